Background: an optimization exercise with open tools, aiming at small area and a short achievable clock period. Do not read the settings as production practice.
In this exercise RTL edits were held to simulation tests only and were not proved equivalent to the original.
Runs are listed by start time; runs that overlapped did not see each other's results, and the first one shown may already differ from the original design.
The series may have gaps, and a smaller design here may also do less where the tests do not look.

### flow/run.sh
#!/bin/bash
# synth_recipe.tcl (not shown) runs the flow's synth.tcl, then flattens the netlist and writes it again
# the make line also repeats each setting of config.mk as NAME=value (left out here)
make -C /OpenROAD-flow-scripts/flow DESIGN_CONFIG=/design/flow/config.mk WORK_HOME=/design/flow/orfs CLKGATE_MAP_FILE= SYNTH_SCRIPT=/design/flow/synth_recipe.tcl finish
### flow/config.mk
export PLATFORM = sky130hd
export DESIGN_NAME = lc4_processor
export DESIGN_NICKNAME = lc4_processor
export VERILOG_FILES = /design/flow/design.v
export SDC_FILE = /design/flow/constraint.sdc
export NUM_CORES = 4
export LEC_CHECK = 0
export CAP_MARGIN = 20
export CORE_MARGIN = 2
export CORE_UTILIZATION = 28
export SLEW_MARGIN = 20
### flow/constraint.sdc
create_clock -name core_clock -period 45.0 [get_ports {clk}]
set_input_delay 9.0000 -clock core_clock [delete_from_list [all_inputs] [get_ports {clk}]]
set_output_delay 9.0000 -clock core_clock [all_outputs]
set_load 0.01 [all_outputs]
### flow/design.v
`timescale 1ns / 1ps
`default_nettype none
module Nbit_reg #(parameter n=1, r=0)
   (input  wire [n-1:0] in,
    output wire [n-1:0] out,
    input  wire         clk,
    input  wire         we,
    input  wire         gwe,
    input  wire         rst
    );
   reg [n-1:0] state;
   assign out = state;
   always @(posedge clk) 
     begin 
       if (gwe & rst) 
         state <= r;
       else if (gwe & we) 
         state <= in; 
     end
endmodule
`timescale 1ns / 1ps
`default_nettype none
module lc4_divider(input  wire [15:0] i_dividend,
                   input  wire [15:0] i_divisor,
                   output wire [15:0] o_remainder,
                   output wire [15:0] o_quotient);
      wire[15:0] dividend[16:0];
      wire[15:0] quotient[16:0];
      wire[15:0] remainder[16:0];
      assign dividend[0] = i_dividend;
      assign quotient[0] = 16'd0;
      assign remainder[0] = 16'd0;
      genvar i;
      for(i = 0; i < 16; i = i+1) begin
        lc4_divider_one_iter h0(.i_dividend(dividend[i]), .i_divisor(i_divisor), .i_remainder(remainder[i]), .i_quotient(quotient[i]), .o_dividend(dividend[i+1]), .o_remainder(remainder[i+1]), .o_quotient(quotient[i+1]));
      end
      assign o_remainder = i_divisor == 0 ? 0 : remainder[16];
      assign o_quotient = i_divisor == 0 ? 0 : quotient[16];
endmodule  
module lc4_divider_one_iter(input  wire [15:0] i_dividend,
                            input  wire [15:0] i_divisor,
                            input  wire [15:0] i_remainder,
                            input  wire [15:0] i_quotient,
                            output wire [15:0] o_dividend,
                            output wire [15:0] o_remainder,
                            output wire [15:0] o_quotient);
      wire [15:0] remainder, temp_quotient, temp_remainder;
      wire [0:0] less_than;
      assign remainder =  (i_remainder << 1) | ((i_dividend >> 15) & 16'd1);
      assign less_than = remainder < i_divisor;
      assign temp_quotient = less_than[0] ? ((i_quotient << 1) | 16'd0) : ((i_quotient << 1) | 16'd1);
      assign temp_remainder = less_than[0] ? remainder : (remainder - i_divisor);
      assign o_quotient = (i_divisor == 0) ? 16'd0 : temp_quotient;
      assign o_remainder = (i_divisor == 0) ? 16'd0 : temp_remainder;
      assign o_dividend = i_dividend << 1;
endmodule
`timescale 1ns / 1ps
`default_nettype none
module lc4_alu(input  wire [15:0] i_insn,
               input wire [15:0]  i_pc,
               input wire [15:0]  i_r1data,
               input wire [15:0]  i_r2data,
               output wire [15:0] o_result);
      wire [15:0] o_br, o_operation, o_cmp, o_jsr, o_logic, o_ldr_str, o_rti, o_const, o_shift, o_jump, o_hiconst, o_trap;
      br h0(.operation_type(i_insn[15:12]), .br_type(i_insn[11:9]), 
            .adder(i_insn[8:0]), .pc(i_pc), .o(o_br));
      operation h1(.operation_type(i_insn[15:12]), .op_type(i_insn[5:3]), 
                   .adder(i_insn[4:0]), .r1_data(i_r1data), .r2_data(i_r2data), .o(o_operation));
      compare h2(.operation_type(i_insn[15:12]), .cmp_type(i_insn[8:7]), 
                 .adder(i_insn[6:0]), .r1_data(i_r1data), .r2_data(i_r2data), .o(o_cmp));
      jsr h3(.operation_type(i_insn[15:12]), .jsr_type(i_insn[11]), 
                 .adder(i_insn[10:0]), .r1_data(i_r1data), .pc(i_pc), .o(o_jsr));
      alu_logic h4(.operation_type(i_insn[15:12]), .logic_type(i_insn[5:3]), 
                 .adder(i_insn[4:0]), .r1_data(i_r1data), .r2_data(i_r2data), .o(o_logic));
      ldr_str h5(.operation_type(i_insn[15:12]), .adder(i_insn[5:0]), 
                 .r1_data(i_r1data), .o(o_ldr_str));
      rti h6(.operation_type(i_insn[15:12]), .r1_data(i_r1data), .o(o_rti));
      alu_const h7(.operation_type(i_insn[15:12]), .i_const(i_insn[8:0]), .o(o_const));
      shift h8(.operation_type(i_insn[15:12]), .shift_type(i_insn[5:4]), 
               .shift_amount(i_insn[3:0]), .r1_data(i_r1data), .r2_data(i_r2data), .o(o_shift));
      jump h9(.operation_type(i_insn[15:12]), .jump_type(i_insn[11]), 
               .jump_amount(i_insn[10:0]), .r1_data(i_r1data), .pc(i_pc), .o(o_jump));
      hiconst h10(.operation_type(i_insn[15:12]), .i_hiconst(i_insn[7:0]), 
                  .r1_data(i_r1data), .o(o_hiconst));
      trap h11(.operation_type(i_insn[15:12]), .trap_amount(i_insn[8:0]), .o(o_trap));
      assign o_result = o_br | o_operation | o_cmp | o_jsr | o_logic | o_ldr_str | o_rti | o_const | o_shift | o_jump | o_hiconst | o_trap;
endmodule
module br(input wire [3:0] operation_type,
            input wire[2:0] br_type,
            input wire[8:0] adder,
            input wire[15:0] pc,
            output wire[15:0] o);
      wire[15:0] pc_plus_one, pc_plus_adder;
      assign pc_plus_one = pc + 1;
      assign pc_plus_adder = (pc_plus_one + {{7{adder[8]}}, adder});
      assign o = {16{(operation_type == 0)}} & pc_plus_adder;
endmodule
module operation(input wire [3:0] operation_type,
            input wire[2:0] op_type,
            input wire[4:0] adder,
            input wire[15:0] r1_data,
            input wire[15:0] r2_data,
            output wire[15:0] o);
      wire[15:0] plus, times, minus, div, plus_adder, remainder, quotient;
      assign plus = (r1_data + r2_data) & {16{(op_type == 0)}};
      assign times = (r1_data * r2_data) & {16{(op_type == 1)}};
      assign minus = (r1_data - r2_data) & {16{(op_type == 2)}};
      assign plus_adder = (r1_data + {{11{adder[4]}}, adder}) & {16{(op_type >= 4)}};
      lc4_divider h0(.i_dividend(r1_data), .i_divisor(r2_data), .o_remainder(remainder), .o_quotient(quotient));
      assign div = quotient & {16{(op_type == 3)}};
      assign o = (plus | times | minus | plus_adder | div) & {16{(operation_type == 1)}}; 
endmodule
module compare(input wire [3:0] operation_type,
            input wire[1:0] cmp_type,
            input wire[6:0] adder,
            input wire[15:0] r1_data,
            input wire[15:0] r2_data,
            output wire[15:0] o);
      wire[15:0] signed_reg, usigned_reg, signed_input, unsigned_input;
      assign signed_reg = (($signed(r1_data) > $signed(r2_data)) | 
                            {16{($signed(r1_data) < $signed(r2_data))}}) 
                          & {16{(cmp_type == 0)}};
      assign usigned_reg = ((r1_data > r2_data) | 
                            {16{(r1_data < r2_data)}}) 
                          & {16{(cmp_type == 1)}};
      assign signed_input = (($signed(r1_data) > $signed(adder)) | 
                            {16{($signed(r1_data) < $signed(adder))}}) 
                          & {16{(cmp_type == 2)}};
      assign unsigned_input = ((r1_data > adder) | 
                            {16{(r1_data < adder)}}) 
                          & {16{(cmp_type == 3)}};
      assign o = (signed_reg | usigned_reg | signed_input | unsigned_input) & {16{(operation_type == 2)}}; 
endmodule
module jsr(input wire [3:0] operation_type,
            input wire[0:0] jsr_type,
            input wire[10:0] adder,
            input wire[15:0] r1_data,
            input wire[15:0] pc,
            output wire[15:0] o);
      wire[15:0] o_jsr, o_jsrr;
      assign o_jsrr = (r1_data) & {16{(jsr_type == 0)}};
      assign o_jsr = ((pc & 16'd32768) | (adder << 4)) & {16{(jsr_type == 1)}};
      assign o = (o_jsr | o_jsrr) & {16{(operation_type == 4)}}; 
endmodule
module alu_logic(input wire [3:0] operation_type,
            input wire[2:0] logic_type,
            input wire[4:0] adder,
            input wire[15:0] r1_data,
            input wire[15:0] r2_data,
            output wire[15:0] o);
      wire[15:0] andd, nott, orr, xorr, and_with_input;
      assign andd = (r1_data & r2_data) & {16{(logic_type == 0)}};
      assign nott = ~r1_data & {16{(logic_type == 1)}};
      assign orr = (r1_data | r2_data) & {16{(logic_type == 2)}};
      assign xorr = (r1_data ^ r2_data) & {16{(logic_type == 3)}};
      assign and_with_input = (r1_data & {{11{adder[4]}}, adder}) & {16{(logic_type >= 4)}};
      assign o = (andd | orr | xorr | nott | and_with_input) & {16{(operation_type == 5)}}; 
endmodule
module ldr_str(input wire [3:0] operation_type,
            input wire[5:0] adder,
            input wire[15:0] r1_data,
            output wire[15:0] o);
      assign o = (r1_data + {{10{adder[5]}}, adder}) & {16{((operation_type == 6) || (operation_type == 7))}}; 
endmodule
module rti(input wire [3:0] operation_type,
            input wire[15:0] r1_data,
            output wire[15:0] o);
      assign o = r1_data & {16{(operation_type == 8)}}; 
endmodule
module alu_const(input wire [3:0] operation_type,
            input wire[8:0] i_const,
            output wire[15:0] o);
      assign o = {{7{i_const[8]}}, i_const} & {16{(operation_type == 9)}}; 
endmodule
module shift(input wire [3:0] operation_type,
            input wire[1:0] shift_type,
            input wire[3:0] shift_amount,
            input wire[15:0] r1_data,
            input wire[15:0] r2_data,
            output wire[15:0] o);
      wire[15:0] sll, sra, srl, mod, remainder, quotient;
      assign sll = (r1_data << shift_amount) & {16{(shift_type == 0)}};
      assign sra = $signed(($signed(r1_data)) >>> shift_amount) & {16{(shift_type == 1)}};
      assign srl = (r1_data >> shift_amount) & {16{(shift_type == 2)}};
      lc4_divider h0(.i_dividend(r1_data), .i_divisor(r2_data), .o_remainder(remainder), .o_quotient(quotient));
      assign mod = remainder & {16{(shift_type == 3)}};
      assign o = (sll | sra | srl | mod) & {16{(operation_type == 10)}}; 
endmodule
module jump(input wire [3:0] operation_type,
            input wire[0:0] jump_type,
            input wire[10:0] jump_amount,
            input wire[15:0] r1_data,
            input wire[15:0] pc,
            output wire[15:0] o);
      wire[15:0] jmp, jmpr;
      assign jmp = r1_data & {16{(jump_type == 0)}};
      assign jmpr = (pc + 1 + {{5{jump_amount[10]}}, jump_amount}) & {16{(jump_type== 1)}};
      assign o = (jmp | jmpr) & {16{(operation_type == 12)}}; 
endmodule
module hiconst(input wire [3:0] operation_type,
            input wire[7:0] i_hiconst,
            input wire[15:0] r1_data,
            output wire[15:0] o);
      assign o = ((16'd255 & r1_data) | (i_hiconst << 8)) & {16{(operation_type == 13)}}; 
endmodule
module trap(input wire [3:0] operation_type,
            input wire[7:0] trap_amount,
            output wire[15:0] o);
      assign o = (trap_amount | 16'd32768) & {16{(operation_type == 15)}}; 
endmodule
`timescale 1ns / 1ps
`default_nettype none
module lc4_decoder(input  wire [15:0] insn,                
                   output wire [ 2:0] r1sel,               
                   output wire        r1re,                
                   output wire [ 2:0] r2sel,               
                   output wire        r2re,                
                   output wire [ 2:0] wsel,                
                   output wire        regfile_we,          
                   output wire        nzp_we,              
                   output wire        select_pc_plus_one,  
                   output wire        is_load,             
                   output wire        is_store,            
                   output wire        is_branch,           
                   output wire        is_control_insn      
                   );
   wire [3:0] opcode = insn[15:12];
   assign     is_branch = (opcode == 4'b0000 & insn != 0);
   wire       is_arith = (opcode == 4'b0001);
   wire       is_add = (is_arith & (insn[5:3] == 3'b000));
   wire       is_mul = (is_arith & (insn[5:3] == 3'b001));
   wire       is_sub = (is_arith & (insn[5:3] == 3'b010));
   wire       is_div = (is_arith & (insn[5:3] == 3'b011));
   wire       is_addi = (is_arith & insn[5]);
   wire       is_compare = (opcode == 4'b0010);
   wire       is_cmp = (is_compare & (insn[8:7] == 2'b00));
   wire       is_cmpu = (is_compare & (insn[8:7] == 2'b01));
   wire       is_cmpi = (is_compare & (insn[8:7] == 2'b10));
   wire       is_cmpiu = (is_compare & (insn[8:7] == 2'b11));
   wire       is_jsr = (insn[15:11] == 5'b01001);
   wire       is_jsrr = (insn[15:11] == 5'b01000);
   wire       is_logic = (opcode == 4'b0101);
   wire       is_and = (is_logic & (insn[5:3] == 3'b000));
   wire       is_not = (is_logic & (insn[5:3] == 3'b001));
   wire       is_or = (is_logic & (insn[5:3] == 3'b010));
   wire       is_xor = (is_logic & (insn[5:3] == 3'b011));
   wire       is_andi = (is_logic & insn[5]);
   wire       is_ldr = (opcode == 4'b0110);
   wire       is_str = (opcode == 4'b0111);
   wire       is_rti = (opcode == 4'b1000);
   wire       is_const = (opcode == 4'b1001);
   wire       is_shift = (opcode == 4'b1010);
   wire       is_sll = (is_shift & (insn[5:4] == 2'b00));
   wire       is_sra = (is_shift & (insn[5:4] == 2'b01));
   wire       is_srl = (is_shift & (insn[5:4] == 2'b10));
   wire       is_mod = (is_shift & (insn[5:4] == 2'b11));
   wire       is_jmpr = (insn[15:11] == 5'b11000);
   wire       is_jmp = (insn[15:11] == 5'b11001);
   wire       is_hiconst = (opcode == 4'b1101);
   wire       is_trap = (opcode == 4'b1111);
   assign r1sel = (is_compare | is_hiconst) ? insn[11:9] :   
                  (is_rti) ? 3'd7 : insn[8:6];
   assign r1re = is_arith | 
                 is_compare | 
                 is_jsrr | 
                 is_logic | 
                 is_ldr | 
                 is_str | 
                 is_rti | 
                 is_shift | 
                 is_jmpr |
                 is_hiconst
                 ;
   assign r2sel = (is_str) ? insn[11:9] : insn[2:0];  
   assign r2re = is_add | is_mul |  is_sub | is_div |
                 is_cmp | is_cmpu |
                 is_and | is_or | is_xor |
                 is_str |
                 is_mod;
   assign wsel = (is_jsr | is_jsrr | is_trap) ? 3'd7 : insn[11:9];   
   assign regfile_we = is_arith | is_jsr | is_jsrr | is_logic | is_ldr | is_const | is_shift | is_hiconst | is_trap;
   assign nzp_we = regfile_we | is_compare;
   assign select_pc_plus_one = is_trap | is_jsrr | is_jsr;
   assign is_load = is_ldr;
   assign is_store = is_str;
   assign is_control_insn =  is_jsr | is_jsrr | is_rti | is_jmpr | is_jmp | is_trap;
endmodule
`timescale 1ns / 1ps
`default_nettype none
module lc4_regfile_ss #(parameter n = 16)
   (input  wire         clk,
    input  wire         gwe,
    input  wire         rst,
    input  wire [  2:0] i_rs_A,       
    output wire [n-1:0] o_rs_data_A,  
    input  wire [  2:0] i_rt_A,       
    output wire [n-1:0] o_rt_data_A,  
    input  wire [  2:0] i_rs_B,       
    output wire [n-1:0] o_rs_data_B,  
    input  wire [  2:0] i_rt_B,       
    output wire [n-1:0] o_rt_data_B,  
    input  wire [  2:0]  i_rd_A,      
    input  wire [n-1:0]  i_wdata_A,   
    input  wire          i_rd_we_A,   
    input  wire [  2:0]  i_rd_B,      
    input  wire [n-1:0]  i_wdata_B,   
    input  wire          i_rd_we_B    
    );
    wire[15:0] outputs[15:0];
    wire[1:0] we_1[15:0];
    wire[1:0] we_2[15:0];
    assign we_1[0] = (i_rd_A === 3'b000) && i_rd_we_A;
    assign we_1[1] = (i_rd_A === 3'b001) && i_rd_we_A;
    assign we_1[2] = (i_rd_A === 3'b010) && i_rd_we_A;
    assign we_1[3] = (i_rd_A === 3'b011) && i_rd_we_A;
    assign we_1[4] = (i_rd_A === 3'b100) && i_rd_we_A;
    assign we_1[5] = (i_rd_A === 3'b101) && i_rd_we_A;
    assign we_1[6] = (i_rd_A === 3'b110) && i_rd_we_A;
    assign we_1[7] = (i_rd_A === 3'b111) && i_rd_we_A;
    assign we_2[0] = (i_rd_B === 3'b000) && i_rd_we_B;
    assign we_2[1] = (i_rd_B === 3'b001) && i_rd_we_B;
    assign we_2[2] = (i_rd_B === 3'b010) && i_rd_we_B;
    assign we_2[3] = (i_rd_B === 3'b011) && i_rd_we_B;
    assign we_2[4] = (i_rd_B === 3'b100) && i_rd_we_B;
    assign we_2[5] = (i_rd_B === 3'b101) && i_rd_we_B;
    assign we_2[6] = (i_rd_B === 3'b110) && i_rd_we_B;
    assign we_2[7] = (i_rd_B === 3'b111) && i_rd_we_B;
    Nbit_reg #(n) r0(.in(we_2[0] ? i_wdata_B : i_wdata_A), .out(outputs[0]), .clk(clk),
                    .we(we_1[0] | we_2[0]), .gwe(gwe), .rst(rst));
    Nbit_reg #(n) r1(.in(we_2[1] ? i_wdata_B : i_wdata_A), .out(outputs[1]), .clk(clk), 
                    .we(we_1[1] | we_2[1]), .gwe(gwe), .rst(rst));
    Nbit_reg #(n) r2(.in(we_2[2] ? i_wdata_B : i_wdata_A), .out(outputs[2]), .clk(clk), 
                  .we(we_1[2] | we_2[2]), .gwe(gwe), .rst(rst));
    Nbit_reg #(n) r3(.in(we_2[3] ? i_wdata_B : i_wdata_A), .out(outputs[3]), .clk(clk), 
                  .we(we_1[3] | we_2[3]), .gwe(gwe), .rst(rst));
    Nbit_reg #(n) r4(.in(we_2[4] ? i_wdata_B : i_wdata_A), .out(outputs[4]), .clk(clk), 
                  .we(we_1[4] | we_2[4]), .gwe(gwe), .rst(rst));
    Nbit_reg #(n) r5(.in(we_2[5] ? i_wdata_B : i_wdata_A), .out(outputs[5]), .clk(clk),
                  .we(we_1[5] | we_2[5]), .gwe(gwe), .rst(rst));
    Nbit_reg #(n) r6(.in(we_2[6] ? i_wdata_B : i_wdata_A), .out(outputs[6]), .clk(clk),
                  .we(we_1[6] | we_2[6]), .gwe(gwe), .rst(rst));
    Nbit_reg #(n) r7(.in(we_2[7] ? i_wdata_B : i_wdata_A), .out(outputs[7]), .clk(clk), 
                  .we(we_1[7] | we_2[7]), .gwe(gwe), .rst(rst));
    assign o_rs_data_A = outputs[i_rs_A];
    assign o_rt_data_A = outputs[i_rt_A];
    assign o_rs_data_B = outputs[i_rs_B];
    assign o_rt_data_B = outputs[i_rt_B];
endmodule
`timescale 1ns / 1ps
`default_nettype none
module lc4_processor(input wire         clk,              
                     input wire         rst,              
                     input wire         gwe,              
                     output wire [15:0] o_cur_pc,         
                     input wire [15:0]  i_cur_insn_A,     
                     input wire [15:0]  i_cur_insn_B,     
                     output wire [15:0] o_dmem_addr,      
                     input wire [15:0]  i_cur_dmem_data,  
                     output wire        o_dmem_we,        
                     output wire [15:0] o_dmem_towrite,   
                     output wire [ 1:0] test_stall_A,         
                     output wire [ 1:0] test_stall_B,         
                     output wire [15:0] test_cur_pc_A,        
                     output wire [15:0] test_cur_pc_B,
                     output wire [15:0] test_cur_insn_A,      
                     output wire [15:0] test_cur_insn_B,
                     output wire        test_regfile_we_A,    
                     output wire        test_regfile_we_B,
                     output wire [ 2:0] test_regfile_wsel_A,  
                     output wire [ 2:0] test_regfile_wsel_B,
                     output wire [15:0] test_regfile_data_A,  
                     output wire [15:0] test_regfile_data_B,
                     output wire        test_nzp_we_A,        
                     output wire        test_nzp_we_B,
                     output wire [ 2:0] test_nzp_new_bits_A,  
                     output wire [ 2:0] test_nzp_new_bits_B,
                     output wire        test_dmem_we_A,       
                     output wire        test_dmem_we_B,
                     output wire [15:0] test_dmem_addr_A,     
                     output wire [15:0] test_dmem_addr_B,
                     output wire [15:0] test_dmem_data_A,     
                     output wire [15:0] test_dmem_data_B
                     );
    wire [15:0] pc, next_pc, fetch_pc_A, fetch_pc_B, fetch_insn_A, fetch_insn_B,
    decode_pc_A, decode_pc_B, decode_insn_A, decode_insn_B,
    d_r1data_A, d_r2data_A, d_r1data_B, d_r2data_B,
    execute_insn_A, execute_insn_B, execute_pc_A, execute_pc_B,
    x_r1data_A, x_r2data_A, x_r1data_B, x_r2data_B,
    x_alu_output_A, x_alu_output_B,
    memory_insn_A, memory_insn_B, memory_pc_A, memory_pc_B,
    write_insn_A, write_insn_B, write_pc_A, write_pc_B,
    to_write_A, to_write_B, m_alu_output_A, m_alu_output_B, 
    w_alu_output_A, w_alu_output_B, x_next_insn_A, x_next_insn_B,
    x_next_pc_A, x_next_pc_B, x_next_r1data_A, x_next_r1data_B,
    x_next_r2data_A, x_next_r2data_B,
    next_execute_insn_B, next_execute_pc_B, w_r2data_A, w_r2data_B,
    next_x_alu_output_B, m_r2data_A, m_r2data_B, w_dmem_data,
    next_x_r2data_A,next_x_r2data_B, next_x_r1data_A, next_x_r1data_B,
    m_r1data_A, m_r1data_B;
    wire [1:0] d_stall_A, d_stall_B, x_stall_A, x_stall_B, m_stall_A, m_stall_B, w_stall_A, w_stall_B,
    fetch_stall_A, fetch_stall_B, next_x_stall_B;
    wire [2:0] d_r1sel_A, d_r2sel_A, d_wsel_A, d_r1sel_B, d_r2sel_B, d_wsel_B, 
               x_wsel_A, x_wsel_B, m_wsel_A, m_wsel_B, w_wsel_A, w_wsel_B,
               x_next_wsel_A, x_next_wsel_B, x_next_stall_A, x_next_stall_B, write_nzp_from,
               next_x_wsel_B, x_r1sel_A, x_r1sel_B, x_r2sel_A, x_r2sel_B, m_r1sel_A, m_r1sel_B,
               m_r2sel_A, m_r2sel_B;
    wire next_n, next_z, next_p, n, z, p, cur_nzp_we, stall_1,
         d_r1re_A, d_r2re_A, d_r1re_B, d_r2re_B, d_is_control_insn_A, d_is_control_insn_B,
         d_regfile_we_A, d_regfile_we_B, d_nzp_we_A, d_nzp_we_B, x_nzp_we_A, x_nzp_we_B, m_nzp_we_A, m_nzp_we_B,
         d_select_pc_plus_one_A, d_select_pc_plus_one_B, d_is_branch_A, d_is_branch_B, w_nzp_we_A, w_nzp_we_B,
         d_is_load_A, d_is_load_B, d_is_store_A, d_is_store_B,
         x_regfile_we_A, x_regfile_we_B, w_regfile_we_A, w_regfile_we_B, m_regfile_we_A, m_regfile_we_B,
         x_next_regfile_we_A, x_next_regfile_we_B, x_is_control_insn_A, x_is_control_insn_B,
        x_next_nzp_we_A, x_next_nzp_we_B,mx_1_A_B, mx_2_A_B, mx_1_B_A,
        mx_2_B_A, mx_1_A_A, mx_2_A_A, mx_1_B_B, mx_2_B_B, wx_1_A_B, wx_2_A_B, wx_1_B_A,
        wx_2_B_A, wx_1_A_A, wx_2_A_A, wx_1_B_B, wx_2_B_B, pb_2_A_B, pb_1_B_A,
        pb_2_B_A, pb_1_A_A, pb_2_A_A, pb_1_B_B, pb_2_B_B, pb_1_A_B,
        next_n_test_A, next_z_test_A, next_p_test_A, x_is_branch_A, x_is_branch_B,
        next_n_test_B, next_z_test_B, next_p_test_B, branch_A, branch_B,
        x_is_load_A, x_is_load_B, m_is_load_A, m_is_load_B, w_is_load_A, w_is_load_B,
        next_x_regfile_we_B, next_x_nzp_we_B, next_x_is_load_B, stall_2_A, stall_2_B,
        curr_n, curr_p, curr_z, x_select_pc_plus_one_A, x_select_pc_plus_one_B,
        m_select_pc_plus_one_A, w_select_pc_plus_one_A, w_select_pc_plus_one_B,
        m_select_pc_plus_one_B, stall_3_B, stall_3_A, m_is_store_A, m_is_store_B,
        x_is_store_A, x_is_store_B, w_is_store_A, w_is_store_B, next_x_is_store_B,
        wm_A_A, wm_B_B, wm_B_A, wm_A_B, within_b;
    Nbit_reg #(1, 0) n_reg (.in(next_n), .out(n), .clk(clk), .we(write_nzp_from != 0), .gwe(gwe), .rst(rst));
    Nbit_reg #(1, 0) z_reg (.in(next_z), .out(z), .clk(clk), .we(write_nzp_from != 0), .gwe(gwe), .rst(rst));
    Nbit_reg #(1, 0) p_reg (.in(next_p), .out(p), .clk(clk), .we(write_nzp_from != 0), .gwe(gwe), .rst(rst));
    assign write_nzp_from = (3'b001 & {3{m_nzp_we_A & !m_nzp_we_B & !x_nzp_we_A &!x_nzp_we_B & m_is_load_A}}) |
                            (3'b10 & {3{m_nzp_we_B & !x_nzp_we_A & !x_nzp_we_B & m_is_load_B}}) |
                            (3'b11 & {3{x_nzp_we_A & !x_nzp_we_B}}) |
                            (3'b100 & {3{x_nzp_we_B & !stall_2_A}});
    assign next_n = (($signed(i_cur_dmem_data) < 0) & ((write_nzp_from == 1) | (write_nzp_from == 2))) |
                    (($signed(x_alu_output_A) < 0) & (write_nzp_from == 3)) |
                    (($signed(x_alu_output_B) < 0) & (write_nzp_from == 4));
    assign next_z = (($signed(i_cur_dmem_data) == 0) & ((write_nzp_from == 1) | (write_nzp_from == 2))) |
                    (($signed(x_alu_output_A) == 0) & (write_nzp_from == 3)) |
                    (($signed(x_alu_output_B) == 0) & (write_nzp_from == 4));
    assign next_p = (($signed(i_cur_dmem_data) > 0) & ((write_nzp_from == 1) | (write_nzp_from == 2))) |
                    (($signed(x_alu_output_A) > 0) & (write_nzp_from == 3)) |
                    (($signed(x_alu_output_B) > 0) & (write_nzp_from == 4));
    Nbit_reg #(16, 16'h8200) PC_reg (.in(next_pc), .out(pc), .clk(clk), .we(1'b1), .gwe(gwe), .rst(rst));
    assign next_pc = ((pc + 2) & {16{!stall_1 & (stall_2_A == 0) & (stall_2_B == 0) & (stall_3_A == 0) & (stall_3_B == 0)}}) |
                     ((pc + 1)  & {16{(stall_1 | stall_3_B) & (stall_2_A == 0) & (stall_2_B == 0) & (stall_3_A == 0)}}) |
                     ((pc)  & {16{(stall_3_A == 1) & (stall_2_A == 0) & (stall_2_B == 0)}}) |
    									(x_alu_output_A & {16{stall_2_A == 1}}) | (x_alu_output_B & {16{(stall_2_B == 1) &
    									(stall_2_A == 0)}});
    assign o_cur_pc = pc;
    assign fetch_insn_A = (i_cur_insn_A & {16{!stall_1 & !stall_2_A & !stall_2_B & !stall_3_A & !stall_3_B}})  
                           | (decode_insn_B & {16{(stall_1 | stall_3_B) & !stall_3_A}}) | (decode_insn_A & {16{stall_3_A}});
    assign fetch_insn_B = (i_cur_insn_B & {16{!stall_1 & !stall_2_A & !stall_2_B & !stall_3_A & !stall_3_B}})  
                           | (i_cur_insn_A & {16{(stall_1 | stall_3_B) & !stall_3_A}}) | (decode_insn_B & {16{(stall_3_A)}});
    assign fetch_pc_A = (pc & {16{!stall_1 & !stall_2_A & !stall_2_B & !stall_3_A & !stall_3_B}}) 
                         | (decode_pc_B & {16{(stall_1 | stall_3_B) & !stall_3_A}}) | (decode_pc_A & {16{stall_3_A}});
    assign fetch_pc_B = ((pc + 1) & {16{!stall_1 & !stall_2_A & !stall_2_B & !stall_3_A & !stall_3_B}}) 
                        | (pc & {16{(stall_1 | stall_3_B) & !stall_3_A}}) | (decode_pc_B & {16{(stall_3_A)}});
    Nbit_reg #(16, 16'd0) D_insn_A (.in(fetch_insn_A), .out(decode_insn_A), .clk(clk), .we(1), .gwe(gwe), .rst(rst));
    Nbit_reg #(16, 16'd0) D_insn_B (.in(fetch_insn_B), .out(decode_insn_B), .clk(clk), .we(1), .gwe(gwe), .rst(rst));
    Nbit_reg #(16, 16'd0) D_pc_A (.in(fetch_pc_A), .out(decode_pc_A), .clk(clk), .we(1), .gwe(gwe), .rst(rst));
    Nbit_reg #(16, 16'd0) D_pc_B (.in(fetch_pc_B), .out(decode_pc_B), .clk(clk), .we(1), .gwe(gwe), .rst(rst));
    Nbit_reg #(2, 2'b10) D_stall_A (.in(fetch_stall_A), .out(d_stall_A), .clk(clk), .we(1), .gwe(gwe), .rst(rst));
    Nbit_reg #(2, 2'b10) D_stall_B (.in(fetch_stall_B), .out(d_stall_B), .clk(clk), .we(1), .gwe(gwe), .rst(rst));
    lc4_decoder d_A(.insn(decode_insn_A), .r1sel(d_r1sel_A), .r1re(d_r1re_A), .r2sel(d_r2sel_A), .r2re(d_r2re_A), 
                     .wsel(d_wsel_A), .regfile_we(d_regfile_we_A), .nzp_we(d_nzp_we_A), 
                     .select_pc_plus_one(d_select_pc_plus_one_A), .is_load(d_is_load_A), 
                     .is_store(d_is_store_A), .is_branch(d_is_branch_A), .is_control_insn(d_is_control_insn_A));
    lc4_decoder d_B(.insn(decode_insn_B), .r1sel(d_r1sel_B), .r1re(d_r1re_B), .r2sel(d_r2sel_B), .r2re(d_r2re_B), 
                     .wsel(d_wsel_B), .regfile_we(d_regfile_we_B), .nzp_we(d_nzp_we_B), 
                     .select_pc_plus_one(d_select_pc_plus_one_B), .is_load(d_is_load_B), 
                     .is_store(d_is_store_B), .is_branch(d_is_branch_B), .is_control_insn(d_is_control_insn_B));
    assign stall_1 = (((((d_wsel_A == d_r1sel_B) & d_r1re_B) || ((d_wsel_A == d_r2sel_B) & d_r2re_B & (!d_is_store_B))) & d_regfile_we_A) ||
    								 (d_is_branch_B & d_nzp_we_A) || ((d_is_load_A | d_is_store_A) & (d_is_load_B | d_is_store_B)) ||
    								 (d_is_load_A & d_is_branch_B)) && 
    								 ((d_stall_A == 0) && (d_stall_B == 0) && (stall_2_A == 0) && (stall_2_B == 0));
    assign stall_2_A = (branch_A || x_is_control_insn_A) && (x_stall_A == 0);
    assign stall_2_B = (branch_B || x_is_control_insn_B) && (x_stall_B == 0);
    assign stall_3_B = (((((x_wsel_A == d_r1sel_B) & d_r1re_B) || ((x_wsel_A == d_r2sel_B) & d_r2re_B & !d_is_store_B)) & x_is_load_A & (x_stall_A == 0)) ||
                       ((((x_wsel_B == d_r1sel_B) & d_r1re_B) || ((x_wsel_B == d_r2sel_B) & d_r2re_B & !d_is_store_B)) & x_is_load_B & (x_stall_B == 0)) ||
                       (d_is_branch_B & !d_nzp_we_A & ((x_is_load_B & (x_stall_B==0)) | (x_is_load_A & (x_stall_A==0) & ((x_nzp_we_B == 0) | (x_stall_B != 0)))))) &&
                       !stall_1;
    assign stall_3_A = (((((x_wsel_A == d_r1sel_A) & d_r1re_A) || ((x_wsel_A == d_r2sel_A) & d_r2re_A & !d_is_store_A)) & x_is_load_A & (x_stall_A == 0)) ||
                       ((((x_wsel_B == d_r1sel_A) & d_r1re_A) || ((x_wsel_B == d_r2sel_A) & d_r2re_A & !d_is_store_A)) & x_is_load_B & (x_stall_B == 0)) ||
                       (d_is_branch_A & ((x_is_load_B & (x_stall_B==0)) | (x_is_load_A & (x_stall_A==0) & ((x_nzp_we_B == 0) | (x_stall_B != 0))))));
    assign fetch_stall_A = ((stall_2_A | stall_2_B) ? 2'b10 : 2'b00);
    assign fetch_stall_B = ((stall_2_A | stall_2_B) ? 2'b10 : 2'b00);
    assign mx_1_A_B = (d_r1sel_A == x_wsel_B) & d_r1re_A & x_regfile_we_B & (x_stall_B == 0) & (stall_3_A == 0);
    assign mx_2_A_B = (d_r2sel_A == x_wsel_B) & d_r2re_A & x_regfile_we_B & (x_stall_B == 0) & (stall_3_A == 0);
    assign mx_1_B_A = (d_r1sel_B == x_wsel_A) & d_r1re_B & x_regfile_we_A & (x_stall_A == 0) & (stall_3_B == 0) & (stall_3_A == 0);
    assign mx_2_B_A = (d_r2sel_B == x_wsel_A) & d_r2re_B & x_regfile_we_A & (x_stall_A == 0) & (stall_3_B == 0) & (stall_3_A == 0);
    assign mx_1_A_A = (d_r1sel_A == x_wsel_A) & d_r1re_A & x_regfile_we_A & (x_stall_A == 0) & (stall_3_A == 0);
    assign mx_2_A_A = (d_r2sel_A == x_wsel_A) & d_r2re_A & x_regfile_we_A & (x_stall_A == 0) & (stall_3_A == 0);
    assign mx_1_B_B = (d_r1sel_B == x_wsel_B) & d_r1re_B & x_regfile_we_B & (x_stall_B == 0) & (stall_3_B == 0) & (stall_3_A == 0);
    assign mx_2_B_B = (d_r2sel_B == x_wsel_B) & d_r2re_B & x_regfile_we_B & (x_stall_B == 0) & (stall_3_B == 0) & (stall_3_A == 0);
    assign wx_1_A_B = (d_r1sel_A == m_wsel_B) & d_r1re_A & m_regfile_we_B & (m_stall_B == 0);
    assign wx_2_A_B = (d_r2sel_A == m_wsel_B) & d_r2re_A & m_regfile_we_B & (m_stall_B == 0);
    assign wx_1_B_A = (d_r1sel_B == m_wsel_A) & d_r1re_B & m_regfile_we_A & (m_stall_A == 0);
    assign wx_2_B_A = (d_r2sel_B == m_wsel_A) & d_r2re_B & m_regfile_we_A & (m_stall_A == 0);
    assign wx_1_A_A = (d_r1sel_A == m_wsel_A) & d_r1re_A & m_regfile_we_A & (m_stall_A == 0);
    assign wx_2_A_A = (d_r2sel_A == m_wsel_A) & d_r2re_A & m_regfile_we_A & (m_stall_A == 0);
    assign wx_1_B_B = (d_r1sel_B == m_wsel_B) & d_r1re_B & m_regfile_we_B & (m_stall_B == 0);
    assign wx_2_B_B = (d_r2sel_B == m_wsel_B) & d_r2re_B & m_regfile_we_B & (m_stall_B == 0);
    assign pb_1_A_B = (d_r1sel_A == w_wsel_B) & d_r1re_A & w_regfile_we_B & (w_stall_B == 0);
    assign pb_2_A_B = (d_r2sel_A == w_wsel_B) & d_r2re_A & w_regfile_we_B & (w_stall_B == 0);
    assign pb_1_B_A = (d_r1sel_B == w_wsel_A) & d_r1re_B & w_regfile_we_A & (w_stall_A == 0);
    assign pb_2_B_A = (d_r2sel_B == w_wsel_A) & d_r2re_B & w_regfile_we_A & (w_stall_A == 0);
    assign pb_1_A_A = (d_r1sel_A == w_wsel_A) & d_r1re_A & w_regfile_we_A & (w_stall_A == 0);
    assign pb_2_A_A = (d_r2sel_A == w_wsel_A) & d_r2re_A & w_regfile_we_A & (w_stall_A == 0);
    assign pb_1_B_B = (d_r1sel_B == w_wsel_B) & d_r1re_B & w_regfile_we_B & (w_stall_B == 0);
    assign pb_2_B_B = (d_r2sel_B == w_wsel_B) & d_r2re_B & w_regfile_we_B & (w_stall_B == 0);
    assign wm_A_A = x_is_store_A & m_is_load_A & (m_wsel_A == x_r2sel_A) & ((m_wsel_B != x_r2sel_A) | (m_stall_B != 0)) & (m_stall_A == 0);
    assign wm_B_B = x_is_store_B & m_is_load_B & (m_wsel_B == x_r2sel_B) & ((x_wsel_A != x_r2sel_B) | (x_stall_A != 0)) & (m_stall_B == 0);
    assign wm_A_B = x_is_store_A & m_is_load_B & (m_wsel_B == x_r2sel_A) & (m_stall_B == 0);
    assign wm_B_A = x_is_store_B & m_is_load_A & (m_wsel_A == x_r2sel_B) & ((x_wsel_A != x_r2sel_B) | (x_stall_A != 0)) & ((m_wsel_B != x_r2sel_B) | (m_stall_B != 0)) & (m_stall_A == 0);
    assign within_b = (m_r2sel_B == m_wsel_A) & m_is_store_B & m_regfile_we_A;
    lc4_regfile_ss h1    (.clk(clk) , .gwe(gwe) , .rst(rst), .i_rs_A(d_r1sel_A), 
                          .o_rs_data_A(d_r1data_A), .i_rt_A(d_r2sel_A), .o_rt_data_A(d_r2data_A),
                          .i_rs_B(d_r1sel_B), .o_rs_data_B(d_r1data_B), .i_rt_B(d_r2sel_B), 
                          .o_rt_data_B(d_r2data_B), .i_rd_A(w_wsel_A),
                          .i_wdata_A(to_write_A), .i_rd_we_A(w_regfile_we_A), .i_rd_B(w_wsel_B), 
                          .i_wdata_B(to_write_B), .i_rd_we_B(w_regfile_we_B));
    assign x_next_insn_A = decode_insn_A & {16{!stall_2_A & !stall_2_B}} & {16{!stall_3_A}};
    assign x_next_insn_B = decode_insn_B & {16{!stall_1}} & {16{!stall_2_A & !stall_2_B}} & {16{!stall_3_A & !stall_3_B}};
    assign x_next_pc_A = decode_pc_A;
    assign x_next_pc_B = decode_pc_B;
    assign x_next_r1data_A = ((d_r1data_A & {16{!(mx_1_A_B | mx_1_A_A | wx_1_A_B | wx_1_A_A | pb_1_A_B | pb_1_A_A)}}) |
                              (x_alu_output_B & {16{mx_1_A_B}}) |
                              (x_alu_output_A & {16{mx_1_A_A & !mx_1_A_B}}) |
                              (m_alu_output_B & {16{wx_1_A_B & !mx_1_A_A & !mx_1_A_B & !m_is_load_B}}) |
                              (m_alu_output_A & {16{wx_1_A_A & !wx_1_A_B & !mx_1_A_A & !mx_1_A_B & !m_is_load_A}}) |
                              (i_cur_dmem_data & {16{wx_1_A_B & !mx_1_A_A & !mx_1_A_B & m_is_load_B}}) |
                              (i_cur_dmem_data & {16{wx_1_A_A & !wx_1_A_B & !mx_1_A_A & !mx_1_A_B & m_is_load_A}}) |
                              (to_write_B & {16{pb_1_A_B & !wx_1_A_A & !wx_1_A_B & !mx_1_A_A & !mx_1_A_B}}) |
                              (to_write_A & {16{pb_1_A_A & !pb_1_A_B & !wx_1_A_A & !wx_1_A_B & !mx_1_A_A & !mx_1_A_B}}));
    assign x_next_r1data_B = ((d_r1data_B & {16{!(mx_1_B_A | mx_1_B_B | wx_1_B_A | wx_1_B_B | pb_1_B_A | pb_1_B_B)}}) |
                              (x_alu_output_B & {16{mx_1_B_B}}) |
                              (x_alu_output_A & {16{mx_1_B_A & !mx_1_B_B}}) |
                              (m_alu_output_B & {16{wx_1_B_B & !mx_1_B_A & !mx_1_B_B & !m_is_load_B}}) |
                              (m_alu_output_A & {16{wx_1_B_A & !wx_1_B_B & !mx_1_B_B & !mx_1_B_A & !m_is_load_A}}) |
                              (i_cur_dmem_data & {16{wx_1_B_B & !mx_1_B_A & !mx_1_B_B & m_is_load_B}}) |
                              (i_cur_dmem_data & {16{wx_1_B_A & !wx_1_B_B & !mx_1_B_B & !mx_1_B_A & m_is_load_A}}) |
                              (to_write_B & {16{pb_1_B_B & !wx_1_B_A & !wx_1_B_B & !mx_1_B_B & !mx_1_B_A}}) |
                              (to_write_A & {16{pb_1_B_A & !pb_1_B_B & !wx_1_B_B & !wx_1_B_A & !mx_1_B_B & !mx_1_B_A}}));
    assign x_next_r2data_A = ((d_r2data_A & {16{!(mx_2_A_B | mx_2_A_A | wx_2_A_B | wx_2_A_A | pb_2_A_B | pb_2_A_A)}}) |
                              (x_alu_output_B & {16{mx_2_A_B}}) |
                              (x_alu_output_A & {16{mx_2_A_A & !mx_2_A_B}}) |
                              (m_alu_output_B & {16{wx_2_A_B & !mx_2_A_A & !mx_2_A_B & !m_is_load_B}}) |
                              (m_alu_output_A & {16{wx_2_A_A & !wx_2_A_B & !mx_2_A_A & !mx_2_A_B & !m_is_load_A}}) |
                              (i_cur_dmem_data & {16{wx_2_A_B & !mx_2_A_A & !mx_2_A_B &  m_is_load_B}}) |
                              (i_cur_dmem_data & {16{wx_2_A_A & !wx_2_A_B & !mx_2_A_A & !mx_2_A_B & m_is_load_A}}) |
                              (to_write_B & {16{pb_2_A_B & !wx_2_A_A & !wx_2_A_B & !mx_2_A_A & !mx_2_A_B}}) |
                              (to_write_A & {16{pb_2_A_A & !pb_2_A_B & !wx_2_A_A & !wx_2_A_B & !mx_2_A_A & !mx_2_A_B}}));
    assign x_next_r2data_B = ((d_r2data_B & {16{!(mx_2_B_A | mx_2_B_B | wx_2_B_A | wx_2_B_B | pb_2_B_A | pb_2_B_B)}}) |
                              (x_alu_output_B & {16{mx_2_B_B}}) |
                              (x_alu_output_A & {16{mx_2_B_A & !mx_2_B_B}}) |
                              (m_alu_output_B & {16{wx_2_B_B & !mx_2_B_A & !mx_2_B_B & !m_is_load_B}}) |
                              (m_alu_output_A & {16{wx_2_B_A & !wx_2_B_B & !mx_2_B_B & !mx_2_B_A & !m_is_load_A}}) |
                              (i_cur_dmem_data & {16{wx_2_B_B & !mx_2_B_A & !mx_2_B_B & m_is_load_B}}) |
                              (i_cur_dmem_data & {16{wx_2_B_A & !wx_2_B_B & !mx_2_B_B & !mx_2_B_A & m_is_load_A}}) |
                              (to_write_B & {16{pb_2_B_B & !wx_2_B_A & !wx_2_B_B & !mx_2_B_B & !mx_2_B_A}}) |
                              (to_write_A & {16{pb_2_B_A & !pb_2_B_B & !wx_2_B_B & !wx_2_B_A & !mx_2_B_B & !mx_2_B_A}}));
    assign x_next_regfile_we_A = d_regfile_we_A & (stall_2_A == 0) & (stall_2_B == 0) & (d_stall_A == 0) & !stall_3_A;
    assign x_next_regfile_we_B = d_regfile_we_B & !stall_1 & !stall_2_A & !stall_2_B & (d_stall_B == 0) & !stall_3_A & !stall_3_B;
    assign x_next_nzp_we_A = d_nzp_we_A & !stall_2_A & !stall_2_B & (d_stall_A == 0) & !stall_3_A;
    assign x_next_nzp_we_B = d_nzp_we_B & !stall_1 & (stall_2_A == 0) & !stall_2_B & (d_stall_B == 0) & !stall_3_A & !stall_3_B;
    assign x_next_wsel_A = d_wsel_A;
    assign x_next_wsel_B = d_wsel_B;
    assign x_next_stall_A = ({2{stall_3_A & !stall_2_A & !stall_2_B}} & 2'b11) | ({2{(stall_2_A | stall_2_B)}} & 2'b10) 
                            | ({2{!(stall_2_A | stall_2_B | stall_3_A)}} & d_stall_A);
    assign x_next_stall_B = ({2{(stall_3_B) & !stall_1 & !stall_2_A & !stall_2_B & !stall_3_A}} & 2'b11) | ({2{(stall_2_A | stall_2_B)}} & 2'b10) 
                            | ((!(stall_2_A | stall_2_B) & (stall_3_A | stall_1)) ? 2'b01 : d_stall_B);
    Nbit_reg #(16, 16'd0) X_insn_A (.in(x_next_insn_A), .out(execute_insn_A), .clk(clk), .we(1), .gwe(gwe), .rst(rst));
    Nbit_reg #(16, 16'd0) X_insn_B (.in(x_next_insn_B), .out(execute_insn_B), .clk(clk), .we(1), .gwe(gwe), .rst(rst));
    Nbit_reg #(16, 16'd0) X_pc_A (.in(x_next_pc_A), .out(execute_pc_A), .clk(clk), .we(1), .gwe(gwe), .rst(rst));
    Nbit_reg #(16, 16'd0) X_pc_B (.in(x_next_pc_B), .out(execute_pc_B), .clk(clk), .we(1), .gwe(gwe), .rst(rst));
    Nbit_reg #(16, 1'd0) X_r1data_A (.in(x_next_r1data_A), .out(x_r1data_A), .clk(clk), .we(1), .gwe(gwe), .rst(rst));
    Nbit_reg #(16, 1'd0) X_r1data_B (.in(x_next_r1data_B), .out(x_r1data_B), .clk(clk), .we(1), .gwe(gwe), .rst(rst));
    Nbit_reg #(16, 1'd0) X_r2data_A (.in(x_next_r2data_A), .out(x_r2data_A), .clk(clk), .we(1), .gwe(gwe), .rst(rst));
    Nbit_reg #(16, 1'd0) X_r2data_B (.in(x_next_r2data_B), .out(x_r2data_B), .clk(clk), .we(1), .gwe(gwe), .rst(rst));
    Nbit_reg #(1, 1'd0) X_regfile_we_A (.in(x_next_regfile_we_A), .out(x_regfile_we_A), .clk(clk), .we(1), .gwe(gwe), .rst(rst));
    Nbit_reg #(1, 1'd0) X_regfile_we_B (.in(x_next_regfile_we_B), .out(x_regfile_we_B), .clk(clk), .we(1), .gwe(gwe), .rst(rst));
    Nbit_reg #(1, 1'd0) X_nzp_we_A (.in(x_next_nzp_we_A), .out(x_nzp_we_A), .clk(clk), .we(1), .gwe(gwe), .rst(rst));
    Nbit_reg #(1, 1'd0) X_nzp_we_B (.in(x_next_nzp_we_B), .out(x_nzp_we_B), .clk(clk), .we(1), .gwe(gwe), .rst(rst));
    Nbit_reg #(1, 1'd0) X_ld_A (.in(d_is_load_A), .out(x_is_load_A), .clk(clk), .we(1), .gwe(gwe), .rst(rst));
    Nbit_reg #(1, 1'd0) X_ld_B (.in(d_is_load_B & !stall_1), .out(x_is_load_B), .clk(clk), .we(1), .gwe(gwe), .rst(rst));
    Nbit_reg #(1, 1'd0) X_str_A (.in(d_is_store_A), .out(x_is_store_A), .clk(clk), .we(1), .gwe(gwe), .rst(rst));
    Nbit_reg #(1, 1'd0) X_str_B (.in(d_is_store_B & !stall_1), .out(x_is_store_B), .clk(clk), .we(1), .gwe(gwe), .rst(rst));
    Nbit_reg #(1, 1'd0) X_branch_A (.in(d_is_branch_A), .out(x_is_branch_A), .clk(clk), .we(1), .gwe(gwe), .rst(rst));
    Nbit_reg #(1, 1'd0) X_branch_B (.in(d_is_branch_B & !stall_1), .out(x_is_branch_B), .clk(clk), .we(1), .gwe(gwe), .rst(rst));
    Nbit_reg #(1, 1'd0) X_pc_plus_one_A (.in(d_select_pc_plus_one_A), .out(x_select_pc_plus_one_A), .clk(clk), .we(1), .gwe(gwe), .rst(rst));
    Nbit_reg #(1, 1'd0) X_pc_plus_one_B (.in(d_select_pc_plus_one_B & !stall_1), .out(x_select_pc_plus_one_B), .clk(clk), .we(1), .gwe(gwe), .rst(rst));
    Nbit_reg #(1, 1'd0) X_control_A (.in(d_is_control_insn_A), .out(x_is_control_insn_A), .clk(clk), .we(1), .gwe(gwe), .rst(rst));
    Nbit_reg #(1, 1'd0) X_control_B (.in(d_is_control_insn_B & !stall_1), .out(x_is_control_insn_B), .clk(clk), .we(1), .gwe(gwe), .rst(rst));
    Nbit_reg #(3, 3'd0) X_wsel_A (.in(x_next_wsel_A), .out(x_wsel_A), .clk(clk), .we(1), .gwe(gwe), .rst(rst));
    Nbit_reg #(3, 3'd0) X_wsel_B (.in(x_next_wsel_B), .out(x_wsel_B), .clk(clk), .we(1), .gwe(gwe), .rst(rst));
    Nbit_reg #(3, 3'd0) X_r1sel_A (.in(d_r1sel_A), .out(x_r1sel_A), .clk(clk), .we(1), .gwe(gwe), .rst(rst));
    Nbit_reg #(3, 3'd0) X_r1sel_B (.in(d_r1sel_B), .out(x_r1sel_B), .clk(clk), .we(1), .gwe(gwe), .rst(rst));
    Nbit_reg #(3, 3'd0) X_r2sel_A (.in(d_r2sel_A), .out(x_r2sel_A), .clk(clk), .we(1), .gwe(gwe), .rst(rst));
    Nbit_reg #(3, 3'd0) X_r2sel_B (.in(d_r2sel_B), .out(x_r2sel_B), .clk(clk), .we(1), .gwe(gwe), .rst(rst));
    Nbit_reg #(2, 2'b10) X_stall_A (.in(x_next_stall_A), .out(x_stall_A), .clk(clk), .we(1), .gwe(gwe), .rst(rst));
    Nbit_reg #(2, 2'b10) X_stall_B (.in(x_next_stall_B), .out(x_stall_B), .clk(clk), .we(1), .gwe(gwe), .rst(rst));
    lc4_alu ALU_A(.i_insn(execute_insn_A), .i_pc(execute_pc_A), 
                  .i_r1data(x_r1data_A), .i_r2data(x_r2data_A), .o_result(x_alu_output_A));
    lc4_alu ALU_B(.i_insn(execute_insn_B), .i_pc(execute_pc_B), 
                  .i_r1data(x_r1data_B), .i_r2data(x_r2data_B), .o_result(x_alu_output_B));
    assign curr_n = n;
    assign curr_p = p;
    assign curr_z = z;
    assign branch_A = ((execute_insn_A[11:9] == 1 && curr_p) | (execute_insn_A[11:9] == 2 && curr_z) | 
    (execute_insn_A[11:9] == 3 && (curr_z | curr_p)) | (execute_insn_A[11:9] == 4 && curr_n) |
    (execute_insn_A[11:9] == 5 && (curr_n | curr_p)) | (execute_insn_A[11:9] == 6 && (curr_n | curr_z)) |
    (execute_insn_A[11:9] == 7 && (curr_n | curr_p | curr_z))) && x_is_branch_A;
    assign branch_B = ((execute_insn_B[11:9] == 1 && curr_p) | (execute_insn_B[11:9] == 2 && curr_z) | 
    (execute_insn_B[11:9] == 3 && (curr_z | curr_p)) | (execute_insn_B[11:9] == 4 && curr_n) |
    (execute_insn_B[11:9] == 5 && (curr_n | curr_p)) | (execute_insn_B[11:9] == 6 && (curr_n | curr_z)) |
    (execute_insn_B[11:9] == 7 && (curr_n | curr_p | curr_z))) && x_is_branch_B && !branch_A;
    assign next_execute_insn_B = execute_insn_B;
    assign next_execute_pc_B = execute_pc_B;
    assign next_x_regfile_we_B = x_regfile_we_B  & (stall_2_A == 0);
    assign next_x_nzp_we_B = x_nzp_we_B & (stall_2_A == 0);
    assign next_x_alu_output_B = x_alu_output_B;
    assign next_x_wsel_B = x_wsel_B;
    assign next_x_stall_B = ({2{(stall_2_A == 1)}} & 2'b10) | ({2{(stall_2_A == 0)}} & x_stall_B);
    assign next_x_is_load_B = x_is_load_B & (stall_2_A == 0);
    assign next_x_is_store_B = x_is_store_B & (stall_2_A == 0);
    assign next_x_r2data_A = (x_r2data_A & {16{!wm_A_A & !wm_A_B}}) | 
                             (i_cur_dmem_data & {16{wm_A_A | wm_A_B}});
    assign next_x_r2data_B = (x_r2data_B & {16{!wm_B_A & !wm_B_B}}) | 
                             (i_cur_dmem_data & {16{(wm_B_B | wm_B_A)}});
    Nbit_reg #(16, 16'd0) M_insn_A (.in(execute_insn_A), .out(memory_insn_A), .clk(clk), .we(1), .gwe(gwe), .rst(rst));
    Nbit_reg #(16, 16'd0) M_insn_B (.in(next_execute_insn_B), .out(memory_insn_B), .clk(clk), .we(1), .gwe(gwe), .rst(rst));
    Nbit_reg #(16, 16'd0) M_pc_A (.in(execute_pc_A), .out(memory_pc_A), .clk(clk), .we(1), .gwe(gwe), .rst(rst));
    Nbit_reg #(16, 16'd0) M_pc_B (.in(next_execute_pc_B), .out(memory_pc_B), .clk(clk), .we(1), .gwe(gwe), .rst(rst));
    Nbit_reg #(1, 1'd0) M_regfile_we_A (.in(x_regfile_we_A), .out(m_regfile_we_A), .clk(clk), .we(1), .gwe(gwe), .rst(rst));
    Nbit_reg #(1, 1'd0) M_regfile_we_B (.in(next_x_regfile_we_B), .out(m_regfile_we_B), .clk(clk), .we(1), .gwe(gwe), .rst(rst));
    Nbit_reg #(1, 1'd0) M_nzp_we_A (.in(x_nzp_we_A), .out(m_nzp_we_A), .clk(clk), .we(1), .gwe(gwe), .rst(rst));
    Nbit_reg #(1, 1'd0) M_nzp_we_B (.in(next_x_nzp_we_B), .out(m_nzp_we_B), .clk(clk), .we(1), .gwe(gwe), .rst(rst));
    Nbit_reg #(16, 16'd0) M_alu_output_A (.in(x_alu_output_A), .out(m_alu_output_A), .clk(clk), .we(1), .gwe(gwe), .rst(rst));
    Nbit_reg #(16, 16'd0) M_alu_output_B (.in(next_x_alu_output_B), .out(m_alu_output_B), .clk(clk), .we(1), .gwe(gwe), .rst(rst));
    Nbit_reg #(3, 3'd0) M_wsel_A (.in(x_wsel_A), .out(m_wsel_A), .clk(clk), .we(1), .gwe(gwe), .rst(rst));
    Nbit_reg #(3, 3'd0) M_wsel_B (.in(next_x_wsel_B), .out(m_wsel_B), .clk(clk), .we(1), .gwe(gwe), .rst(rst));
    Nbit_reg #(2, 2'b10) M_stall_A (.in(x_stall_A), .out(m_stall_A), .clk(clk), .we(1), .gwe(gwe), .rst(rst));
    Nbit_reg #(2, 2'b10) M_stall_B (.in(next_x_stall_B), .out(m_stall_B), .clk(clk), .we(1), .gwe(gwe), .rst(rst));
    Nbit_reg #(16, 16'd0) M_r2data_A (.in(next_x_r2data_A), .out(m_r2data_A), .clk(clk), .we(1), .gwe(gwe), .rst(rst));
    Nbit_reg #(16, 16'd0) M_r2data_B (.in(next_x_r2data_B), .out(m_r2data_B), .clk(clk), .we(1), .gwe(gwe), .rst(rst));
    Nbit_reg #(3, 3'd0) M_r1sel_A (.in(x_r1sel_A), .out(m_r1sel_A), .clk(clk), .we(1), .gwe(gwe), .rst(rst));
    Nbit_reg #(3, 3'd0) M_r1sel_B (.in(x_r1sel_B), .out(m_r1sel_B), .clk(clk), .we(1), .gwe(gwe), .rst(rst));
    Nbit_reg #(3, 3'd0) M_r2sel_A (.in(x_r2sel_A), .out(m_r2sel_A), .clk(clk), .we(1), .gwe(gwe), .rst(rst));
    Nbit_reg #(3, 3'd0) M_r2sel_B (.in(x_r2sel_B), .out(m_r2sel_B), .clk(clk), .we(1), .gwe(gwe), .rst(rst));
    Nbit_reg #(1, 1'd0) M_ld_A (.in(x_is_load_A), .out(m_is_load_A), .clk(clk), .we(1), .gwe(gwe), .rst(rst));
    Nbit_reg #(1, 1'd0) M_ld_B (.in(next_x_is_load_B), .out(m_is_load_B), .clk(clk), .we(1), .gwe(gwe), .rst(rst));
    Nbit_reg #(1, 1'd0) M_str_A (.in(x_is_store_A), .out(m_is_store_A), .clk(clk), .we(1), .gwe(gwe), .rst(rst));
    Nbit_reg #(1, 1'd0) M_str_B (.in(next_x_is_store_B), .out(m_is_store_B), .clk(clk), .we(1), .gwe(gwe), .rst(rst));
    Nbit_reg #(1, 1'd0) M_pc_plus_one_A (.in(x_select_pc_plus_one_A), .out(m_select_pc_plus_one_A), .clk(clk), .we(1), .gwe(gwe), .rst(rst));
    Nbit_reg #(1, 1'd0) M_pc_plus_one_B (.in(x_select_pc_plus_one_B), .out(m_select_pc_plus_one_B), .clk(clk), .we(1), .gwe(gwe), .rst(rst));
    assign o_dmem_addr = (m_alu_output_A & {16{(m_is_load_A | m_is_store_A) & (m_stall_A == 0)}}) |  (m_alu_output_B & {16{(m_is_load_B | m_is_store_B) & (m_stall_B == 0)}});
    assign o_dmem_we = (m_is_store_A & (m_stall_A == 0)) | (m_is_store_B & (m_stall_B == 0));
    assign o_dmem_towrite = (m_alu_output_A & {16{m_is_store_B & within_b}}) | (m_r2data_A & {16{m_is_store_A}}) |  (m_r2data_B & {16{m_is_store_B & !within_b}});
    Nbit_reg #(16, 16'd0) W_insn_A (.in(memory_insn_A), .out(write_insn_A), .clk(clk), .we(1), .gwe(gwe), .rst(rst));
    Nbit_reg #(16, 16'd0) W_insn_B (.in(memory_insn_B), .out(write_insn_B), .clk(clk), .we(1), .gwe(gwe), .rst(rst));
    Nbit_reg #(16, 16'd0) W_pc_A (.in(memory_pc_A), .out(write_pc_A), .clk(clk), .we(1), .gwe(gwe), .rst(rst));
    Nbit_reg #(16, 16'd0) W_pc_B (.in(memory_pc_B), .out(write_pc_B), .clk(clk), .we(1), .gwe(gwe), .rst(rst));
    Nbit_reg #(1, 1'd0) W_regfile_we_A (.in(m_regfile_we_A), .out(w_regfile_we_A), .clk(clk), .we(1), .gwe(gwe), .rst(rst));
    Nbit_reg #(1, 1'd0) W_regfile_we_B (.in(m_regfile_we_B), .out(w_regfile_we_B), .clk(clk), .we(1), .gwe(gwe), .rst(rst));
    Nbit_reg #(16, 16'd0) W_alu_output_A (.in(m_alu_output_A), .out(w_alu_output_A), .clk(clk), .we(1), .gwe(gwe), .rst(rst));
    Nbit_reg #(16, 16'd0) W_alu_output_B (.in(m_alu_output_B), .out(w_alu_output_B), .clk(clk), .we(1), .gwe(gwe), .rst(rst));
    Nbit_reg #(1, 1'd0) W_nzp_we_A (.in(m_nzp_we_A), .out(w_nzp_we_A), .clk(clk), .we(1), .gwe(gwe), .rst(rst));
    Nbit_reg #(1, 1'd0) W_nzp_we_B (.in(m_nzp_we_B), .out(w_nzp_we_B), .clk(clk), .we(1), .gwe(gwe), .rst(rst));
    Nbit_reg #(3, 3'd0) W_wsel_A (.in(m_wsel_A), .out(w_wsel_A), .clk(clk), .we(1), .gwe(gwe), .rst(rst));
    Nbit_reg #(3, 3'd0) W_wsel_B (.in(m_wsel_B), .out(w_wsel_B), .clk(clk), .we(1), .gwe(gwe), .rst(rst));
    Nbit_reg #(2, 2'd10) W_stall_A (.in(m_stall_A), .out(w_stall_A), .clk(clk), .we(1), .gwe(gwe), .rst(rst));
    Nbit_reg #(2, 2'd10) W_stall_B (.in(m_stall_B), .out(w_stall_B), .clk(clk), .we(1), .gwe(gwe), .rst(rst));
    Nbit_reg #(16, 16'd0) W_r2data_A (.in(m_r2data_A), .out(w_r2data_A), .clk(clk), .we(1), .gwe(gwe), .rst(rst));
    Nbit_reg #(16, 16'd0) W_r2data_B (.in((m_r2data_B & {16{!m_is_store_B | !within_b}}) | (m_alu_output_A & {16{m_is_store_B & within_b}})), .out(w_r2data_B), .clk(clk), .we(1), .gwe(gwe), .rst(rst));
    Nbit_reg #(1, 1'd0) W_ld_A (.in(m_is_load_A), .out(w_is_load_A), .clk(clk), .we(1), .gwe(gwe), .rst(rst));
    Nbit_reg #(1, 1'd0) W_ld_B (.in(m_is_load_B), .out(w_is_load_B), .clk(clk), .we(1), .gwe(gwe), .rst(rst));
    Nbit_reg #(1, 1'd0) W_str_A (.in(m_is_store_A), .out(w_is_store_A), .clk(clk), .we(1), .gwe(gwe), .rst(rst));
    Nbit_reg #(1, 1'd0) W_str_B (.in(m_is_store_B), .out(w_is_store_B), .clk(clk), .we(1), .gwe(gwe), .rst(rst));
    Nbit_reg #(16, 16'd0) W_dmem (.in(i_cur_dmem_data), .out(w_dmem_data), .clk(clk), .we(1), .gwe(gwe), .rst(rst));
    Nbit_reg #(1, 1'd0) W_pc_plus_one_A (.in(m_select_pc_plus_one_A), .out(w_select_pc_plus_one_A), .clk(clk), .we(1), .gwe(gwe), .rst(rst));
    Nbit_reg #(1, 1'd0) W_pc_plus_one_B (.in(m_select_pc_plus_one_B), .out(w_select_pc_plus_one_B), .clk(clk), .we(1), .gwe(gwe), .rst(rst));
    assign to_write_A = ((w_alu_output_A & {16{!w_select_pc_plus_one_A & !w_is_load_A}}) | 
                        ((write_pc_A + 1) & {16{w_select_pc_plus_one_A & !w_is_load_A}}) |
                        ((w_dmem_data) & {16{!w_select_pc_plus_one_A & w_is_load_A}}));
    assign to_write_B = ((w_alu_output_B & {16{!w_select_pc_plus_one_B & !w_is_load_B}}) |
                        ((write_pc_B + 1) & {16{w_select_pc_plus_one_B & !w_is_load_B}}) |
                        ((w_dmem_data) & {16{!w_select_pc_plus_one_B & w_is_load_B}}));
    assign next_n_test_A = $signed(to_write_A) < 0;
    assign next_z_test_A = $signed(to_write_A) == 0;
    assign next_p_test_A = $signed(to_write_A) > 0;
    assign next_n_test_B = $signed(to_write_B) < 0;
    assign next_z_test_B = $signed(to_write_B) == 0;
    assign next_p_test_B = $signed(to_write_B) > 0;
    assign test_cur_pc_A = write_pc_A;        
    assign test_cur_pc_B = write_pc_B;
    assign test_cur_insn_A = write_insn_A;      
    assign test_cur_insn_B = write_insn_B;
    assign test_regfile_we_A = w_regfile_we_A;    
    assign test_regfile_we_B = w_regfile_we_B;
    assign test_regfile_wsel_A = w_wsel_A;  
    assign test_regfile_wsel_B = w_wsel_B;
    assign test_regfile_data_A = to_write_A;  
    assign test_regfile_data_B = to_write_B;
    assign test_nzp_we_A = w_nzp_we_A;        
    assign test_nzp_we_B = w_nzp_we_B;
    assign test_nzp_new_bits_A = {next_n_test_A,next_z_test_A,next_p_test_A};  
    assign test_nzp_new_bits_B = {next_n_test_B,next_z_test_B,next_p_test_B};
    assign test_dmem_we_A = (w_is_store_A) & (w_stall_A == 0);       
    assign test_dmem_we_B = (w_is_store_B) & (w_stall_B == 0);
    assign test_dmem_addr_A = (w_alu_output_A & {16{w_is_load_A | w_is_store_A}});     
    assign test_dmem_addr_B = (w_alu_output_B & {16{w_is_load_B | w_is_store_B}});
    assign test_dmem_data_A = (w_r2data_A & {16{(!w_is_load_A & w_is_store_A) & (w_stall_A == 0)}}) | 
    (w_dmem_data & {16{(w_is_load_A & !w_is_store_A) & (w_stall_A == 0)}});     
    assign test_dmem_data_B = (w_r2data_B & {16{(!w_is_load_B & w_is_store_B) & 
    (w_stall_B == 0)}}) | (w_dmem_data & {16{(w_is_load_B & !w_is_store_B) & (w_stall_B == 0)}});
    assign test_stall_A = w_stall_A;
    assign test_stall_B = w_stall_B;
endmodule
==> flow_metrics.tcl, run 1 <==
set metrics [dict create \
    cts_root_buf "clkbuf_16" \
    ys_seq_area_frac 0.151 \
    finalSetupTns_ns 0 \
    hold_path_class "flip-flop to flip-flop" \
    cpMaxStageDelayCell "o31ai_2" \
    io_pins 282 \
    async_reset_ff_frac 0 \
    rows 209 \
    synth_edf_count 0 \
    synth_area_per_cell_um2 7.24 \
    syn_inst 12600 \
    synthesis.area_um2 90800 \
    num_vias 103000 \
    grt_usage 0.279 \
    period_share 0.942 \
    hold_slack_ns 0.459 \
    cts_tree "built" \
    path_class "flip-flop to flip-flop" \
    placed_area_um2 98600 \
    dr.pass1.iters 10 \
    grt_overflow 0 \
    drc 0 \
    tightest_slew_ns 1.31 \
    worst_clock_skew_ns 0.0484 \
    ys.flop_type "dfxtp_1" \
    grt_pass1_vias 93300 \
    wire_per_inst_um 28.9 \
    synth-seq-cells 685 \
    critPathMaxStageDelay_ns 0.72 \
    final_common_cell "nand2_1" \
    via_per_inst 6.15 \
    finalHoldViolCount 0 \
    final_antenna_net_count 0 \
    drive_above_1_share 0.0634 \
    crit_fanout 30 \
    cp.required_ns 45.61 \
    layout_common_cells "1479 x nand2_1, 1398 x nor2_1, 940 x a21oi_1" \
    cpMostUsedCell "ha_1" \
    clkTransAtPathRegs_ns 0.07 \
    finalSetupViolCount 0 \
    rsz0062_at_grt "no" \
    core_um2 323000 \
    status "no timing/DRC/antenna violations" \
    fp.dieH_um 574 \
    grt_first_pass_wirelength_um 685000 \
    nets 13500 \
    gp_congestion 1.05 \
    max_clock_freq_mhz 23.6 \
    fp.dieArea_um2 329000 \
    report.final.slew_viol_count 0 \
    syn2layout_area_growth_pct 11.3 \
    ys_types 123 \
    antenna_found_initial 34 \
    cts_max_path_buffers 3 \
    synth-warning-count 228 \
    maxCapViolations 0 \
    post-cts-setup-buffers 0 \
    drt_wl_total_um 485000 \
    initial_core_util 0.281 \
    port_buffers 281 \
    critPathLaunchType "flip-flop" \
    grt_max_degree 176 \
    detailed_place_hpwl_um 358000 \
    ctsHtreeMaxLevel 3 \
    drtIter0Drc 16200 \
    final_cell_area_um2 101000 \
    die_w_um 574 \
    slew-limit-headroom 0.127 \
    clkSinkCount 685 \
    insertion_delay_ns 0.71 \
    crit_path_end_kind "flip-flop" \
    arrival_ns 43.02 \
    cts_buffers 71 \
    timing.final.crit_period_ns 42.41 \
]
## through the flow
step | instances | utilization | setup slack (ns)
after floorplan | 12600 | - | 8.84
after global routing | 16800 | 0.313 | 0.0147
after global placement | 16600 | 0.305 | 2.64
after CTS | 16800 | 0.312 | 1.56
final | 16800 | 0.313 | 2.59
after detailed placement | 16600 | 0.305 | 1.71
## area by class of cell
cell class	instances	area (um^2)
flip-flops and latches	685	13700
repair buffers	626	5440
clock inverters	30	382
fillers	35100	222000
clock buffers	95	2030
multi-input cells	10400	71900
inverters	597	2250
well taps	4325	5410
diodes	9	22.5
## critical path, delay by kind of cell (launching register included)
family / cells / cell delay (ns)
AO/OA/AOI/OAI: 72 / 21.86
XOR/XNOR: 1 / 0.08
adder cells (fa/ha/maj): 17 / 5.45
buffers and inverters: 7 / 1.77
flip-flops: 1 / 0.31
multiplexers: 2 / 0.76
AND/OR/NAND/NOR: 45 / 12.01
## path summary, 6_finish.rpt
check	from	endpoint	slack (ns)	cells after the start
worst max-delay path	X_r1data_B.state[15]$_SDFFE_PP0P_	z_reg.state$_SDFFE_PP0P_	2.59	144
worst min-delay path	X_branch_B.state$_SDFFE_PP0P_	X_branch_B.state$_SDFFE_PP0P_	0.46	1
worst max register to register	X_r1data_B.state[15]$_SDFFE_PP0P_	z_reg.state$_SDFFE_PP0P_	2.59	144
worst min register to register	X_branch_B.state$_SDFFE_PP0P_	X_branch_B.state$_SDFFE_PP0P_	0.46	1
## routing by layer
layer	vias to the layer above	GRT usage	wire length (um)
li1	45600	-	-
met1	49400	0.371	196000
met2	6679	0.381	186000
met3	1425	0.0872	62500
met4	24	0.188	39600
met5	-	0.00465	315
## logic make-up after synthesis
kind of cell / share of synthesized area
AND/OR/NAND/NOR: 0.213
AO/OA/AOI/OAI: 0.318
buffers and inverters: 0.0633
adder cells (fa/ha/maj): 0.159
flip-flops: 0.151
XOR/XNOR: 0.0625
multiplexers: 0.0323
other: 0.0000413
## Yosys cell counts, types with 84 or more instances
library cell,n,area share
o22ai_1,116,0.0080
a21o_1,155,0.013
clkbuf_1,716,0.030
a22o_1,143,0.014
nor3_1,254,0.014
a22oi_1,86,0.0071
buf_1,84,0.0035
dfxtp_1,685,0.15
a222oi_1,108,0.012
o21ai_0,681,0.038
nor2_1,1410,0.058
nand4_1,84,0.0058
mux2i_1,140,0.015
o2bb2ai_1,292,0.028
a31oi_1,144,0.0099
xor2_1,230,0.022
a221oi_1,147,0.014
and3_1,108,0.0074
nor2b_1,147,0.010
and2_1,89,0.0061
inv_1,574,0.024
nand3_1,242,0.013
o21a_1,176,0.015
fa_1,198,0.044
xnor2_1,418,0.040
a21oi_1,940,0.052
nand2_1,1481,0.061
nand2b_1,117,0.0081
o211ai_1,136,0.011
a211oi_1,302,0.025
ha_1,838,0.12
## timing repair
action	4_1_cts	5_1_grt
resized for setup	0	12
endpoints found under the setup margin	0	99
hold buffers	0	0
Power of run 1 is left out: the tool's default activity adds up to more than one toggle a clock period on the data nets, which glitch-free logic cannot reach.
==> run 2, diff against run 1 <==
--- a/flow/design.v
+++ b/flow/design.v
@@ -25,187 +25,195 @@
                    output wire [15:0] o_remainder,
                    output wire [15:0] o_quotient);
-      wire[15:0] dividend[16:0];
-      wire[15:0] quotient[16:0];
-      wire[15:0] remainder[16:0];
-      assign dividend[0] = i_dividend;
-      assign quotient[0] = 16'd0;
-      assign remainder[0] = 16'd0;
-      genvar i;
-      for(i = 0; i < 16; i = i+1) begin
-        lc4_divider_one_iter h0(.i_dividend(dividend[i]), .i_divisor(i_divisor), .i_remainder(remainder[i]), .i_quotient(quotient[i]), .o_dividend(dividend[i+1]), .o_remainder(remainder[i+1]), .o_quotient(quotient[i+1]));
-      end
-      assign o_remainder = i_divisor == 0 ? 0 : remainder[16];
-      assign o_quotient = i_divisor == 0 ? 0 : quotient[16];
-endmodule  
-module lc4_divider_one_iter(input  wire [15:0] i_dividend,
-                            input  wire [15:0] i_divisor,
-                            input  wire [15:0] i_remainder,
-                            input  wire [15:0] i_quotient,
-                            output wire [15:0] o_dividend,
-                            output wire [15:0] o_remainder,
-                            output wire [15:0] o_quotient);
-      wire [15:0] remainder, temp_quotient, temp_remainder;
-      wire [0:0] less_than;
-      assign remainder =  (i_remainder << 1) | ((i_dividend >> 15) & 16'd1);
-      assign less_than = remainder < i_divisor;
-      assign temp_quotient = less_than[0] ? ((i_quotient << 1) | 16'd0) : ((i_quotient << 1) | 16'd1);
-      assign temp_remainder = less_than[0] ? remainder : (remainder - i_divisor);
-      assign o_quotient = (i_divisor == 0) ? 16'd0 : temp_quotient;
-      assign o_remainder = (i_divisor == 0) ? 16'd0 : temp_remainder;
-      assign o_dividend = i_dividend << 1;
+   wire [17:0] m1 = {2'd0, i_divisor};
+   wire [17:0] m2 = {m1[16:0], 1'b0};
+   wire [17:0] m3 = m1 + m2;
+   wire [1:0] t0 = i_dividend[15:14];
+   wire [2:0] s0_1 = {1'b0, t0} - {1'b0, m1[1:0]};
+   wire g0_1 = ~|m1[17:2] & ~s0_1[2];
+   wire [2:0] s0_2 = {1'b0, t0} - {1'b0, m2[1:0]};
+   wire g0_2 = ~|m2[17:2] & ~s0_2[2];
+   wire [2:0] s0_3 = {1'b0, t0} - {1'b0, m3[1:0]};
+   wire g0_3 = ~|m3[17:2] & ~s0_3[2];
+   reg [1:0] q0; reg [1:0] r0;
+   always @* begin
+      q0 = 2'd0; r0 = t0;
+      if (g0_1) begin q0 = 2'd1; r0 = s0_1[1:0]; end
+      if (g0_2) begin q0 = 2'd2; r0 = s0_2[1:0]; end
+      if (g0_3) begin q0 = 2'd3; r0 = s0_3[1:0]; end
+   end
+   wire [3:0] t1 = {r0, i_dividend[13:12]};
+   wire [4:0] s1_1 = {1'b0, t1} - {1'b0, m1[3:0]};
+   wire g1_1 = ~|m1[17:4] & ~s1_1[4];
+   wire [4:0] s1_2 = {1'b0, t1} - {1'b0, m2[3:0]};
+   wire g1_2 = ~|m2[17:4] & ~s1_2[4];
+   wire [4:0] s1_3 = {1'b0, t1} - {1'b0, m3[3:0]};
+   wire g1_3 = ~|m3[17:4] & ~s1_3[4];
+   reg [1:0] q1; reg [3:0] r1;
+   always @* begin
+      q1 = 2'd0; r1 = t1;
+      if (g1_1) begin q1 = 2'd1; r1 = s1_1[3:0]; end
+      if (g1_2) begin q1 = 2'd2; r1 = s1_2[3:0]; end
+      if (g1_3) begin q1 = 2'd3; r1 = s1_3[3:0]; end
+   end
+   wire [5:0] t2 = {r1, i_dividend[11:10]};
+   wire [6:0] s2_1 = {1'b0, t2} - {1'b0, m1[5:0]};
+   wire g2_1 = ~|m1[17:6] & ~s2_1[6];
+   wire [6:0] s2_2 = {1'b0, t2} - {1'b0, m2[5:0]};
+   wire g2_2 = ~|m2[17:6] & ~s2_2[6];
+   wire [6:0] s2_3 = {1'b0, t2} - {1'b0, m3[5:0]};
+   wire g2_3 = ~|m3[17:6] & ~s2_3[6];
+   reg [1:0] q2; reg [5:0] r2;
+   always @* begin
+      q2 = 2'd0; r2 = t2;
+      if (g2_1) begin q2 = 2'd1; r2 = s2_1[5:0]; end
+      if (g2_2) begin q2 = 2'd2; r2 = s2_2[5:0]; end
+      if (g2_3) begin q2 = 2'd3; r2 = s2_3[5:0]; end
+   end
+   wire [7:0] t3 = {r2, i_dividend[9:8]};
+   wire [8:0] s3_1 = {1'b0, t3} - {1'b0, m1[7:0]};
+   wire g3_1 = ~|m1[17:8] & ~s3_1[8];
+   wire [8:0] s3_2 = {1'b0, t3} - {1'b0, m2[7:0]};
+   wire g3_2 = ~|m2[17:8] & ~s3_2[8];
+   wire [8:0] s3_3 = {1'b0, t3} - {1'b0, m3[7:0]};
+   wire g3_3 = ~|m3[17:8] & ~s3_3[8];
+   reg [1:0] q3; reg [7:0] r3;
+   always @* begin
+      q3 = 2'd0; r3 = t3;
+      if (g3_1) begin q3 = 2'd1; r3 = s3_1[7:0]; end
+      if (g3_2) begin q3 = 2'd2; r3 = s3_2[7:0]; end
+      if (g3_3) begin q3 = 2'd3; r3 = s3_3[7:0]; end
+   end
+   wire [9:0] t4 = {r3, i_dividend[7:6]};
+   wire [10:0] s4_1 = {1'b0, t4} - {1'b0, m1[9:0]};
+   wire g4_1 = ~|m1[17:10] & ~s4_1[10];
+   wire [10:0] s4_2 = {1'b0, t4} - {1'b0, m2[9:0]};
+   wire g4_2 = ~|m2[17:10] & ~s4_2[10];
+   wire [10:0] s4_3 = {1'b0, t4} - {1'b0, m3[9:0]};
+   wire g4_3 = ~|m3[17:10] & ~s4_3[10];
+   reg [1:0] q4; reg [9:0] r4;
+   always @* begin
+      q4 = 2'd0; r4 = t4;
+      if (g4_1) begin q4 = 2'd1; r4 = s4_1[9:0]; end
+      if (g4_2) begin q4 = 2'd2; r4 = s4_2[9:0]; end
+      if (g4_3) begin q4 = 2'd3; r4 = s4_3[9:0]; end
+   end
+   wire [11:0] t5 = {r4, i_dividend[5:4]};
+   wire [12:0] s5_1 = {1'b0, t5} - {1'b0, m1[11:0]};
+   wire g5_1 = ~|m1[17:12] & ~s5_1[12];
+   wire [12:0] s5_2 = {1'b0, t5} - {1'b0, m2[11:0]};
+   wire g5_2 = ~|m2[17:12] & ~s5_2[12];
+   wire [12:0] s5_3 = {1'b0, t5} - {1'b0, m3[11:0]};
+   wire g5_3 = ~|m3[17:12] & ~s5_3[12];
+   reg [1:0] q5; reg [11:0] r5;
+   always @* begin
+      q5 = 2'd0; r5 = t5;
+      if (g5_1) begin q5 = 2'd1; r5 = s5_1[11:0]; end
+      if (g5_2) begin q5 = 2'd2; r5 = s5_2[11:0]; end
+      if (g5_3) begin q5 = 2'd3; r5 = s5_3[11:0]; end
+   end
+   wire [13:0] t6 = {r5, i_dividend[3:2]};
+   wire [14:0] s6_1 = {1'b0, t6} - {1'b0, m1[13:0]};
+   wire g6_1 = ~|m1[17:14] & ~s6_1[14];
+   wire [14:0] s6_2 = {1'b0, t6} - {1'b0, m2[13:0]};
+   wire g6_2 = ~|m2[17:14] & ~s6_2[14];
+   wire [14:0] s6_3 = {1'b0, t6} - {1'b0, m3[13:0]};
+   wire g6_3 = ~|m3[17:14] & ~s6_3[14];
+   reg [1:0] q6; reg [13:0] r6;
+   always @* begin
+      q6 = 2'd0; r6 = t6;
+      if (g6_1) begin q6 = 2'd1; r6 = s6_1[13:0]; end
+      if (g6_2) begin q6 = 2'd2; r6 = s6_2[13:0]; end
+      if (g6_3) begin q6 = 2'd3; r6 = s6_3[13:0]; end
+   end
+   wire [15:0] t7 = {r6, i_dividend[1:0]};
+   wire [16:0] s7_1 = {1'b0, t7} - {1'b0, m1[15:0]};
+   wire g7_1 = ~|m1[17:16] & ~s7_1[16];
+   wire [16:0] s7_2 = {1'b0, t7} - {1'b0, m2[15:0]};
+   wire g7_2 = ~|m2[17:16] & ~s7_2[16];
+   wire [16:0] s7_3 = {1'b0, t7} - {1'b0, m3[15:0]};
+   wire g7_3 = ~|m3[17:16] & ~s7_3[16];
+   reg [1:0] q7; reg [15:0] r7;
+   always @* begin
+      q7 = 2'd0; r7 = t7;
+      if (g7_1) begin q7 = 2'd1; r7 = s7_1[15:0]; end
+      if (g7_2) begin q7 = 2'd2; r7 = s7_2[15:0]; end
+      if (g7_3) begin q7 = 2'd3; r7 = s7_3[15:0]; end
+   end
+   wire nz = |i_divisor;
+   assign o_quotient  = {q0, q1, q2, q3, q4, q5, q6, q7} & {16{nz}};
+   assign o_remainder = r7 & {16{nz}};
 endmodule
 `timescale 1ns / 1ps
 `default_nettype none
 module lc4_alu(input  wire [15:0] i_insn,
-               input wire [15:0]  i_pc,
-               input wire [15:0]  i_r1data,
-               input wire [15:0]  i_r2data,
-               output wire [15:0] o_result);
-      wire [15:0] o_br, o_operation, o_cmp, o_jsr, o_logic, o_ldr_str, o_rti, o_const, o_shift, o_jump, o_hiconst, o_trap;
-      br h0(.operation_type(i_insn[15:12]), .br_type(i_insn[11:9]), 
-            .adder(i_insn[8:0]), .pc(i_pc), .o(o_br));
-      operation h1(.operation_type(i_insn[15:12]), .op_type(i_insn[5:3]), 
-                   .adder(i_insn[4:0]), .r1_data(i_r1data), .r2_data(i_r2data), .o(o_operation));
-      compare h2(.operation_type(i_insn[15:12]), .cmp_type(i_insn[8:7]), 
-                 .adder(i_insn[6:0]), .r1_data(i_r1data), .r2_data(i_r2data), .o(o_cmp));
-      jsr h3(.operation_type(i_insn[15:12]), .jsr_type(i_insn[11]), 
-                 .adder(i_insn[10:0]), .r1_data(i_r1data), .pc(i_pc), .o(o_jsr));
-      alu_logic h4(.operation_type(i_insn[15:12]), .logic_type(i_insn[5:3]), 
-                 .adder(i_insn[4:0]), .r1_data(i_r1data), .r2_data(i_r2data), .o(o_logic));
-      ldr_str h5(.operation_type(i_insn[15:12]), .adder(i_insn[5:0]), 
-                 .r1_data(i_r1data), .o(o_ldr_str));
-      rti h6(.operation_type(i_insn[15:12]), .r1_data(i_r1data), .o(o_rti));
-      alu_const h7(.operation_type(i_insn[15:12]), .i_const(i_insn[8:0]), .o(o_const));
-      shift h8(.operation_type(i_insn[15:12]), .shift_type(i_insn[5:4]), 
-               .shift_amount(i_insn[3:0]), .r1_data(i_r1data), .r2_data(i_r2data), .o(o_shift));
-      jump h9(.operation_type(i_insn[15:12]), .jump_type(i_insn[11]), 
-               .jump_amount(i_insn[10:0]), .r1_data(i_r1data), .pc(i_pc), .o(o_jump));
-      hiconst h10(.operation_type(i_insn[15:12]), .i_hiconst(i_insn[7:0]), 
-                  .r1_data(i_r1data), .o(o_hiconst));
-      trap h11(.operation_type(i_insn[15:12]), .trap_amount(i_insn[8:0]), .o(o_trap));
-      assign o_result = o_br | o_operation | o_cmp | o_jsr | o_logic | o_ldr_str | o_rti | o_const | o_shift | o_jump | o_hiconst | o_trap;
-endmodule
-module br(input wire [3:0] operation_type,
-            input wire[2:0] br_type,
-            input wire[8:0] adder,
-            input wire[15:0] pc,
-            output wire[15:0] o);
-      wire[15:0] pc_plus_one, pc_plus_adder;
-      assign pc_plus_one = pc + 1;
-      assign pc_plus_adder = (pc_plus_one + {{7{adder[8]}}, adder});
-      assign o = {16{(operation_type == 0)}} & pc_plus_adder;
-endmodule
-module operation(input wire [3:0] operation_type,
-            input wire[2:0] op_type,
-            input wire[4:0] adder,
-            input wire[15:0] r1_data,
-            input wire[15:0] r2_data,
-            output wire[15:0] o);
-      wire[15:0] plus, times, minus, div, plus_adder, remainder, quotient;
-      assign plus = (r1_data + r2_data) & {16{(op_type == 0)}};
-      assign times = (r1_data * r2_data) & {16{(op_type == 1)}};
-      assign minus = (r1_data - r2_data) & {16{(op_type == 2)}};
-      assign plus_adder = (r1_data + {{11{adder[4]}}, adder}) & {16{(op_type >= 4)}};
-      lc4_divider h0(.i_dividend(r1_data), .i_divisor(r2_data), .o_remainder(remainder), .o_quotient(quotient));
-      assign div = quotient & {16{(op_type == 3)}};
-      assign o = (plus | times | minus | plus_adder | div) & {16{(operation_type == 1)}}; 
-endmodule
-module compare(input wire [3:0] operation_type,
-            input wire[1:0] cmp_type,
-            input wire[6:0] adder,
-            input wire[15:0] r1_data,
-            input wire[15:0] r2_data,
-            output wire[15:0] o);
-      wire[15:0] signed_reg, usigned_reg, signed_input, unsigned_input;
-      assign signed_reg = (($signed(r1_data) > $signed(r2_data)) | 
-                            {16{($signed(r1_data) < $signed(r2_data))}}) 
-                          & {16{(cmp_type == 0)}};
-      assign usigned_reg = ((r1_data > r2_data) | 
-                            {16{(r1_data < r2_data)}}) 
-                          & {16{(cmp_type == 1)}};
-      assign signed_input = (($signed(r1_data) > $signed(adder)) | 
-                            {16{($signed(r1_data) < $signed(adder))}}) 
-                          & {16{(cmp_type == 2)}};
-      assign unsigned_input = ((r1_data > adder) | 
-                            {16{(r1_data < adder)}}) 
-                          & {16{(cmp_type == 3)}};
-      assign o = (signed_reg | usigned_reg | signed_input | unsigned_input) & {16{(operation_type == 2)}}; 
-endmodule
-module jsr(input wire [3:0] operation_type,
-            input wire[0:0] jsr_type,
-            input wire[10:0] adder,
-            input wire[15:0] r1_data,
-            input wire[15:0] pc,
-            output wire[15:0] o);
-      wire[15:0] o_jsr, o_jsrr;
-      assign o_jsrr = (r1_data) & {16{(jsr_type == 0)}};
-      assign o_jsr = ((pc & 16'd32768) | (adder << 4)) & {16{(jsr_type == 1)}};
-      assign o = (o_jsr | o_jsrr) & {16{(operation_type == 4)}}; 
-endmodule
-module alu_logic(input wire [3:0] operation_type,
-            input wire[2:0] logic_type,
-            input wire[4:0] adder,
-            input wire[15:0] r1_data,
-            input wire[15:0] r2_data,
-            output wire[15:0] o);
-      wire[15:0] andd, nott, orr, xorr, and_with_input;
-      assign andd = (r1_data & r2_data) & {16{(logic_type == 0)}};
-      assign nott = ~r1_data & {16{(logic_type == 1)}};
-      assign orr = (r1_data | r2_data) & {16{(logic_type == 2)}};
-      assign xorr = (r1_data ^ r2_data) & {16{(logic_type == 3)}};
-      assign and_with_input = (r1_data & {{11{adder[4]}}, adder}) & {16{(logic_type >= 4)}};
-      assign o = (andd | orr | xorr | nott | and_with_input) & {16{(operation_type == 5)}}; 
-endmodule
-module ldr_str(input wire [3:0] operation_type,
-            input wire[5:0] adder,
-            input wire[15:0] r1_data,
-            output wire[15:0] o);
-      assign o = (r1_data + {{10{adder[5]}}, adder}) & {16{((operation_type == 6) || (operation_type == 7))}}; 
-endmodule
-module rti(input wire [3:0] operation_type,
-            input wire[15:0] r1_data,
-            output wire[15:0] o);
-      assign o = r1_data & {16{(operation_type == 8)}}; 
-endmodule
-module alu_const(input wire [3:0] operation_type,
-            input wire[8:0] i_const,
-            output wire[15:0] o);
-      assign o = {{7{i_const[8]}}, i_const} & {16{(operation_type == 9)}}; 
-endmodule
-module shift(input wire [3:0] operation_type,
-            input wire[1:0] shift_type,
-            input wire[3:0] shift_amount,
-            input wire[15:0] r1_data,
-            input wire[15:0] r2_data,
-            output wire[15:0] o);
-      wire[15:0] sll, sra, srl, mod, remainder, quotient;
-      assign sll = (r1_data << shift_amount) & {16{(shift_type == 0)}};
-      assign sra = $signed(($signed(r1_data)) >>> shift_amount) & {16{(shift_type == 1)}};
-      assign srl = (r1_data >> shift_amount) & {16{(shift_type == 2)}};
-      lc4_divider h0(.i_dividend(r1_data), .i_divisor(r2_data), .o_remainder(remainder), .o_quotient(quotient));
-      assign mod = remainder & {16{(shift_type == 3)}};
-      assign o = (sll | sra | srl | mod) & {16{(operation_type == 10)}}; 
-endmodule
-module jump(input wire [3:0] operation_type,
-            input wire[0:0] jump_type,
-            input wire[10:0] jump_amount,
-            input wire[15:0] r1_data,
-            input wire[15:0] pc,
-            output wire[15:0] o);
-      wire[15:0] jmp, jmpr;
-      assign jmp = r1_data & {16{(jump_type == 0)}};
-      assign jmpr = (pc + 1 + {{5{jump_amount[10]}}, jump_amount}) & {16{(jump_type== 1)}};
-      assign o = (jmp | jmpr) & {16{(operation_type == 12)}}; 
-endmodule
-module hiconst(input wire [3:0] operation_type,
-            input wire[7:0] i_hiconst,
-            input wire[15:0] r1_data,
-            output wire[15:0] o);
-      assign o = ((16'd255 & r1_data) | (i_hiconst << 8)) & {16{(operation_type == 13)}}; 
-endmodule
-module trap(input wire [3:0] operation_type,
-            input wire[7:0] trap_amount,
-            output wire[15:0] o);
-      assign o = (trap_amount | 16'd32768) & {16{(operation_type == 15)}}; 
+               input  wire [15:0] i_pc,
+               input  wire [15:0] i_r1data,
+               input  wire [15:0] i_r2data,
+               output reg  [15:0] o_result);
+   wire [3:0] op  = i_insn[15:12];
+   wire [2:0] sub = i_insn[5:3];
+   wire [15:0] sext5  = {{11{i_insn[4]}}, i_insn[4:0]};
+   wire [15:0] sext6  = {{10{i_insn[5]}}, i_insn[5:0]};
+   wire [15:0] sext9  = {{7{i_insn[8]}}, i_insn[8:0]};
+   wire [15:0] sext11 = {{5{i_insn[10]}}, i_insn[10:0]};
+   wire pcrel   = (op == 4'd0) | (op == 4'd12);
+   wire is_sub  = (op == 4'd1) & (sub == 3'd2);
+   reg  [15:0] add_b;
+   always @* begin
+      case (op)
+         4'd0:    add_b = sext9;
+         4'd12:   add_b = sext11;
+         4'd6, 4'd7: add_b = sext6;
+         default: add_b = i_insn[5] ? sext5 : (is_sub ? ~i_r2data : i_r2data);
+      endcase
+   end
+   wire [15:0] add_a = pcrel ? i_pc : i_r1data;
+   wire [15:0] sum   = add_a + add_b + {15'd0, pcrel | is_sub};
+   wire [15:0] cmp_b = i_insn[8] ? (i_insn[7] ? {9'd0, i_insn[6:0]} : {{9{i_insn[6]}}, i_insn[6:0]})
+                                 : i_r2data;
+   wire        sgn   = ~i_insn[7];
+   wire [16:0] cdiff = {1'b0, i_r1data ^ {sgn, 15'd0}} - {1'b0, cmp_b ^ {sgn, 15'd0}};
+   wire        c_lt  = cdiff[16];
+   wire        c_eq  = (i_r1data == cmp_b);
+   wire [15:0] cmp_res = c_lt ? 16'hFFFF : {15'd0, ~c_eq};
+   wire [15:0] prod = i_r1data * i_r2data;
+   wire [15:0] quo, rem;
+   lc4_divider div(.i_dividend(i_r1data), .i_divisor(i_r2data),
+                   .o_remainder(rem), .o_quotient(quo));
+   wire [15:0] sll = i_r1data << i_insn[3:0];
+   wire [15:0] srl = i_r1data >> i_insn[3:0];
+   wire [15:0] sra = $signed(i_r1data) >>> i_insn[3:0];
+   always @* begin
+      case (op)
+         4'd0:  o_result = sum;
+         4'd1:  case (sub)
+                   3'd1:    o_result = prod;
+                   3'd3:    o_result = quo;
+                   default: o_result = sum;
+                endcase
+         4'd2:  o_result = cmp_res;
+         4'd4:  o_result = i_insn[11] ? {i_pc[15], i_insn[10:0], 4'd0} : i_r1data;
+         4'd5:  case (sub)
+                   3'd0:    o_result = i_r1data & i_r2data;
+                   3'd1:    o_result = ~i_r1data;
+                   3'd2:    o_result = i_r1data | i_r2data;
+                   3'd3:    o_result = i_r1data ^ i_r2data;
+                   default: o_result = i_r1data & sext5;
+                endcase
+         4'd6, 4'd7: o_result = sum;
+         4'd8:  o_result = i_r1data;
+         4'd9:  o_result = sext9;
+         4'd10: case (i_insn[5:4])
+                   2'd0:    o_result = sll;
+                   2'd1:    o_result = sra;
+                   2'd2:    o_result = srl;
+                   default: o_result = rem;
+                endcase
+         4'd12: o_result = i_insn[11] ? sum : i_r1data;
+         4'd13: o_result = {i_insn[7:0], i_r1data[7:0]};
+         4'd15: o_result = {8'h80, i_insn[7:0]};
+         default: o_result = 16'd0;
+      endcase
+   end
 endmodule
 `timescale 1ns / 1ps
--- a/flow/config.mk
+++ b/flow/config.mk
@@ -6,6 +6,7 @@
 export NUM_CORES = 4
 export LEC_CHECK = 0
+export ABC_AREA = 1
 export CAP_MARGIN = 20
 export CORE_MARGIN = 2
-export CORE_UTILIZATION = 28
+export CORE_UTILIZATION = 35
 export SLEW_MARGIN = 20
==> run 2 against run 1 <==
Net effect: register-to-register slack gained 18 ns; non-clock buffer count shrank 69; fmax grew 74%; area after synthesis shrank 14%; die area shrank 31%; wire length shrank 12%; sequential share of layout area grew 2.1 points; highest routed layer unchanged.
==> flow_metrics.tcl, run 2 <==
set metrics [dict create \
    syn2layout_area_growth_pct 12.3 \
    fp.dieH_um 476 \
    tightest_slew_ns 1.27 \
    maxCapViolations 0 \
    worst_clock_skew_ns 0.0863 \
    drtIter0Drc 12500 \
    cts_max_path_buffers 3 \
    fp.dieArea_um2 227000 \
    cts_root_buf "clkbuf_16" \
    ys_seq_area_frac 0.176 \
    final_antenna_net_count 0 \
    grt_max_degree 166 \
    grt_pass1_vias 83200 \
    initial_core_util 0.351 \
    detailed_place_hpwl_um 326000 \
    die_w_um 476 \
    synth.top_cells.by_count "2318 x nand2_1, 1995 x inv_1, 974 x a21oi_1" \
    nets 13100 \
    synth-seq-cells 685 \
    async_reset_ff_frac 0 \
    grt_overflow 0 \
    clkSinkCount 685 \
    finalSetupViolCount 0 \
    path_class "flip-flop to flip-flop" \
    num_vias 90700 \
    crit_fanout 19 \
    critPathLaunchType "flip-flop" \
    synthesis.area_um2 78000 \
    hold_path_class "flip-flop to flip-flop" \
    report.final.slew_viol_count 0 \
    cpMostUsedCell "nand2_1" \
    synth_area_leader_cell "dfxtp_1" \
    synth-warning-count 228 \
    synth_edf_count 0 \
    synth_top_cells_by_area "dfxtp_1 18%, ha_1 11%, nand2_1 11%, inv_1 9.6%, a21oi_1 6.3%" \
    grt_usage 0.360 \
    drive_above_1_share 0.0573 \
    arrival_ns 24.99 \
    final_common_cell "nand2_1" \
    core_um2 222000 \
    post-cts-setup-buffers 0 \
    ys_types 82 \
    clkTransAtPathRegs_ns 0.06 \
    port_buffers 281 \
    rows 173 \
    insertion_delay_ns 0.75 \
    use_met1 0.460 \
    antenna_found_initial 28 \
    gp_congestion 1.12 \
    grt_first_pass_wirelength_um 599000 \
    timing.final.crit_period_ns 24.35 \
    max_clock_freq_mhz 41.1 \
    rsz0062_at_grt "no" \
    cts_buffers 79 \
    layout_common_cells "2317 x nand2_1, 1993 x inv_1, 970 x a21oi_1" \
    dr.pass1.iters 11 \
    grt.met2_usage 0.522 \
    synth_area_per_cell_um2 6.53 \
    drt_wl_total_um 425000 \
    io_pins 282 \
    period_share 0.541 \
    cts-hold-fix-buffers 0 \
    finalSetupTns_ns 0 \
    finalHoldViolCount 0 \
    synth_top_area_frac 0.176 \
    cts_tree "built" \
    cpMaxStageDelayCell "dfxtp_1" \
    synth_most_common_cell "nand2_1" \
    ctsHtreeMaxLevel 3 \
    cp.required_ns 45.64 \
    wire_per_inst_um 28.1 \
    ys.flop_type "dfxtp_1" \
    gr-max-usage-layer "met2" \
    slew-limit-headroom 0.147 \
    postCtsResizedCells 0 \
    status "no timing/DRC/antenna violations" \
    drc 0 \
    via_per_inst 5.99 \
    syn_inst 11900 \
    grtUsageMet3 0.114 \
    critPathMaxStageDelay_ns 1.05 \
    n_fill_cell 23900 \
    crit_path_end_kind "flip-flop" \
]
==> run 2: final timing paths <==
kind,startpoint,end,cells after the start,slack [ns]
worst max-delay path,X_r2data_B.state[7]$_SDFFE_PP0P_,z_reg.state$_SDFFE_PP0P_,120,20.65
worst min register to register,M_pc_A.state[4]$_SDFFE_PP0P_,W_pc_A.state[4]$_SDFFE_PP0P_,2,0.43
worst min-delay path,M_pc_A.state[4]$_SDFFE_PP0P_,W_pc_A.state[4]$_SDFFE_PP0P_,2,0.43
worst max register to register,X_r2data_B.state[7]$_SDFFE_PP0P_,z_reg.state$_SDFFE_PP0P_,120,20.65
==> run 2: cell type report <==
class                           instances  area (um^2)  area share
Timing Repair Buffer                  557         4920      0.0562
Tap cell                             2975         3720      0.0425
Clock buffer                          110         2270      0.0260
Multi-Input combinational cell       8660        54500       0.622
Clock inverter                         34          517     0.00590
Inverter                             2098         7900      0.0902
Antenna cell                           15         37.5    0.000429
Sequential cell                       685        13700       0.157
==> run 2: critical path, delay by kind of cell (launching register included) <==
kind	cells	cell delay (ns)
AO/OA/AOI/OAI	34	6.88
AND/OR/NAND/NOR	59	9.16
flip-flops	1	1.05
adder cells (fa/ha/maj)	8	2.73
buffers and inverters	17	3.32
multiplexers	2	1.05
==> run 2: per-stage QoR <==
step / cells / util / hold slack (ns) / area (um^2) / setup WS [ns]
global placement: 15000 / 0.382 / 0.439 / 84700 / 20.81
CTS: 15100 / 0.394 / 0.423 / 87500 / 21.36
global route: 15100 / 0.395 / 0.462 / 87600 / 18.89
floorplan: 11900 / - / 0.429 / 78000 / 28.12
detailed placement: 15000 / 0.382 / 0.445 / 84700 / 21.56
finish: 15100 / 0.395 / 0.432 / 87600 / 20.65
==> run 2: cells by family (layout without fill, tap and decap cells) <==
group | after synthesis | in the layout | share of synthesized area
other cells | 0 | 15 | 0
buf+inv | 2602 | 2799 | 0.127
fa+ha+maj | 928 | 928 | 0.169
xor+xnor | 418 | 418 | 0.0469
compound gates | 3439 | 3439 | 0.271
mux | 8 | 8 | 0.00103
simple gates | 3867 | 3867 | 0.209
flops | 685 | 685 | 0.176
==> run 2: per-layer routing <==
layer | vias to the layer above | share of wire
met3 | 1473 | 0.12
met1 | 42600 | 0.40
met2 | 5930 | 0.40
met5 | - | 0.00041
met4 | 26 | 0.079
li1 | 40700 | -
Power of run 2 is left out for the same reason.
==> run 3, diff against run 2 <==
--- a/flow/design.v
+++ b/flow/design.v
@@ -19,4 +19,19 @@
      end
 endmodule
+module Nbit_reg_nr #(parameter n=1)
+   (input  wire [n-1:0] in,
+    output wire [n-1:0] out,
+    input  wire         clk,
+    input  wire         we,
+    input  wire         gwe
+    );
+   reg [n-1:0] state;
+   assign out = state;
+   always @(posedge clk)
+     begin
+       if (gwe & we)
+         state <= in;
+     end
+endmodule
 `timescale 1ns / 1ps
 `default_nettype none
@@ -155,25 +170,26 @@
    wire [15:0] sext5  = {{11{i_insn[4]}}, i_insn[4:0]};
    wire [15:0] sext6  = {{10{i_insn[5]}}, i_insn[5:0]};
+   wire [15:0] sext7  = {{9{i_insn[6]}}, i_insn[6:0]};
    wire [15:0] sext9  = {{7{i_insn[8]}}, i_insn[8:0]};
    wire [15:0] sext11 = {{5{i_insn[10]}}, i_insn[10:0]};
-   wire pcrel   = (op == 4'd0) | (op == 4'd12);
-   wire is_sub  = (op == 4'd1) & (sub == 3'd2);
+   wire [15:0] cmp_b = i_insn[8] ? (i_insn[7] ? {9'd0, i_insn[6:0]} : sext7) : i_r2data;
+   wire pcrel  = (op == 4'd0) | (op == 4'd12);
+   wire is_cmp = (op == 4'd2);
+   wire is_sub = (op == 4'd1) & ~i_insn[5] & (i_insn[4:3] == 2'd2);
    reg  [15:0] add_b;
    always @* begin
       case (op)
-         4'd0:    add_b = sext9;
-         4'd12:   add_b = sext11;
+         4'd0:       add_b = sext9;
+         4'd12:      add_b = sext11;
          4'd6, 4'd7: add_b = sext6;
-         default: add_b = i_insn[5] ? sext5 : (is_sub ? ~i_r2data : i_r2data);
+         4'd2:       add_b = ~cmp_b;
+         default:    add_b = i_insn[5] ? sext5 : (is_sub ? ~i_r2data : i_r2data);
       endcase
    end
    wire [15:0] add_a = pcrel ? i_pc : i_r1data;
-   wire [15:0] sum   = add_a + add_b + {15'd0, pcrel | is_sub};
-   wire [15:0] cmp_b = i_insn[8] ? (i_insn[7] ? {9'd0, i_insn[6:0]} : {{9{i_insn[6]}}, i_insn[6:0]})
-                                 : i_r2data;
-   wire        sgn   = ~i_insn[7];
-   wire [16:0] cdiff = {1'b0, i_r1data ^ {sgn, 15'd0}} - {1'b0, cmp_b ^ {sgn, 15'd0}};
-   wire        c_lt  = cdiff[16];
-   wire        c_eq  = (i_r1data == cmp_b);
+   wire [16:0] sum   = {1'b0, add_a} + {1'b0, add_b} + {16'd0, pcrel | is_sub | is_cmp};
+   wire c_ltu = ~sum[16];
+   wire c_lt  = (~i_insn[7] & (i_r1data[15] ^ cmp_b[15])) ? i_r1data[15] : c_ltu;
+   wire c_eq  = (sum[15:0] == 16'd0);
    wire [15:0] cmp_res = c_lt ? 16'hFFFF : {15'd0, ~c_eq};
    wire [15:0] prod = i_r1data * i_r2data;
@@ -181,14 +197,29 @@
    lc4_divider div(.i_dividend(i_r1data), .i_divisor(i_r2data),
                    .o_remainder(rem), .o_quotient(quo));
-   wire [15:0] sll = i_r1data << i_insn[3:0];
-   wire [15:0] srl = i_r1data >> i_insn[3:0];
-   wire [15:0] sra = $signed(i_r1data) >>> i_insn[3:0];
+   wire        is_sll = (i_insn[5:4] == 2'd0);
+   wire [15:0] r1_rev;
+   genvar k;
+   generate
+      for (k = 0; k < 16; k = k + 1) begin : rv
+         assign r1_rev[k] = i_r1data[15-k];
+      end
+   endgenerate
+   wire [15:0] sh_in  = is_sll ? r1_rev : i_r1data;
+   wire        sh_fill = (i_insn[5:4] == 2'd1) & i_r1data[15];
+   wire [31:0] sh_ext = {{16{sh_fill}}, sh_in} >> i_insn[3:0];
+   wire [15:0] sh_out = sh_ext[15:0];
+   wire [15:0] sh_rev;
+   generate
+      for (k = 0; k < 16; k = k + 1) begin : ro
+         assign sh_rev[k] = sh_out[15-k];
+      end
+   endgenerate
    always @* begin
       case (op)
-         4'd0:  o_result = sum;
+         4'd0:  o_result = sum[15:0];
          4'd1:  case (sub)
                    3'd1:    o_result = prod;
                    3'd3:    o_result = quo;
-                   default: o_result = sum;
+                   default: o_result = sum[15:0];
                 endcase
          4'd2:  o_result = cmp_res;
@@ -201,14 +232,13 @@
                    default: o_result = i_r1data & sext5;
                 endcase
-         4'd6, 4'd7: o_result = sum;
+         4'd6, 4'd7: o_result = sum[15:0];
          4'd8:  o_result = i_r1data;
          4'd9:  o_result = sext9;
          4'd10: case (i_insn[5:4])
-                   2'd0:    o_result = sll;
-                   2'd1:    o_result = sra;
-                   2'd2:    o_result = srl;
-                   default: o_result = rem;
+                   2'd0:    o_result = sh_rev;
+                   2'd3:    o_result = rem;
+                   default: o_result = sh_out;
                 endcase
-         4'd12: o_result = i_insn[11] ? sum : i_r1data;
+         4'd12: o_result = i_insn[11] ? sum[15:0] : i_r1data;
          4'd13: o_result = {i_insn[7:0], i_r1data[7:0]};
          4'd15: o_result = {8'h80, i_insn[7:0]};
@@ -582,8 +612,8 @@
     Nbit_reg #(16, 16'd0) X_pc_A (.in(x_next_pc_A), .out(execute_pc_A), .clk(clk), .we(1), .gwe(gwe), .rst(rst));
     Nbit_reg #(16, 16'd0) X_pc_B (.in(x_next_pc_B), .out(execute_pc_B), .clk(clk), .we(1), .gwe(gwe), .rst(rst));
-    Nbit_reg #(16, 1'd0) X_r1data_A (.in(x_next_r1data_A), .out(x_r1data_A), .clk(clk), .we(1), .gwe(gwe), .rst(rst));
-    Nbit_reg #(16, 1'd0) X_r1data_B (.in(x_next_r1data_B), .out(x_r1data_B), .clk(clk), .we(1), .gwe(gwe), .rst(rst));
-    Nbit_reg #(16, 1'd0) X_r2data_A (.in(x_next_r2data_A), .out(x_r2data_A), .clk(clk), .we(1), .gwe(gwe), .rst(rst));
-    Nbit_reg #(16, 1'd0) X_r2data_B (.in(x_next_r2data_B), .out(x_r2data_B), .clk(clk), .we(1), .gwe(gwe), .rst(rst));
+    Nbit_reg_nr #(16) X_r1data_A (.in(x_next_r1data_A), .out(x_r1data_A), .clk(clk), .we(1), .gwe(gwe));
+    Nbit_reg_nr #(16) X_r1data_B (.in(x_next_r1data_B), .out(x_r1data_B), .clk(clk), .we(1), .gwe(gwe));
+    Nbit_reg_nr #(16) X_r2data_A (.in(x_next_r2data_A), .out(x_r2data_A), .clk(clk), .we(1), .gwe(gwe));
+    Nbit_reg_nr #(16) X_r2data_B (.in(x_next_r2data_B), .out(x_r2data_B), .clk(clk), .we(1), .gwe(gwe));
     Nbit_reg #(1, 1'd0) X_regfile_we_A (.in(x_next_regfile_we_A), .out(x_regfile_we_A), .clk(clk), .we(1), .gwe(gwe), .rst(rst));
     Nbit_reg #(1, 1'd0) X_regfile_we_B (.in(x_next_regfile_we_B), .out(x_regfile_we_B), .clk(clk), .we(1), .gwe(gwe), .rst(rst));
@@ -650,6 +680,6 @@
     Nbit_reg #(2, 2'b10) M_stall_A (.in(x_stall_A), .out(m_stall_A), .clk(clk), .we(1), .gwe(gwe), .rst(rst));
     Nbit_reg #(2, 2'b10) M_stall_B (.in(next_x_stall_B), .out(m_stall_B), .clk(clk), .we(1), .gwe(gwe), .rst(rst));
-    Nbit_reg #(16, 16'd0) M_r2data_A (.in(next_x_r2data_A), .out(m_r2data_A), .clk(clk), .we(1), .gwe(gwe), .rst(rst));
-    Nbit_reg #(16, 16'd0) M_r2data_B (.in(next_x_r2data_B), .out(m_r2data_B), .clk(clk), .we(1), .gwe(gwe), .rst(rst));
+    Nbit_reg_nr #(16) M_r2data_A (.in(next_x_r2data_A), .out(m_r2data_A), .clk(clk), .we(1), .gwe(gwe));
+    Nbit_reg_nr #(16) M_r2data_B (.in(next_x_r2data_B), .out(m_r2data_B), .clk(clk), .we(1), .gwe(gwe));
     Nbit_reg #(3, 3'd0) M_r1sel_A (.in(x_r1sel_A), .out(m_r1sel_A), .clk(clk), .we(1), .gwe(gwe), .rst(rst));
     Nbit_reg #(3, 3'd0) M_r1sel_B (.in(x_r1sel_B), .out(m_r1sel_B), .clk(clk), .we(1), .gwe(gwe), .rst(rst));
@@ -679,11 +709,11 @@
     Nbit_reg #(2, 2'd10) W_stall_A (.in(m_stall_A), .out(w_stall_A), .clk(clk), .we(1), .gwe(gwe), .rst(rst));
     Nbit_reg #(2, 2'd10) W_stall_B (.in(m_stall_B), .out(w_stall_B), .clk(clk), .we(1), .gwe(gwe), .rst(rst));
-    Nbit_reg #(16, 16'd0) W_r2data_A (.in(m_r2data_A), .out(w_r2data_A), .clk(clk), .we(1), .gwe(gwe), .rst(rst));
-    Nbit_reg #(16, 16'd0) W_r2data_B (.in((m_r2data_B & {16{!m_is_store_B | !within_b}}) | (m_alu_output_A & {16{m_is_store_B & within_b}})), .out(w_r2data_B), .clk(clk), .we(1), .gwe(gwe), .rst(rst));
+    Nbit_reg_nr #(16) W_r2data_A (.in(m_r2data_A), .out(w_r2data_A), .clk(clk), .we(1), .gwe(gwe));
+    Nbit_reg_nr #(16) W_r2data_B (.in((m_r2data_B & {16{!m_is_store_B | !within_b}}) | (m_alu_output_A & {16{m_is_store_B & within_b}})), .out(w_r2data_B), .clk(clk), .we(1), .gwe(gwe));
     Nbit_reg #(1, 1'd0) W_ld_A (.in(m_is_load_A), .out(w_is_load_A), .clk(clk), .we(1), .gwe(gwe), .rst(rst));
     Nbit_reg #(1, 1'd0) W_ld_B (.in(m_is_load_B), .out(w_is_load_B), .clk(clk), .we(1), .gwe(gwe), .rst(rst));
     Nbit_reg #(1, 1'd0) W_str_A (.in(m_is_store_A), .out(w_is_store_A), .clk(clk), .we(1), .gwe(gwe), .rst(rst));
     Nbit_reg #(1, 1'd0) W_str_B (.in(m_is_store_B), .out(w_is_store_B), .clk(clk), .we(1), .gwe(gwe), .rst(rst));
-    Nbit_reg #(16, 16'd0) W_dmem (.in(i_cur_dmem_data), .out(w_dmem_data), .clk(clk), .we(1), .gwe(gwe), .rst(rst));
+    Nbit_reg_nr #(16) W_dmem (.in(i_cur_dmem_data), .out(w_dmem_data), .clk(clk), .we(1), .gwe(gwe));
     Nbit_reg #(1, 1'd0) W_pc_plus_one_A (.in(m_select_pc_plus_one_A), .out(w_select_pc_plus_one_A), .clk(clk), .we(1), .gwe(gwe), .rst(rst));
     Nbit_reg #(1, 1'd0) W_pc_plus_one_B (.in(m_select_pc_plus_one_B), .out(w_select_pc_plus_one_B), .clk(clk), .we(1), .gwe(gwe), .rst(rst));
==> run 3 against run 2 <==
Net effect: flip-flop and latch count is the same; critical path type unchanged; register-to-register slack gained 1.8 ns; cell count shrank 3.8%; die area shrank 1.4%; non-clock buffer count shrank 19; still clean; first-iteration DRC count shrank 6.8%; highest routed layer unchanged; worst hold slack gained 0.0076 ns; count of clock-buffer cells in the layout grew 2; area after synthesis shrank 1.4%.
==> flow_metrics.tcl, run 3 <==
set metrics [dict create \
    status "no timing/DRC/antenna violations" \
    ctsHtreeMaxLevel 3 \
    ys_types 84 \
    cpMaxStageDelayCell "nor2_1" \
    grtUsageMet3 0.106 \
    via_per_inst 5.97 \
    insertion_delay_ns 0.81 \
    initial_core_util 0.351 \
    timing.final.crit_period_ns 22.51 \
    synth_top_area_frac 0.141 \
    synthesis.area_um2 76900 \
    final_common_cell "nand2_1" \
    worstReg2RegStart "X_r2data_A.state[1]$_DFFE_PP_" \
    worst_clock_skew_ns 0.109 \
    detailed_place_hpwl_um 319000 \
    grt_pass1_vias 79900 \
    finalSetupTns_ns 0 \
    num_vias 87000 \
    cts_buffers 82 \
    rsz0062_at_grt "no" \
    rrSetupSlack_ns 22.49 \
    r2r-end "z_reg.state$_SDFFE_PP0P_" \
    synth_top_cells_by_area "dfxtp_1 14%, ha_1 11%, nand2_1 11%, inv_1 9.4%, a21oi_1 5.7%" \
    post-cts-setup-buffers 0 \
    ys_seq_area_frac 0.197 \
    drtIter0Drc 11700 \
    postCtsResizedCells 0 \
    nets 12600 \
    arrival_ns 23.22 \
    path_class "flip-flop to flip-flop" \
    drt_wl_total_um 415000 \
    cpMostUsedCell "nand2_1" \
    fp.dieArea_um2 223000 \
    finalHoldViolCount 0 \
    cts-hold-fix-buffers 0 \
    synth-seq-cells 685 \
    port_buffers 281 \
    ys.flop_type "dfxtp_1" \
    finalSetupViolCount 0 \
    cp-endpoint "z_reg.state$_SDFFE_PP0P_" \
    grt_max_degree 134 \
    slew-limit-headroom 0.109 \
    hold_path_class "flip-flop to flip-flop" \
    gp_congestion 1.09 \
    critPathMaxStageDelay_ns 0.89 \
    synth_area_per_cell_um2 6.71 \
    crit_path_end_kind "flip-flop" \
    fp.dieH_um 473 \
    clkSinkCount 685 \
    drc 0 \
    report.final.slew_viol_count 0 \
    dr.pass1.iters 7 \
    grt_usage 0.358 \
    rows 172 \
    max_clock_freq_mhz 44.4 \
    grt_overflow 0 \
    synth.top_cells.by_count "2181 x nand2_1, 1919 x inv_1, 876 x a21oi_1" \
    synth_edf_count 144 \
    grt_first_pass_wirelength_um 585000 \
    use_met1 0.446 \
    cts_tree "built" \
    clkTransAtPathRegs_ns 0.06 \
    period_share 0.500 \
    wire_per_inst_um 28.5 \
    hold_depth 2 \
    cp.required_ns 45.71 \
    synth_area_leader_cell "dfxtp_1" \
    crit_path_start "X_r2data_A.state[1]$_DFFE_PP_" \
    reg2reg_depth 128 \
    critPathLaunchType "flip-flop" \
    cts_max_path_buffers 3 \
    gr-max-usage-layer "met2" \
    grt.met2_usage 0.524 \
    io_pins 282 \
    cts_root_buf "clkbuf_16" \
    layout_common_cells "2180 x nand2_1, 1914 x inv_1, 875 x a21oi_1" \
    crit_fanout 26 \
    async_reset_ff_frac 0 \
    drive_above_1_share 0.0589 \
    antenna_found_initial 50 \
    synth-warning-count 228 \
    tightest_slew_ns 1.30 \
    synth_most_common_cell "nand2_1" \
    syn2layout_area_growth_pct 12.3 \
    core_um2 219000 \
    syn_inst 11500 \
    die_w_um 473 \
    maxCapViolations 0 \
    final_antenna_net_count 0 \
]
run 3: changes by cell type after synthesis, sizes merged, moves of 54 or more:
| cell | previous run | this run |
|---|---|---|
| dfxtp | 685 | 541 |
| o221ai | 143 | 89 |
| nand2 | 2352 | 2244 |
| a21oi | 980 | 886 |
| inv | 2051 | 1968 |
| edfxtp | 0 | 144 |
run 3: cell families after synthesis:
family | count (synthesis) | share of synthesized area
buf+inv | 2470 | 0.122
mux | 23 | 0.00300
compound gates | 3226 | 0.258
simple gates | 3765 | 0.209
fa+ha+maj | 900 | 0.167
flops | 685 | 0.197
xor+xnor | 391 | 0.0446
run 3: how the worst min path moves through the flow:
stage,startpoint,end,slack [ns]
2_1_floorplan,M_r2data_A.state[0]$_DFFE_PP_,W_r2data_A.state[0]$_DFFE_PP_,0.43
3_3_place_gp,W_insn_A.state[5]$_SDFFE_PP0P_,W_insn_A.state[5]$_SDFFE_PP0P_,0.44
3_5_place_dp,M_r2data_A.state[10]$_DFFE_PP_,W_r2data_A.state[10]$_DFFE_PP_,0.44
4_1_cts,M_pc_A.state[4]$_SDFFE_PP0P_,W_pc_A.state[4]$_SDFFE_PP0P_,0.45
5_1_grt,M_r2data_A.state[5]$_DFFE_PP_,W_r2data_A.state[5]$_DFFE_PP_,0.46
6_report,M_pc_B.state[15]$_SDFFE_PP0P_,W_pc_B.state[15]$_SDFFE_PP0P_,0.44
run 3: final cells by class:
class / count / area, um^2
multi-input combinational: 8305 / 52500
fill: 23500 / 133000
inverter: 2000 / 7520
clock inverter: 41 / 430
antenna: 14 / 35.0
tap: 2871 / 3590
timing repair buffer: 538 / 4770
clock buffer: 112 / 2280
sequential: 685 / 15200
run 3: per-layer routing:
layer / vias to the layer above / wire length [um]
li1: 39200 / -
met1: 40600 / 162000
met2: 5488 / 169000
met3: 1557 / 47600
met4: 52 / 36000
met5: - / 430
run 3: through the flow:
stage	instances	setup WS, ns	hold WS (ns)	cell area (um^2)	utilization
after floorplan	11500	27.81	0.427	76900	-
after global placement	14400	23.26	0.440	83500	0.381
after detailed placement	14400	22.92	0.441	83500	0.381
after CTS	14500	22.80	0.447	86200	0.393
after global routing	14600	20.14	0.460	86300	0.394
final	14600	22.49	0.439	86300	0.394
run 3: critical path, delay by kind of cell, from the launching register on:
kind | cells | cell delay (ns)
AOI/OAI and AO/OA | 27 | 6.13
buffers and inverters | 16 | 3.58
adders and majority gates | 8 | 2.93
and+or+nand+nor | 77 | 9.45
DFF | 1 | 0.32
Power of run 3 is not shown: the default activity estimate is doubtful for this run.
==> run 4, diff against run 3 <==
--- a/flow/design.v
+++ b/flow/design.v
@@ -40,122 +40,152 @@
                    output wire [15:0] o_remainder,
                    output wire [15:0] o_quotient);
-   wire [17:0] m1 = {2'd0, i_divisor};
-   wire [17:0] m2 = {m1[16:0], 1'b0};
-   wire [17:0] m3 = m1 + m2;
-   wire [1:0] t0 = i_dividend[15:14];
-   wire [2:0] s0_1 = {1'b0, t0} - {1'b0, m1[1:0]};
-   wire g0_1 = ~|m1[17:2] & ~s0_1[2];
-   wire [2:0] s0_2 = {1'b0, t0} - {1'b0, m2[1:0]};
-   wire g0_2 = ~|m2[17:2] & ~s0_2[2];
-   wire [2:0] s0_3 = {1'b0, t0} - {1'b0, m3[1:0]};
-   wire g0_3 = ~|m3[17:2] & ~s0_3[2];
-   reg [1:0] q0; reg [1:0] r0;
-   always @* begin
-      q0 = 2'd0; r0 = t0;
-      if (g0_1) begin q0 = 2'd1; r0 = s0_1[1:0]; end
-      if (g0_2) begin q0 = 2'd2; r0 = s0_2[1:0]; end
-      if (g0_3) begin q0 = 2'd3; r0 = s0_3[1:0]; end
+   wire [18:0] m1 = {3'd0, i_divisor};
+   wire [18:0] m2 = {m1[17:0], 1'b0};
+   wire [18:0] m3 = m1 + m2;
+   wire [18:0] m4 = {m2[17:0], 1'b0};
+   wire [18:0] m5 = m4 + m1;
+   wire [18:0] m6 = {m3[17:0], 1'b0};
+   wire [18:0] m7 = {m1[15:0], 3'd0} - m1;
+   wire [0:0] t0 = i_dividend[15:15];
+   wire [1:0] s0_1 = {1'b0, t0} - {1'b0, m1[0:0]};
+   wire g0_1 = ~|m1[18:1] & ~s0_1[1];
+   reg [0:0] q0; reg [0:0] r0;
+   always @* begin
+      q0 = 1'd0; r0 = t0;
+      if (g0_1) begin q0 = 1'd1; r0 = s0_1[0:0]; end
    end
-   wire [3:0] t1 = {r0, i_dividend[13:12]};
+   wire [3:0] t1 = {r0, i_dividend[14:12]};
    wire [4:0] s1_1 = {1'b0, t1} - {1'b0, m1[3:0]};
-   wire g1_1 = ~|m1[17:4] & ~s1_1[4];
+   wire g1_1 = ~|m1[18:4] & ~s1_1[4];
    wire [4:0] s1_2 = {1'b0, t1} - {1'b0, m2[3:0]};
-   wire g1_2 = ~|m2[17:4] & ~s1_2[4];
+   wire g1_2 = ~|m2[18:4] & ~s1_2[4];
    wire [4:0] s1_3 = {1'b0, t1} - {1'b0, m3[3:0]};
-   wire g1_3 = ~|m3[17:4] & ~s1_3[4];
-   reg [1:0] q1; reg [3:0] r1;
-   always @* begin
-      q1 = 2'd0; r1 = t1;
-      if (g1_1) begin q1 = 2'd1; r1 = s1_1[3:0]; end
-      if (g1_2) begin q1 = 2'd2; r1 = s1_2[3:0]; end
-      if (g1_3) begin q1 = 2'd3; r1 = s1_3[3:0]; end
-   end
-   wire [5:0] t2 = {r1, i_dividend[11:10]};
-   wire [6:0] s2_1 = {1'b0, t2} - {1'b0, m1[5:0]};
-   wire g2_1 = ~|m1[17:6] & ~s2_1[6];
-   wire [6:0] s2_2 = {1'b0, t2} - {1'b0, m2[5:0]};
-   wire g2_2 = ~|m2[17:6] & ~s2_2[6];
-   wire [6:0] s2_3 = {1'b0, t2} - {1'b0, m3[5:0]};
-   wire g2_3 = ~|m3[17:6] & ~s2_3[6];
-   reg [1:0] q2; reg [5:0] r2;
-   always @* begin
-      q2 = 2'd0; r2 = t2;
-      if (g2_1) begin q2 = 2'd1; r2 = s2_1[5:0]; end
-      if (g2_2) begin q2 = 2'd2; r2 = s2_2[5:0]; end
-      if (g2_3) begin q2 = 2'd3; r2 = s2_3[5:0]; end
-   end
-   wire [7:0] t3 = {r2, i_dividend[9:8]};
-   wire [8:0] s3_1 = {1'b0, t3} - {1'b0, m1[7:0]};
-   wire g3_1 = ~|m1[17:8] & ~s3_1[8];
-   wire [8:0] s3_2 = {1'b0, t3} - {1'b0, m2[7:0]};
-   wire g3_2 = ~|m2[17:8] & ~s3_2[8];
-   wire [8:0] s3_3 = {1'b0, t3} - {1'b0, m3[7:0]};
-   wire g3_3 = ~|m3[17:8] & ~s3_3[8];
-   reg [1:0] q3; reg [7:0] r3;
-   always @* begin
-      q3 = 2'd0; r3 = t3;
-      if (g3_1) begin q3 = 2'd1; r3 = s3_1[7:0]; end
-      if (g3_2) begin q3 = 2'd2; r3 = s3_2[7:0]; end
-      if (g3_3) begin q3 = 2'd3; r3 = s3_3[7:0]; end
-   end
-   wire [9:0] t4 = {r3, i_dividend[7:6]};
-   wire [10:0] s4_1 = {1'b0, t4} - {1'b0, m1[9:0]};
-   wire g4_1 = ~|m1[17:10] & ~s4_1[10];
-   wire [10:0] s4_2 = {1'b0, t4} - {1'b0, m2[9:0]};
-   wire g4_2 = ~|m2[17:10] & ~s4_2[10];
-   wire [10:0] s4_3 = {1'b0, t4} - {1'b0, m3[9:0]};
-   wire g4_3 = ~|m3[17:10] & ~s4_3[10];
-   reg [1:0] q4; reg [9:0] r4;
-   always @* begin
-      q4 = 2'd0; r4 = t4;
-      if (g4_1) begin q4 = 2'd1; r4 = s4_1[9:0]; end
-      if (g4_2) begin q4 = 2'd2; r4 = s4_2[9:0]; end
-      if (g4_3) begin q4 = 2'd3; r4 = s4_3[9:0]; end
-   end
-   wire [11:0] t5 = {r4, i_dividend[5:4]};
-   wire [12:0] s5_1 = {1'b0, t5} - {1'b0, m1[11:0]};
-   wire g5_1 = ~|m1[17:12] & ~s5_1[12];
-   wire [12:0] s5_2 = {1'b0, t5} - {1'b0, m2[11:0]};
-   wire g5_2 = ~|m2[17:12] & ~s5_2[12];
-   wire [12:0] s5_3 = {1'b0, t5} - {1'b0, m3[11:0]};
-   wire g5_3 = ~|m3[17:12] & ~s5_3[12];
-   reg [1:0] q5; reg [11:0] r5;
-   always @* begin
-      q5 = 2'd0; r5 = t5;
-      if (g5_1) begin q5 = 2'd1; r5 = s5_1[11:0]; end
-      if (g5_2) begin q5 = 2'd2; r5 = s5_2[11:0]; end
-      if (g5_3) begin q5 = 2'd3; r5 = s5_3[11:0]; end
-   end
-   wire [13:0] t6 = {r5, i_dividend[3:2]};
-   wire [14:0] s6_1 = {1'b0, t6} - {1'b0, m1[13:0]};
-   wire g6_1 = ~|m1[17:14] & ~s6_1[14];
-   wire [14:0] s6_2 = {1'b0, t6} - {1'b0, m2[13:0]};
-   wire g6_2 = ~|m2[17:14] & ~s6_2[14];
-   wire [14:0] s6_3 = {1'b0, t6} - {1'b0, m3[13:0]};
-   wire g6_3 = ~|m3[17:14] & ~s6_3[14];
-   reg [1:0] q6; reg [13:0] r6;
-   always @* begin
-      q6 = 2'd0; r6 = t6;
-      if (g6_1) begin q6 = 2'd1; r6 = s6_1[13:0]; end
-      if (g6_2) begin q6 = 2'd2; r6 = s6_2[13:0]; end
-      if (g6_3) begin q6 = 2'd3; r6 = s6_3[13:0]; end
-   end
-   wire [15:0] t7 = {r6, i_dividend[1:0]};
-   wire [16:0] s7_1 = {1'b0, t7} - {1'b0, m1[15:0]};
-   wire g7_1 = ~|m1[17:16] & ~s7_1[16];
-   wire [16:0] s7_2 = {1'b0, t7} - {1'b0, m2[15:0]};
-   wire g7_2 = ~|m2[17:16] & ~s7_2[16];
-   wire [16:0] s7_3 = {1'b0, t7} - {1'b0, m3[15:0]};
-   wire g7_3 = ~|m3[17:16] & ~s7_3[16];
-   reg [1:0] q7; reg [15:0] r7;
-   always @* begin
-      q7 = 2'd0; r7 = t7;
-      if (g7_1) begin q7 = 2'd1; r7 = s7_1[15:0]; end
-      if (g7_2) begin q7 = 2'd2; r7 = s7_2[15:0]; end
-      if (g7_3) begin q7 = 2'd3; r7 = s7_3[15:0]; end
+   wire g1_3 = ~|m3[18:4] & ~s1_3[4];
+   wire [4:0] s1_4 = {1'b0, t1} - {1'b0, m4[3:0]};
+   wire g1_4 = ~|m4[18:4] & ~s1_4[4];
+   wire [4:0] s1_5 = {1'b0, t1} - {1'b0, m5[3:0]};
+   wire g1_5 = ~|m5[18:4] & ~s1_5[4];
+   wire [4:0] s1_6 = {1'b0, t1} - {1'b0, m6[3:0]};
+   wire g1_6 = ~|m6[18:4] & ~s1_6[4];
+   wire [4:0] s1_7 = {1'b0, t1} - {1'b0, m7[3:0]};
+   wire g1_7 = ~|m7[18:4] & ~s1_7[4];
+   reg [2:0] q1; reg [3:0] r1;
+   always @* begin
+      q1 = 3'd0; r1 = t1;
+      if (g1_1) begin q1 = 3'd1; r1 = s1_1[3:0]; end
+      if (g1_2) begin q1 = 3'd2; r1 = s1_2[3:0]; end
+      if (g1_3) begin q1 = 3'd3; r1 = s1_3[3:0]; end
+      if (g1_4) begin q1 = 3'd4; r1 = s1_4[3:0]; end
+      if (g1_5) begin q1 = 3'd5; r1 = s1_5[3:0]; end
+      if (g1_6) begin q1 = 3'd6; r1 = s1_6[3:0]; end
+      if (g1_7) begin q1 = 3'd7; r1 = s1_7[3:0]; end
+   end
+   wire [6:0] t2 = {r1, i_dividend[11:9]};
+   wire [7:0] s2_1 = {1'b0, t2} - {1'b0, m1[6:0]};
+   wire g2_1 = ~|m1[18:7] & ~s2_1[7];
+   wire [7:0] s2_2 = {1'b0, t2} - {1'b0, m2[6:0]};
+   wire g2_2 = ~|m2[18:7] & ~s2_2[7];
+   wire [7:0] s2_3 = {1'b0, t2} - {1'b0, m3[6:0]};
+   wire g2_3 = ~|m3[18:7] & ~s2_3[7];
+   wire [7:0] s2_4 = {1'b0, t2} - {1'b0, m4[6:0]};
+   wire g2_4 = ~|m4[18:7] & ~s2_4[7];
+   wire [7:0] s2_5 = {1'b0, t2} - {1'b0, m5[6:0]};
+   wire g2_5 = ~|m5[18:7] & ~s2_5[7];
+   wire [7:0] s2_6 = {1'b0, t2} - {1'b0, m6[6:0]};
+   wire g2_6 = ~|m6[18:7] & ~s2_6[7];
+   wire [7:0] s2_7 = {1'b0, t2} - {1'b0, m7[6:0]};
+   wire g2_7 = ~|m7[18:7] & ~s2_7[7];
+   reg [2:0] q2; reg [6:0] r2;
+   always @* begin
+      q2 = 3'd0; r2 = t2;
+      if (g2_1) begin q2 = 3'd1; r2 = s2_1[6:0]; end
+      if (g2_2) begin q2 = 3'd2; r2 = s2_2[6:0]; end
+      if (g2_3) begin q2 = 3'd3; r2 = s2_3[6:0]; end
+      if (g2_4) begin q2 = 3'd4; r2 = s2_4[6:0]; end
+      if (g2_5) begin q2 = 3'd5; r2 = s2_5[6:0]; end
+      if (g2_6) begin q2 = 3'd6; r2 = s2_6[6:0]; end
+      if (g2_7) begin q2 = 3'd7; r2 = s2_7[6:0]; end
+   end
+   wire [9:0] t3 = {r2, i_dividend[8:6]};
+   wire [10:0] s3_1 = {1'b0, t3} - {1'b0, m1[9:0]};
+   wire g3_1 = ~|m1[18:10] & ~s3_1[10];
+   wire [10:0] s3_2 = {1'b0, t3} - {1'b0, m2[9:0]};
+   wire g3_2 = ~|m2[18:10] & ~s3_2[10];
+   wire [10:0] s3_3 = {1'b0, t3} - {1'b0, m3[9:0]};
+   wire g3_3 = ~|m3[18:10] & ~s3_3[10];
+   wire [10:0] s3_4 = {1'b0, t3} - {1'b0, m4[9:0]};
+   wire g3_4 = ~|m4[18:10] & ~s3_4[10];
+   wire [10:0] s3_5 = {1'b0, t3} - {1'b0, m5[9:0]};
+   wire g3_5 = ~|m5[18:10] & ~s3_5[10];
+   wire [10:0] s3_6 = {1'b0, t3} - {1'b0, m6[9:0]};
+   wire g3_6 = ~|m6[18:10] & ~s3_6[10];
+   wire [10:0] s3_7 = {1'b0, t3} - {1'b0, m7[9:0]};
+   wire g3_7 = ~|m7[18:10] & ~s3_7[10];
+   reg [2:0] q3; reg [9:0] r3;
+   always @* begin
+      q3 = 3'd0; r3 = t3;
+      if (g3_1) begin q3 = 3'd1; r3 = s3_1[9:0]; end
+      if (g3_2) begin q3 = 3'd2; r3 = s3_2[9:0]; end
+      if (g3_3) begin q3 = 3'd3; r3 = s3_3[9:0]; end
+      if (g3_4) begin q3 = 3'd4; r3 = s3_4[9:0]; end
+      if (g3_5) begin q3 = 3'd5; r3 = s3_5[9:0]; end
+      if (g3_6) begin q3 = 3'd6; r3 = s3_6[9:0]; end
+      if (g3_7) begin q3 = 3'd7; r3 = s3_7[9:0]; end
+   end
+   wire [12:0] t4 = {r3, i_dividend[5:3]};
+   wire [13:0] s4_1 = {1'b0, t4} - {1'b0, m1[12:0]};
+   wire g4_1 = ~|m1[18:13] & ~s4_1[13];
+   wire [13:0] s4_2 = {1'b0, t4} - {1'b0, m2[12:0]};
+   wire g4_2 = ~|m2[18:13] & ~s4_2[13];
+   wire [13:0] s4_3 = {1'b0, t4} - {1'b0, m3[12:0]};
+   wire g4_3 = ~|m3[18:13] & ~s4_3[13];
+   wire [13:0] s4_4 = {1'b0, t4} - {1'b0, m4[12:0]};
+   wire g4_4 = ~|m4[18:13] & ~s4_4[13];
+   wire [13:0] s4_5 = {1'b0, t4} - {1'b0, m5[12:0]};
+   wire g4_5 = ~|m5[18:13] & ~s4_5[13];
+   wire [13:0] s4_6 = {1'b0, t4} - {1'b0, m6[12:0]};
+   wire g4_6 = ~|m6[18:13] & ~s4_6[13];
+   wire [13:0] s4_7 = {1'b0, t4} - {1'b0, m7[12:0]};
+   wire g4_7 = ~|m7[18:13] & ~s4_7[13];
+   reg [2:0] q4; reg [12:0] r4;
+   always @* begin
+      q4 = 3'd0; r4 = t4;
+      if (g4_1) begin q4 = 3'd1; r4 = s4_1[12:0]; end
+      if (g4_2) begin q4 = 3'd2; r4 = s4_2[12:0]; end
+      if (g4_3) begin q4 = 3'd3; r4 = s4_3[12:0]; end
+      if (g4_4) begin q4 = 3'd4; r4 = s4_4[12:0]; end
+      if (g4_5) begin q4 = 3'd5; r4 = s4_5[12:0]; end
+      if (g4_6) begin q4 = 3'd6; r4 = s4_6[12:0]; end
+      if (g4_7) begin q4 = 3'd7; r4 = s4_7[12:0]; end
+   end
+   wire [15:0] t5 = {r4, i_dividend[2:0]};
+   wire [16:0] s5_1 = {1'b0, t5} - {1'b0, m1[15:0]};
+   wire g5_1 = ~|m1[18:16] & ~s5_1[16];
+   wire [16:0] s5_2 = {1'b0, t5} - {1'b0, m2[15:0]};
+   wire g5_2 = ~|m2[18:16] & ~s5_2[16];
+   wire [16:0] s5_3 = {1'b0, t5} - {1'b0, m3[15:0]};
+   wire g5_3 = ~|m3[18:16] & ~s5_3[16];
+   wire [16:0] s5_4 = {1'b0, t5} - {1'b0, m4[15:0]};
+   wire g5_4 = ~|m4[18:16] & ~s5_4[16];
+   wire [16:0] s5_5 = {1'b0, t5} - {1'b0, m5[15:0]};
+   wire g5_5 = ~|m5[18:16] & ~s5_5[16];
+   wire [16:0] s5_6 = {1'b0, t5} - {1'b0, m6[15:0]};
+   wire g5_6 = ~|m6[18:16] & ~s5_6[16];
+   wire [16:0] s5_7 = {1'b0, t5} - {1'b0, m7[15:0]};
+   wire g5_7 = ~|m7[18:16] & ~s5_7[16];
+   reg [2:0] q5; reg [15:0] r5;
+   always @* begin
+      q5 = 3'd0; r5 = t5;
+      if (g5_1) begin q5 = 3'd1; r5 = s5_1[15:0]; end
+      if (g5_2) begin q5 = 3'd2; r5 = s5_2[15:0]; end
+      if (g5_3) begin q5 = 3'd3; r5 = s5_3[15:0]; end
+      if (g5_4) begin q5 = 3'd4; r5 = s5_4[15:0]; end
+      if (g5_5) begin q5 = 3'd5; r5 = s5_5[15:0]; end
+      if (g5_6) begin q5 = 3'd6; r5 = s5_6[15:0]; end
+      if (g5_7) begin q5 = 3'd7; r5 = s5_7[15:0]; end
    end
    wire nz = |i_divisor;
-   assign o_quotient  = {q0, q1, q2, q3, q4, q5, q6, q7} & {16{nz}};
-   assign o_remainder = r7 & {16{nz}};
+   assign o_quotient  = {q0, q1, q2, q3, q4, q5} & {16{nz}};
+   assign o_remainder = r5 & {16{nz}};
 endmodule
 `timescale 1ns / 1ps
==> run 4 against run 3 <==
Net effect: non-clock buffer count increased by 73; register-to-register slack better by 1.6 ns; setup slack improved by 1.6 ns; first-iteration DRC count grew 17%; critical path depth shrank 36; cell count rose by 23%; die area up 19%; fmax increased by 7.8%; global-route usage is 0.97 points higher; worst hold slack gained 0.0039 ns; flip-flop and latch count unchanged; utilization barely moved; critical endpoint is now X_r1data_B.state[8]$_DFFE_PP_; largest cell class unchanged.
==> flow_metrics.tcl, run 4 <==
set metrics [dict create \
    critPathLaunchType "flip-flop" \
    ys.flop_type "dfxtp_1" \
    arrival_ns 21.21 \
    r2r-end "X_r1data_B.state[8]$_DFFE_PP_" \
    finalSetupTns_ns 0 \
    antenna_found_initial 34 \
    final_common_cell "nand2_1" \
    die_w_um 516 \
    final_antenna_net_count 0 \
    cts-hold-fix-buffers 0 \
    synth_top_family_by_area "compound AO/OA/AOI/OAI gates" \
    cp_top_family "simple AND/OR/NAND/NOR gates" \
    core_um2 260000 \
    hold_path_class "flip-flop to flip-flop" \
    timing.final.crit_period_ns 20.88 \
    synthXorXnorAreaFrac 0.0569 \
    io_pins 282 \
    ctsHtreeMaxLevel 3 \
    synth_area_per_cell_um2 6.48 \
    period_share 0.464 \
    cpMaxStageDelayCell "o21ai_0" \
    synth.top_cells.by_count "2896 x nand2_1, 2396 x inv_1, 1177 x a21oi_1" \
    synth_edf_count 144 \
    synth_compound_area_frac 0.255 \
    fp.dieArea_um2 266000 \
    critPathMaxStageDelay_ns 1.10 \
    fin_util 0.394 \
    synth_top_cells_by_area "ha_1 13%, nand2_1 12%, dfxtp_1 12%, inv_1 9.8%, a21oi_1 6.4%" \
    async_reset_ff_frac 0 \
    grt_usage 0.367 \
    detailed_place_hpwl_um 394000 \
    cpMostUsedCell "nand2_1" \
    cts_max_path_buffers 3 \
    slew-limit-headroom 0.0695 \
    min_from "M_pc_B.state[6]$_SDFFE_PP0P_" \
    ys_seq_area_frac 0.165 \
    fp.dieH_um 516 \
    drc 0 \
    wire_per_inst_um 28.4 \
    drtIter0Drc 13700 \
    synth-seq-cells 685 \
    muxShareOfSynthArea 0.00229 \
    layout_common_cells "2895 x nand2_1, 2392 x inv_1, 1177 x a21oi_1" \
    drt_wl_total_um 509000 \
    via_per_inst 5.94 \
    rsz0062_at_grt "no" \
    grt_pass1_vias 97400 \
    crit_fanout 20 \
    reg2reg_depth 92 \
    port_buffers 281 \
    holdPathEnd "W_pc_B.state[6]$_SDFFE_PP0P_" \
    maxCapViolations 0 \
    synth-simple-area-share 0.219 \
    num_vias 107000 \
    postCtsResizedCells 0 \
    status "no timing/DRC/antenna violations" \
    synthesis.area_um2 91800 \
    insertion_delay_ns 0.78 \
    path_class "flip-flop to flip-flop" \
    worst_clock_skew_ns 0.109 \
    clkTransAtPathRegs_ns 0.07 \
    cp.required_ns 45.33 \
    syn2layout_area_growth_pct 11.6 \
    path_buf_inv 12 \
    initial_core_util 0.353 \
    grt_overflow 0 \
    synth_most_common_cell "nand2_1" \
    synth_top_area_frac 0.131 \
    drive_above_1_share 0.0507 \
    cts_root_buf "clkbuf_16" \
    cp.depth 92 \
    finalHoldViolCount 0 \
    syn_inst 14200 \
    synth-adder-area-share 0.178 \
    rrSetupSlack_ns 24.12 \
    worstReg2RegStart "X_r2data_A.state[7]$_DFFE_PP_" \
    rows 187 \
    gp_congestion 1.10 \
    report.final.slew_viol_count 0 \
    tightest_slew_ns 1.38 \
    crit_path_end_kind "flip-flop" \
    clkSinkCount 685 \
    post-cts-setup-buffers 0 \
    max_clock_freq_mhz 47.9 \
    hold_depth 2 \
    ys_types 87 \
    dr.pass1.iters 7 \
    nets 15600 \
    grt_first_pass_wirelength_um 712000 \
    cts_tree "built" \
    finalSetupViolCount 0 \
    cts_buffers 77 \
    grt_max_degree 178 \
    synth-warning-count 228 \
    synth_area_leader_cell "ha_1" \
]
run 4: through the flow:
step | cells | setup slack [ns] | area (um^2) | hold slack, ns
after global routing | 17900 | 23.01 | 102000 | 0.472
after global placement | 17800 | 25.14 | 99700 | 0.436
final | 17900 | 24.12 | 102000 | 0.443
after floorplan | 14200 | 30.78 | 91800 | 0.427
after CTS | 17900 | 24.95 | 102000 | 0.456
after detailed placement | 17800 | 25.02 | 99700 | 0.437
run 4: metal layers:
metal  global-route usage  vias to the layer above  wire (um)
li1                     -                    48200          -
met1                0.469                    49900     200000
met2                0.527                     6832     204000
met3                0.109                     1570      62400
met4                0.253                       18      42600
met5              0.00505                        -        307
run 4: area by class of cell:
class | count | area, um^2
fill | 28200 | 158000
multi-input combinational | 10500 | 65500
sequential | 685 | 15200
inverter | 2481 | 9330
timing repair buffer | 611 | 5320
tap | 3496 | 4370
clock buffer | 97 | 2130
clock inverter | 45 | 528
antenna | 19 | 47.5
run 4: cells by family after synthesis:
kind of cell	after synthesis
simple gates	4819
compound gates	3875
buf+inv	2980
fa+ha+maj	1178
flops	685
xor+xnor	593
mux	21
run 4: worst reg2reg max path: cells and delay by family, from the launching register on:
kind | cells | cell delay (ns)
and+or+nand+nor | 43 | 8.99
AOI/OAI and AO/OA | 31 | 5.42
buffers and inverters | 12 | 2.82
adders and majority gates | 6 | 2.44
DFF | 1 | 0.74
run 4: how the worst max path moves through the flow:
stage / end / slack (ns) / startpoint
after global routing: X_r1data_B.state[8]$_DFFE_PP_ / 23.01 / X_r2data_A.state[7]$_DFFE_PP_
final: X_r1data_B.state[8]$_DFFE_PP_ / 24.12 / X_r2data_A.state[7]$_DFFE_PP_
after floorplan: p_reg.state$_SDFFE_PP0P_ / 30.78 / X_r2data_A.state[1]$_DFFE_PP_
after detailed placement: p_reg.state$_SDFFE_PP0P_ / 25.02 / X_r2data_A.state[7]$_DFFE_PP_
after global placement: p_reg.state$_SDFFE_PP0P_ / 25.14 / X_r2data_A.state[7]$_DFFE_PP_
after CTS: p_reg.state$_SDFFE_PP0P_ / 24.95 / X_r2data_A.state[7]$_DFFE_PP_
Power of run 4 is not shown: the default activity estimate is doubtful for this run.

## static timing again, ports no longer ideal
In the flow no input, the clock included, has a driving cell. The finished layouts below were timed again as built, in two steps.
Step 1 assumes that a clkbuf_16 drives the clock port and a buf_2 every other input.
Step 2 times the ports against the registers' clock, not the clock port: input delays grow and output delays shrink by t, the midpoint of the rising clock arrivals with the driver on.
Three values: no drivers, after step 1, after step 2; two values: the first two.
run | t (ns) | slack for setup (ns) | worst setup path at the end | worst data-port slew with drivers (ns)
run 1 | 0.772 | 2.593 / 2.593 / 2.593 | register to register | 0.20
run 2 | 0.802 | 20.651 / 20.651 / 20.651 | register to register | 0.12
run 3 | 0.857 | 22.487 / 22.487 / 22.487 | register to register | 0.32
run 4 | 0.810 | 24.118 / 24.118 / 24.118 | register to register | 0.15
After both steps every run listed still meets setup and hold.
